Background: an optimization exercise with open tools, aiming at small area. Do not read the settings as production practice.
Function was checked by simulation only, so behaviour that the tests miss may differ from the original.
The runs stand in the order in which they began. Some may have run side by side, so a run need not build on the results above it, and the first need not be the original design.
The series may have gaps, and a smaller design here may also do less where the tests do not look.
The clock cells of runs 6 to 12 come from the design's own scripts or RTL, not from TritonCTS.
No driver is modelled on the clock port, so clock power and skew are understated where the tree is cut down; a real chip needs a root buffer or a tree.
Power and IR drop assume default switching activity.

<file path="config.mk">
export PLATFORM = sky130hd
export DESIGN_NAME = randt
export DESIGN_NICKNAME = randt
export VERILOG_FILES = /design/flow/design.v
export SDC_FILE = /design/flow/constraint.sdc
export NUM_CORES = 4
export LEC_CHECK = 0
export CAP_MARGIN = 20
export CORE_MARGIN = 2
export CORE_UTILIZATION = 40
export SLEW_MARGIN = 20
</file>
<file path="constraint.sdc">
create_clock -name core_clock -period 20.0 [get_ports {clk}]
set_input_delay 4.0000 -clock core_clock [delete_from_list [all_inputs] [get_ports {clk}]]
set_output_delay 4.0000 -clock core_clock [all_outputs]
set_load 0.01 [all_outputs]
</file>
<file path="design.v">
module randt (
    input clk,
    input rst,
    input i_Rx_Serial,
    output o_Rx_DV,
    output [7:0] o_Rx_Byte,
    output active,
    output reg tx
);
    parameter IDLE = 3'b000;
    parameter START = 3'b001;
    parameter DATA_STATE = 3'b010;
    parameter STOP = 3'b011;
    parameter CLEAN = 3'b100;
    parameter clks_bit = 434;
    reg [2:0] current_state;
    reg [8:0] clk_count;
    reg [2:0] index_bit;
    reg [7:0] data;
    reg active_reg;
    parameter S_IDLE = 3'b000;
    parameter S_RX_START_BIT = 3'b001;
    parameter S_RX_DATA_BITS = 3'b010;
    parameter S_RX_STOP_BIT = 3'b011;
    parameter S_CLEANUP = 3'b100;
    reg r_Rx_Data_R;
    reg r_Rx_Data;
    reg [12:0] r_Clock_Count;
    reg [2:0] r_Bit_Index;
    reg [7:0] r_Rx_Byte;
    reg r_Rx_DV;
    reg [2:0] r_SM_Main;
    reg start_received;
    reg stop_received;
    always @(posedge clk or posedge rst) begin
        if (rst) begin
            r_Rx_Data_R <= 1'b1;
            r_Rx_Data <= 1'b1;
        end else begin
            r_Rx_Data_R <= i_Rx_Serial;
            r_Rx_Data <= r_Rx_Data_R;
        end
    end
    always @(posedge clk or posedge rst) begin
        if (rst) begin
            r_SM_Main <= S_IDLE;
            r_Rx_DV <= 1'b0;
            r_Clock_Count <= 0;
            r_Bit_Index <= 0;
            r_Rx_Byte <= 8'b0;
            start_received <= 0;
            stop_received <= 0;
        end else begin
            case (r_SM_Main)
                S_IDLE: begin
                    r_Rx_DV <= 1'b0;
                    r_Clock_Count <= 0;
                    r_Bit_Index <= 0;
                    if (r_Rx_Data == 1'b0) 
                        r_SM_Main <= S_RX_START_BIT;
                end
                S_RX_START_BIT: begin
                    if (r_Clock_Count == (clks_bit - 1) / 2) begin
                        if (r_Rx_Data == 1'b0) begin
                            r_Clock_Count <= 0;
                            r_SM_Main <= S_RX_DATA_BITS;
                        end else begin
                            r_SM_Main <= S_IDLE;
                        end
                    end else begin
                        r_Clock_Count <= r_Clock_Count + 1;
                    end
                end
                S_RX_DATA_BITS: begin
                    if (r_Clock_Count < clks_bit - 1) begin
                        r_Clock_Count <= r_Clock_Count + 1;
                    end else begin
                        r_Clock_Count <= 0;
                        r_Rx_Byte[r_Bit_Index] <= r_Rx_Data;
                        if (r_Bit_Index < 7) begin
                            r_Bit_Index <= r_Bit_Index + 1;
                        end else begin
                            r_SM_Main <= S_RX_STOP_BIT;
                        end
                    end
                end
                S_RX_STOP_BIT: begin
                    if (r_Clock_Count < clks_bit - 1) begin
                        r_Clock_Count <= r_Clock_Count + 1;
                    end else begin
                        r_Rx_DV <= 1'b1;
                        r_Clock_Count <= 0;
                        r_SM_Main <= S_CLEANUP;
                    end
                end
                S_CLEANUP: begin
                    r_SM_Main <= S_IDLE;
                    r_Rx_DV <= 1'b0;
                end
            endcase
        end
    end
    assign o_Rx_DV = r_Rx_DV;
    assign o_Rx_Byte = r_Rx_Byte;
  always @(posedge clk or posedge rst) begin
    if (rst) begin
        current_state <= IDLE;
        tx <= 1'b1;
        active_reg <= 0;
        clk_count <= 0;
        index_bit <= 0;
    end else begin
        case (current_state)
            IDLE: begin
                if (o_Rx_DV) begin
                    data <= o_Rx_Byte;
                    active_reg <= 1'b1;
                    index_bit <= 0;   
                    current_state <= START;
                end
            end
            START: begin
                tx <= 1'b0;
                if (clk_count < clks_bit - 1) clk_count <= clk_count + 1;
                else begin
                    clk_count <= 0;
                    current_state <= DATA_STATE;
                end
            end
            DATA_STATE: begin
                tx <= data[index_bit];
                if (clk_count < clks_bit - 1) begin
                    clk_count <= clk_count + 1;
                end else begin
                    clk_count <= 0;
                    if (index_bit < 7) begin
                        index_bit <= index_bit + 1;
                    end else begin
                        current_state <= STOP;
                    end
                end
            end
            STOP: begin
                tx <= 1'b1;
                if (clk_count < clks_bit - 1) clk_count <= clk_count + 1;
                else begin
                    clk_count <= 0;
                    active_reg <= 1'b0;
                    current_state <= IDLE;   
                end
            end
        endcase
    end
end
    assign active = active_reg;
endmodule
</file>
<file path="run.sh">
#!/bin/bash
# synth_recipe.tcl (not shown) runs the flow's synth.tcl, then flattens the netlist and writes it again
# the make line also repeats each setting of config.mk as NAME=value (left out here)
make -C /OpenROAD-flow-scripts/flow DESIGN_CONFIG=/design/flow/config.mk WORK_HOME=/design/flow/orfs CLKGATE_MAP_FILE= SYNTH_SCRIPT=/design/flow/synth_recipe.tcl finish
</file>
==> results.txt, run 1 <==
drt first pass iters=4; number of global-route vias before repair=approximately 2000; Crit-path slowest cell=dfstp_2; RSZ-0062 raised after global routing=no; crit end category=output pin; CP required=between 15000 and 20000 ps; share of the synthesized area in the top cell type=0.376; number of flops mapped to enable cells by yosys=8; number of H-tree levels=2; row count=30; Remaining Overflow, GRT=0; Worst R2R Setup Slack=around 18000 ps; Total GRT Usage=0.161; Num CTS Buffers=5; Crit path buffers/inverters=1; vias=between 2000 and 2500; worst r2r src=r_Bit_Index[0]$_DFFE_PP0P_; post-synthesis register bit count=54; max FFs per register=13; synth-to-layout area growth=10.6%; CP Launch Type=flop; layer with the highest usage=met2; Post-Synth Adder-Cell Area=0.0481; grt met3 use=0.0364; Crit Path Class=reg2out; Post-synth top flop=dfrtp_1; commonest non-fill, non-tap cells in the layout=dfrtp_1, nand2_1, nand3_1, nor2_1, inv_1; Final setup viols=0; status=finished clean; final WL=5.69 mm; min Tclk post-route=5350 ps; die area=7850 um2; fraction of layout cells with a size suffix above 1=0.0782; worst hold start=r_Rx_Data_R$_DFF_PP1_; CP endpoint=tx; clk sinks=54; xor and xnor area share after synthesis=0.0367; final number of max-transition violations=0; IO buf count=13; core area=6870 um2; Worst Hold Class=reg2reg; FMAX=187 MHz; DRC violations left=0; syn nets=297; Top reg by flops=r_Clock_Count; maxcap violations=0; filler cell count=658; GPL Wtd Cong=between 0.8 and 0.9; Compound-Gate Fraction of Synth Area=0.135; routed len/inst=between 10 and 15 um; cell accounting for the most synthesized area=dfrtp_1; CP Depth=1; RR Endpoint=r_Rx_Byte[0]$_DFFE_PP0P_; sum of negative setup slack=0 ps; Worst EP arrival=1350 ps; CTS Root Cell=clkbuf_8; simple-gate share of the synthesized area=0.202; Final Skew=8.97 ps; Syn Inst Count=283; area of the mapped netlist=2860 um2; largest delay contributor family on the critical path=flip-flops; Worst-Skew Late Latency=300 ps; Ant. Diodes=0; 1st-iter DRT viols=118; crit path cell chain=clkdlybuf4s50_1; post-route ant nets=0; Die Y=around 89 um; IO Count=14; Final period util=0.268; sequential share of the synthesized area=0.487; Post-CTS Setup Bufs=0; Layout Nets=307; max_slew headroom=0.462; initial core utilization=0.417; M2 GR Usage=0.243; CTS Hold Bufs=0; placed wire-length estimate=4.00 mm; Syn. warnings=1; Max Root-Sink Buffers=2; ranking of synthesized cells by area=dfrtp_1, edfxtp_1, ha_1; die width=88.6 um; mux share of post-synthesis cell area=0.0533; first-pass GRT wire length=9.89 mm; largest family of logic cells by synthesized area=simple AND/OR/NAND/NOR gates; r2r worst-path depth=6; worst-margin pin slew=~810 ps; worst stage delay on the critical path=530 ps; post-cts sizing count=0; CP max FO=2; Via density=around 5.6; clock transition at the registers of the reported paths=100 ps; syn avg cell area=10.1 um2; Post-synth ARST share=0.852; TritonCTS clock tree=built; initial antenna violation count=0; M1 GR Usage=0.235; pin count of the biggest net entering global routing=47; commonest non-fill, non-tap cell in the layout=dfrtp_1; post-synthesis cell type count=55; Critical Path Source=tx$_DFFE_PP1N_; final hold vios=0
==> worst min-delay path by stage <==
stage | endpoint | slack (ps) | depth (start not counted)
global route | r_Rx_Data$_DFF_PP1_ | 370 | 0
finish | r_Rx_Data$_DFF_PP1_ | 360 | 0
floorplan | r_Rx_Data$_DFF_PP1_ | 350 | 0
global placement | r_Rx_Data$_DFF_PP1_ | 350 | 0
CTS | r_Rx_Data$_DFF_PP1_ | 360 | 0
detailed placement | r_Rx_Data$_DFF_PP1_ | 350 | 0
==> logic make-up (layout without fill, tap and decap cells) <==
| group | Yosys count | in the layout |
|---|---|---|
| AOI/OAI and AO/OA | 56 | 56 |
| DFF | 54 | 54 |
| buffers and inverters | 28 | 39 |
| xor gates and xnor gates | 12 | 12 |
| muxes | 12 | 12 |
| and+or+nand+nor | 110 | 110 |
| adders and majority gates | 11 | 11 |
==> area by class of cell <==
type | count | area, um2 | area share
clock buffer | 6 | 72.6 | 0.0229
timing repair buffer | 16 | 153 | 0.0482
sequential | 54 | 1400 | 0.441
tap | 96 | 120 | 0.0379
inverter | 15 | 57.6 | 0.0182
clock inverter | 2 | 8.76 | 0.00277
multi-input combinational | 201 | 1360 | 0.429
==> synthesized netlist by cell type (all sizes together) (4+ instances only) <==
cell and n:
o2bb2ai 4, mux2 6, edfxtp 8, o21ai 12, xnor2 10, clkbuf 8
nor4 6, inv 15, nor2 20, buf 5, and3 6, a21oi 11
nand2 21, nand4 7, nor3 10, dfrtp 43, nand3 20, a21o 4
ha 11, mux2i 4
==> metal layers <==
layer	vias up	routed length, um	share of wire
met4	0	33	0.0058
met3	2	186	0.033
met1	1071	2890	0.51
li1	1060	-	-
met2	39	2590	0.45
met5	-	0	0
==> stage by stage <==
step / worst slack, ps / instance area [um2] / cells / util / hold slack [ps]
6_report: 14650 / 3170 / 390 / 0.461 / 362
3_5_place_dp: 14690 / 3080 / 382 / 0.449 / 349
2_1_floorplan: 14920 / 2860 / 283 / - / 345
3_3_place_gp: 14670 / 3080 / 382 / 0.449 / 349
4_1_cts: 14630 / 3160 / 390 / 0.461 / 364
5_1_grt: 14580 / 3170 / 390 / 0.461 / 370
Power of run 1 is not shown: the default activity estimate is doubtful for this run.
==> run 2, diff against run 1 <==
==> design.v (replaced) <==
module randt (
    input clk,
    input rst,
    input i_Rx_Serial,
    output o_Rx_DV,
    output [7:0] o_Rx_Byte,
    output active,
    output reg tx
);
    localparam [8:0] C216 = 9'b000011101;
    localparam [8:0] C433 = 9'b110010010;
    localparam [8:0] C0   = 9'b000000000;
    localparam [3:0] R_IDLE  = 4'd0;
    localparam [3:0] R_START = 4'd1;
    localparam [3:0] R_STOP  = 4'd2;
    localparam [3:0] R_CLEAN = 4'd3;
    localparam [3:0] T_IDLE  = 4'd0;
    localparam [3:0] T_START = 4'd1;
    localparam [3:0] T_STOP  = 4'd2;
    reg r_Rx_Data_R;
    reg r_Rx_Data;
    reg [3:0] rs;
    reg [8:0] rc;
    reg [7:0] data;
    reg [3:0] ts;
    reg [8:0] tc;
    always @(posedge clk or posedge rst) begin
        if (rst) begin
            r_Rx_Data_R <= 1'b1;
            r_Rx_Data <= 1'b1;
        end else begin
            r_Rx_Data_R <= i_Rx_Serial;
            r_Rx_Data <= r_Rx_Data_R;
        end
    end
    wire r_hit = (rs == R_START) ? (rc == C216) : (rc == C433);
    wire r_clr = (rs == R_IDLE) || (rs == R_CLEAN) || r_hit;
    always @(posedge clk) begin
        rc[0] <= ~((rc[8] ^ rc[4]) | r_clr);
        rc[8:1] <= ~(rc[7:0] | {8{r_clr}});
    end
    always @(posedge clk or posedge rst) begin
        if (rst) begin
            rs <= R_IDLE;
        end else begin
            case (rs)
                R_IDLE:  if (!r_Rx_Data) rs <= R_START;
                R_START: if (r_hit) rs <= r_Rx_Data ? R_IDLE : 4'b1000;
                R_STOP:  if (r_hit) rs <= R_CLEAN;
                R_CLEAN: rs <= R_IDLE;
                default: if (rs[3] && r_hit) rs <= (rs == 4'b1111) ? R_STOP : rs + 4'd1;
            endcase
        end
    end
    always @(posedge clk) begin
        if (rs[3] && r_hit) data[rs[2:0]] <= r_Rx_Data;
    end
    assign o_Rx_DV = (rs == R_CLEAN);
    assign o_Rx_Byte = data;
    wire t_hit = (tc == C433);
    wire t_clr = (ts == T_IDLE) || t_hit;
    always @(posedge clk) begin
        tc[0] <= ~((tc[8] ^ tc[4]) | t_clr);
        tc[8:1] <= ~(tc[7:0] | {8{t_clr}});
    end
    always @(posedge clk or posedge rst) begin
        if (rst) begin
            ts <= T_IDLE;
        end else begin
            case (ts)
                T_IDLE:  if (o_Rx_DV) ts <= T_START;
                T_START: if (t_hit) ts <= 4'b1000;
                T_STOP:  if (t_hit) ts <= T_IDLE;
                default: if (ts[3] && t_hit) ts <= (ts == 4'b1111) ? T_STOP : ts + 4'd1;
            endcase
        end
    end
    always @(posedge clk or posedge rst) begin
        if (rst) begin
            tx <= 1'b1;
        end else if (tc == C0) begin
            tx <= (ts == T_START) ? 1'b0 : ts[3] ? data[ts[2:0]] : 1'b1;
        end
    end
    assign active = (ts != T_IDLE);
endmodule
==> run 2 against run 1 <==
Clock skew rose by 2.7 ps; sequential share of layout area decreased by 2.0 points; via count is 35% lower; setup slack got worse by 990 ps; critical path type unchanged; largest cell class unchanged.
==> results.txt, run 2 <==
Syn Inst Count=184 (was 283); Worst Hold Class=reg2reg (unchanged); ranking of synthesized cells by area=dfxtp_1, edfxtp_1, dfrtp_1 (was dfrtp_1, edfxtp_1, ha_1); final WL=3.70 mm (was 5.69 mm); fraction of layout cells with a size suffix above 1=0.106 (was 0.0782); commonest non-fill, non-tap cell in the layout=nor2_1 (was dfrtp_1); Layout Nets=211 (was 307); Syn. warnings=1 (unchanged); Worst-Skew Late Latency=280 ps (was 300 ps); 1st-iter DRT viols=72 (was 118); routed len/inst=14.8 um (was 14.6 um); syn avg cell area=9.93 um2 (was 10.1 um2); Max Root-Sink Buffers=2 (unchanged); clk sinks=37 (was 54); die width=71.6 um (was 88.6 um); worst-margin pin slew=744 ps (was 805 ps); GPL Wtd Cong=0.926 (was 0.811); maxcap violations=0 (unchanged); placed wire-length estimate=2.77 mm (was 4.00 mm); max_slew headroom=0.503 (was 0.462); Post-CTS Setup Bufs=0 (unchanged); commonest non-fill, non-tap cells in the layout=nor2_1, dfxtp_1, o21ai_0, clkdlybuf4s50_1 (was dfrtp_1, nand2_1, nand3_1, nor2_1, inv_1); number of global-route vias before repair=1338 (was 2018); post-synthesis cell type count=48 (was 55); post-synthesis register bit count=37 (was 54); RSZ-0062 raised after global routing=no (unchanged); sum of negative setup slack=0 ps (unchanged); pin count of the biggest net entering global routing=13 (was 47); worst hold slack=361 ps (was 362 ps); CTS Root Cell=clkbuf_8 (unchanged); crit path cell chain=ha_1, nor3b_1, clkdlybuf4s50_1 (was clkdlybuf4s50_1); Post-synth ARST share=0.297 (was 0.852); CTS Hold Bufs=0 (unchanged); syn nets=197 (was 297); largest delay contributor family on the critical path=buffers and inverters (was flip-flops); CP required=16000 ps (about the same); post-route ant nets=0 (unchanged); area of the mapped netlist=1830 um2 (was 2860 um2); initial antenna violation count=0 (unchanged); crit end category=output pin (unchanged); Crit Path Class=reg2out (unchanged); drt first pass iters=4 (unchanged); Final setup viols=0 (unchanged); Ant. Diodes=0 (unchanged); TritonCTS clock tree=built (unchanged); Total GRT Usage=0.162 (was 0.161); Worst EP arrival=2340 ps (was 1350 ps); FMAX=158 MHz (was 187 MHz); CP max FO=12 (was 2); Synth top cells by count=nor2_1, dfxtp_1, o21ai_0 (was dfrtp_1, nand2_1, nand3_1, nor2_1, inv_1); number of flops mapped to enable cells by yosys=8 (unchanged); Crit path buffers/inverters=1 (unchanged); IO buf count=13 (unchanged); final hold vios=0 (unchanged); Final Skew=11.7 ps (was 8.97 ps); core area=4380 um2 (was 6870 um2); synth-to-layout area growth=14.3% (was 10.6%); Via density=5.65 (was 5.57); Final WS setup=13660 ps (was 14650 ps); Crit-path slowest cell=clkdlybuf4s50_1 (was dfstp_2); status=finished clean (unchanged); initial core utilization=0.417 (about the same); Remaining Overflow, GRT=0 (unchanged); Die Y=71.6 um (was 88.6 um); number of H-tree levels=2 (unchanged); Num CTS Buffers=5 (unchanged); sequential share of the synthesized area=0.481 (was 0.487); worst stage delay on the critical path=640 ps (was 530 ps); share of the synthesized area in the top cell type=0.197 (was 0.376); CP Launch Type=flop (unchanged); final number of max-transition violations=0 (unchanged); first-pass GRT wire length=6.62 mm (was 9.89 mm); min Tclk post-route=6340 ps (was 5350 ps); vias=1417 (was 2172); DRC violations left=0 (unchanged); Final period util=0.317 (was 0.268); die area=5130 um2 (was 7850 um2); Post-synth top flop=dfxtp_1 (was dfrtp_1); count leader, synth=nor2_1 (was dfrtp_1); post-cts sizing count=0 (unchanged); IO Count=14 (unchanged); row count=24 (was 30); clock transition at the registers of the reported paths=80 ps (was 100 ps); dpl ws=13940 ps (was 14690 ps); cell accounting for the most synthesized area=dfxtp_1 (was dfrtp_1)
==> run 2: cell count changes after synthesis, sizes merged, moves of 4 or more <==
| cell | change |
|---|---|
| dfrtp | -35 |
| nand3 | -14 |
| xnor2 | -8 |
| mux2i | -4 |
| clkbuf | -4 |
| nor3 | -5 |
| and3 | -5 |
| a21oi | -6 |
| nand4 | -6 |
| nor2 | +6 |
| nor4 | -4 |
| nand2 | -9 |
| dfxtp | +18 |
==> run 2: area by class of cell <==
cell class,count,area [um2]
clock buffers,7,86.3
repair buffers,13,130
well taps,52,65.1
fillers,412,2290
flip-flops and latches,37,880
inverters,12,45.0
clock inverters,1,6.26
multi-input cells,129,877
==> run 2: metrics by stage <==
| step | utilization | cell area (um2) | cells |
|---|---|---|---|
| 2_1_floorplan | - | 1830 | 184 |
| 3_3_place_gp | 0.455 | 2000 | 243 |
| 3_5_place_dp | 0.455 | 2000 | 243 |
| 4_1_cts | 0.477 | 2090 | 251 |
| 5_1_grt | 0.477 | 2090 | 251 |
| 6_report | 0.477 | 2090 | 251 |
==> run 2: routing by layer <==
layer,part of all wire,GRT usage,vias to the layer above
met5,0,0,-
met4,0.0081,0.0398,0
met3,0.038,0.0380,4
met2,0.47,0.247,32
met1,0.49,0.235,692
li1,-,-,689
==> run 2: kinds of logic (layout without fill, tap and decap cells) <==
kind of cell,after synthesis,count (layout),share of synthesized area
AO/OA/AOI/OAI,40,40,0.146
XOR/XNOR,5,5,0.0240
adder cells (fa/ha/maj),10,10,0.0684
buffers and inverters,18,33,0.0390
flip-flops,37,37,0.481
multiplexers,7,7,0.0554
AND/OR/NAND/NOR,67,67,0.186
==> run 2: final timing paths <==
check | from | to | slack [ps] | cells after the start
setup / recovery | rs[0]$_DFFE_PP0P_ | o_Rx_DV | 13660 | 3
hold / removal | r_Rx_Data_R$_DFF_PP1_ | r_Rx_Data$_DFF_PP1_ | 360 | 0
setup reg to reg | ts[0]$_DFFE_PP0P_ | ts[1]$_DFFE_PP0P_ | 17640 | 6
hold reg to reg | r_Rx_Data_R$_DFF_PP1_ | r_Rx_Data$_DFF_PP1_ | 360 | 0
max in group asynchronous | rst | tx$_DFFE_PP1N_ | 15610 | 2
min in group asynchronous | rst | rs[1]$_DFFE_PP0P_ | 4030 | 2
Power of run 2 is not shown: the default activity estimate is doubtful for this run.
==> run 3, diff against run 2 <==
==> flow/run.sh (new file) <==
#!/bin/bash
# Standard ORFS layout, with two changes:
#  - synthesis maps logic with an area-oriented ABC script and without the
#    half/full-adder extraction step (same Yosys script, same registers);
#  - ports are buffered with the smallest buffer instead of clkdlybuf4s50_1.
set -euo pipefail
rm -rf myscripts
cp -r "$FLOW_HOME/scripts" myscripts
cp flow/abc_area.script myscripts/abc_area.script
bash standard.sh SCRIPTS_DIR="$PWD/myscripts" ABC_AREA=1 ADDER_MAP_FILE= synth > synth.log 2>&1
bash standard.sh "BUFFER_PORTS_ARGS=-buffer_cell sky130_fd_sc_hd__buf_1" finish > layout.log 2>&1
==> flow/abc_area.script (new file) <==
strash
&get -n
&fraig -x
&put
scorr
dc2
strash
dch -f
map -a
strash
dch -f
map -a
==> standard.sh (new file) <==
#!/bin/bash
# synth_recipe.tcl (not shown) runs the flow's synth.tcl, then flattens the netlist and writes it again
# the make line also repeats each setting of config.mk as NAME=value (left out here)
make -C /OpenROAD-flow-scripts/flow DESIGN_CONFIG=/design/flow/config.mk WORK_HOME=/design/flow/orfs CLKGATE_MAP_FILE= SYNTH_SCRIPT=/design/flow/synth_recipe.tcl "${@:-finish}"
removed: run.sh
==> run 3 against run 2 <==
Critical endpoint unchanged; first-iteration DRC count grew 71%; clock-buffer cell count is the same; critical path type unchanged; non-clock buffer count is the same.
==> results.txt, run 3 <==
Die Y=64.8 um (was 71.6 um); Layout Nets=192 (was 211); Crit path top cell by count=clkinv_1; 1st-iter DRT viols=123 (was 72); Crit-path slowest cell=dfrtp_1 (was clkdlybuf4s50_1); final hold vios=0 (unchanged); status=finished clean (unchanged); CTS Root Cell=clkbuf_8 (unchanged); routed len/inst=11.6 um (was 14.8 um); number of flops mapped to enable cells by yosys=8 (unchanged); Worst R2R Setup Slack=17460 ps (was 17640 ps); sum of negative setup slack=0 ps (unchanged); worst hold start=r_Rx_Data_R$_DFF_PP1_ (unchanged); syn nets=172 (was 197); CP Launch Type=flop (unchanged); row count=22 (was 24); WHS Endpoint=r_Rx_Data$_DFF_PP1_ (unchanged); IO buf count=13 (unchanged); placed wire-length estimate=2.12 mm (was 2.77 mm); worst stage delay on the critical path=420 ps (was 640 ps); GPL Wtd Cong=0.873 (was 0.926); Remaining Overflow, GRT=0 (unchanged); Critical Path Source=rs[0]$_DFFE_PP0P_ (unchanged); area of the mapped netlist=1480 um2 (was 1830 um2); post-synthesis register bit count=37 (unchanged); Final period util=0.281 (was 0.317); CTS Hold Bufs=0 (unchanged); syn avg cell area=8.75 um2 (was 9.93 um2); RR Endpoint=rs[1]$_DFFE_PP0P_ (was ts[1]$_DFFE_PP0P_); Worst EP arrival=1620 ps (was 2340 ps); multi-input combinational cell area=529 um2 (was 877 um2); Post-synth ARST share=0.297 (unchanged); min Tclk post-route=5620 ps (was 6340 ps); Syn Inst Count=169 (was 184); crit end category=output pin (unchanged); die area=4200 um2 (was 5130 um2); max_slew headroom=0.475 (was 0.503); vias=1188 (was 1417); Max Root-Sink Buffers=2 (unchanged); initial core utilization=0.410 (was 0.417); fin area=1690 um2 (was 2090 um2); crit path cell chain=clkinv_1, nor2_1, clkinv_1, nor3_1, buf_1 (was ha_1, nor3b_1, clkdlybuf4s50_1); CP required=16000 ps (about the same); DRC violations left=0 (unchanged); Final Skew=4.82 ps (was 11.7 ps); commonest non-fill, non-tap cell in the layout=nor2_1 (unchanged); Num CTS Buffers=5 (unchanged); filler cell count=354 (was 412); commonest non-fill, non-tap cells in the layout=nor2_1, clkinv_1, dfxtp_1 (was nor2_1, dfxtp_1, o21ai_0, clkdlybuf4s50_1); first-pass GRT wire length=4.64 mm (was 6.62 mm); initial antenna violation count=0 (unchanged); Syn. warnings=1 (unchanged); Post-CTS Setup Bufs=0 (unchanged); RSZ-0062 raised after global routing=no (unchanged); clock transition at the registers of the reported paths=60 ps (was 80 ps); Post-synth top flop=dfxtp_1 (unchanged); IO Count=14 (unchanged); final WL=2.77 mm (was 3.70 mm); core area=3610 um2 (was 4380 um2); TritonCTS clock tree=built (unchanged); Total GRT Usage=0.147 (was 0.162); Worst Hold Class=reg2reg (unchanged); Crit Path Class=reg2out (unchanged); worst-margin pin slew=785 ps (was 744 ps); synth-to-layout area growth=14.6% (was 14.3%); cell accounting for the most synthesized area=dfxtp_1 (unchanged); Final setup viols=0 (unchanged); Synth top cells by count=nor2_1, clkinv_1, dfxtp_1 (was nor2_1, dfxtp_1, o21ai_0); maxcap violations=0 (unchanged); worst hold slack=356 ps (was 361 ps); number of global-route vias before repair=1065 (was 1338); clk sinks=37 (unchanged); Worst-Skew Late Latency=280 ps (about the same); number of H-tree levels=2 (unchanged); CP max FO=6 (was 12); count leader, synth=nor2_1 (unchanged); pin count of the biggest net entering global routing=13 (unchanged); Via density=4.99 (was 5.65); Reg area=880 um2 (unchanged); FMAX=178 MHz (was 158 MHz); placed inst area=1590 um2 (was 2000 um2); sequential share of the synthesized area=0.595 (was 0.481); worst r2r src=rs[0]$_DFFE_PP0P_ (was ts[0]$_DFFE_PP0P_); post-cts sizing count=0 (unchanged); die width=64.8 um (was 71.6 um); Hold Crit Depth=0 (unchanged); share of the synthesized area in the top cell type=0.244 (was 0.197); final number of max-transition violations=0 (unchanged); r2r worst-path depth=10 (was 6); fraction of layout cells with a size suffix above 1=0.0684 (was 0.106); drt first pass iters=4 (unchanged); Ant. Diodes=0 (unchanged); post-synthesis cell type count=22 (was 48); ranking of synthesized cells by area=dfxtp_1, edfxtp_1, dfrtp_1 (unchanged); post-route ant nets=0 (unchanged)
run 3: cell count changes after synthesis, sizes merged, moves of 3 or more:
cell | previous run | this run
nor3 | 5 | 9
clkbuf | 4 | 0
inv | 12 | 0
o21ai | 13 | 8
ha | 10 | 0
a21oi | 5 | 13
mux2 | 5 | 0
nand3 | 6 | 9
nor2 | 26 | 44
clkinv | 0 | 20
nor4bb | 3 | 0
run 3: per-layer routing:
| metal | vias to the layer above | GRT usage | routed length (um) |
|---|---|---|---|
| met5 | - | 0 | 0 |
| met4 | 0 | 0.0638 | 0 |
| met3 | 0 | 0.0590 | 189 |
| met2 | 41 | 0.229 | 1330 |
| met1 | 537 | 0.180 | 1250 |
| li1 | 610 | - | - |
run 3: per-stage QoR:
stage / setup WS (ps) / instances / util
2_1_floorplan: 14940 / 169 / -
3_3_place_gp: 14770 / 230 / 0.440
3_5_place_dp: 14710 / 230 / 0.440
4_1_cts: 14390 / 238 / 0.468
5_1_grt: 14200 / 238 / 0.470
6_report: 14380 / 238 / 0.470
run 3: area by class of cell:
cell class / instances / share of cell area
clock buffer: 7 / 0.0569
clock inverter: 1 / 0.00295
inverter: 20 / 0.0443
multi-input combinational: 112 / 0.312
sequential: 37 / 0.519
tap: 48 / 0.0355
timing repair buffer: 13 / 0.0288
run 3: how the worst max path moves through the flow:
stage | to | cells after the start | slack (ps)
CTS | o_Rx_DV | 5 | 14390
finish | o_Rx_DV | 5 | 14380
detailed placement | o_Rx_DV | 5 | 14710
global route | o_Rx_DV | 5 | 14200
global placement | o_Rx_DV | 5 | 14770
floorplan | o_Rx_DV | 4 | 14940
run 3: cell families (layout without fill, tap and decap cells):
| group | after synthesis | in the layout | synth area share |
|---|---|---|---|
| compound gates | 32 | 32 | 0.125 |
| xor+xnor | 1 | 1 | 0.00592 |
| buf+inv | 20 | 41 | 0.0508 |
| flops | 37 | 37 | 0.595 |
| simple gates | 79 | 79 | 0.223 |
run 3: worst max-delay path: cells and delay by family, from the launching register on:
family	cells	cell delay, ps
AND/OR/NAND/NOR	2	430
flip-flops	1	420
buffers and inverters	3	490
Power of run 3 is not shown: the default activity estimate is doubtful for this run.
==> run 4, diff against run 3 <==
--- a/flow/run.sh
+++ b/flow/run.sh
@@ -10,2 +10,2 @@
 bash standard.sh SCRIPTS_DIR="$PWD/myscripts" ABC_AREA=1 ADDER_MAP_FILE= synth > synth.log 2>&1
-bash standard.sh "BUFFER_PORTS_ARGS=-buffer_cell sky130_fd_sc_hd__buf_1" finish > layout.log 2>&1
+bash standard.sh "BUFFER_PORTS_ARGS=-buffer_cell sky130_fd_sc_hd__buf_1" "CTS_ARGS=-sink_clustering_enable -sink_clustering_size 50 -sink_clustering_max_diameter 500 -buf_list sky130_fd_sc_hd__clkbuf_8 -root_buf sky130_fd_sc_hd__clkbuf_8 -dont_use_dummy_load -repair_clock_nets" finish > layout.log 2>&1
==> run 4 against run 3 <==
Still clean on timing, DRC and antenna; critical path depth is the same; clock-buffer cell count shrank 2; global-route usage is essentially flat; sequential share of layout area grew 1.0 points; setup slack gained 3.9 ps; hold slack lost 1.3 ps; critical path type unchanged; critical endpoint unchanged; largest cell class unchanged; highest routed layer unchanged.
==> results.txt, run 4 <==
Post-Synth Adder-Cell Area=0 (unchanged); vias=1182 (was 1188); initial core utilization=0.410 (unchanged); share of the synthesized area in the top cell type=0.244 (unchanged); cell accounting for the most synthesized area=dfxtp_1 (unchanged); area of the mapped netlist=1480 um2 (unchanged); Syn. warnings=1 (unchanged); number of H-tree levels=2 (unchanged); Crit path top cell by count=clkinv_1 (unchanged); ranking of synthesized cells by area=dfxtp_1, edfxtp_1, dfrtp_1 (unchanged); Synth top cells by count=nor2_1, clkinv_1, dfxtp_1 (unchanged); sequential share of the synthesized area=0.595 (unchanged); TritonCTS clock tree=built (unchanged); Hold Crit Depth=0 (unchanged); CP required=16000 ps (about the same); Worst R2R Setup Slack=17460 ps (about the same); Via density=5.03 (was 4.99); worst-margin pin slew=786 ps (was 785 ps); Final period util=0.281 (about the same); worst hold start=r_Rx_Data_R$_DFF_PP1_ (unchanged); IO buf count=13 (unchanged); Crit path buffers/inverters=3 (unchanged); multi-input combinational cell area=529 um2 (unchanged); clk sinks=37 (unchanged); die width=64.8 um (unchanged); Worst Hold Class=reg2reg (unchanged); post-synthesis cell type count=22 (unchanged); CTS Root Cell=clkbuf_8 (unchanged); worst hold slack=354 ps (was 356 ps); r2r worst-path depth=10 (unchanged); row count=22 (unchanged); Final setup viols=0 (unchanged); xor and xnor area share after synthesis=0.00592 (unchanged); post-route ant nets=0 (unchanged); Compound-Gate Fraction of Synth Area=0.125 (unchanged); Reg area=880 um2 (unchanged); largest delay contributor family on the critical path=buffers and inverters (unchanged); Max Root-Sink Buffers=2 (unchanged); status=finished clean (unchanged); number of global-route vias before repair=1063 (was 1065); Worst-Skew Late Latency=280 ps (about the same); post-synthesis register bit count=37 (unchanged); die area=4200 um2 (unchanged); FMAX=178 MHz (about the same); Syn Inst Count=169 (unchanged); Num CTS Buffers=5 (unchanged); synth-to-layout area growth=12.4% (was 14.6%); placed inst area=1590 um2 (unchanged); routed len/inst=11.7 um (was 11.6 um); post-cts sizing count=0 (unchanged); grt met3 use=0.0590 (unchanged); final number of max-transition violations=0 (unchanged); final hold vios=0 (unchanged); first-pass GRT wire length=4.62 mm (was 4.64 mm); DRC violations left=0 (unchanged); Post-synth top flop=dfxtp_1 (unchanged); layer with the highest usage=met2 (unchanged); syn avg cell area=8.75 um2 (unchanged); Post-synth ARST share=0.297 (unchanged); crit end category=output pin (unchanged); sum of negative setup slack=0 ps (unchanged); CTS Hold Bufs=0 (unchanged); filler cell count=357 (was 354); core area=3610 um2 (unchanged); 1st-iter DRT viols=142 (was 123); M1 GR Usage=0.180 (unchanged); max_slew headroom=0.474 (was 0.475); Final WS setup=14380 ps (about the same); Final Skew=8.96 ps (was 4.82 ps); clock transition at the registers of the reported paths=50 ps (was 60 ps); CP Launch Type=flop (unchanged); IO Count=14 (unchanged); commonest non-fill, non-tap cells in the layout=nor2_1, clkinv_1, dfxtp_1 (unchanged); largest family of logic cells by synthesized area=simple AND/OR/NAND/NOR gates (unchanged); Crit-path slowest cell=dfrtp_1 (unchanged); worst stage delay on the critical path=420 ps (about the same); worst r2r src=rs[0]$_DFFE_PP0P_ (unchanged); pin count of the biggest net entering global routing=13 (unchanged); Total GRT Usage=0.147 (about the same); dpl ws=14710 ps (unchanged); simple-gate share of the synthesized area=0.223 (unchanged); RSZ-0062 raised after global routing=no (unchanged); mux share of post-synthesis cell area=0 (unchanged); Crit Path Class=reg2out (unchanged); maxcap violations=0 (unchanged); syn nets=172 (unchanged); crit path cell chain=clkinv_1, nor2_1, clkinv_1, nor3_1, buf_1 (unchanged); final WL=2.75 mm (was 2.77 mm); Die Y=64.8 um (unchanged); number of flops mapped to enable cells by yosys=8 (unchanged); min Tclk post-route=5620 ps (about the same); Remaining Overflow, GRT=0 (unchanged); Layout Nets=192 (unchanged); count leader, synth=nor2_1 (unchanged); drt first pass iters=4 (unchanged); commonest non-fill, non-tap cell in the layout=nor2_1 (unchanged); Worst EP arrival=1620 ps (about the same); CP max FO=6 (unchanged); placed wire-length estimate=2.12 mm (unchanged); RR Endpoint=rs[1]$_DFFE_PP0P_ (unchanged); Post-CTS Setup Bufs=0 (unchanged); GPL Wtd Cong=0.873 (unchanged); fin area=1660 um2 (was 1690 um2); fraction of layout cells with a size suffix above 1=0.0535 (was 0.0684); WHS Endpoint=r_Rx_Data$_DFF_PP1_ (unchanged); Ant. Diodes=0 (unchanged); M2 GR Usage=0.228 (was 0.229); initial antenna violation count=0 (unchanged)
run 4: cells by family after synthesis:
family / count (synthesis)
flip-flops: 37
AO/OA/AOI/OAI: 32
XOR/XNOR: 1
buffers and inverters: 20
AND/OR/NAND/NOR: 79
run 4: per-stage QoR:
step	utilization	std cells
final	0.461	235
after global routing	0.461	235
after CTS	0.459	235
after detailed placement	0.440	230
after global placement	0.440	230
after floorplan	-	169
run 4: worst max-delay path by stage:
stage                                 start  endpoint  cells past startpoint
after global placement    rs[0]$_DFFE_PP0P_   o_Rx_DV                      5
after CTS                 rs[0]$_DFFE_PP0P_   o_Rx_DV                      5
after floorplan           rs[0]$_DFFE_PP0P_   o_Rx_DV                      4
after global routing      rs[0]$_DFFE_PP0P_   o_Rx_DV                      5
after detailed placement  rs[0]$_DFFE_PP0P_   o_Rx_DV                      5
final                     rs[0]$_DFFE_PP0P_   o_Rx_DV                      5
run 4: cell type report:
type | count | area share
Clock buffer | 5 | 0.0414
Inverter | 20 | 0.0452
Multi-Input combinational cell | 112 | 0.319
Sequential cell | 37 | 0.529
Tap cell | 48 | 0.0361
Timing Repair Buffer | 13 | 0.0294
run 4: layer usage:
layer  up-vias  part of all wire
li1        609                 -
met1       540              0.47
met2        33              0.47
met3         0             0.059
met4         0                 0
met5         -                 0
run 4: worst reg2reg max path: cells and delay by family (launching register included):
family / cells / cell delay, ps
AND/OR/NAND/NOR: 4 / 1220
flip-flops: 1 / 420
buffers and inverters: 3 / 370
AO/OA/AOI/OAI: 3 / 430
Power of run 4 is not shown: the default activity estimate is doubtful for this run.
==> run 5, diff against run 4 <==
--- a/flow/run.sh
+++ b/flow/run.sh
@@ -10,2 +10,2 @@
 bash standard.sh SCRIPTS_DIR="$PWD/myscripts" ABC_AREA=1 ADDER_MAP_FILE= synth > synth.log 2>&1
-bash standard.sh "BUFFER_PORTS_ARGS=-buffer_cell sky130_fd_sc_hd__buf_1" "CTS_ARGS=-sink_clustering_enable -sink_clustering_size 50 -sink_clustering_max_diameter 500 -buf_list sky130_fd_sc_hd__clkbuf_8 -root_buf sky130_fd_sc_hd__clkbuf_8 -dont_use_dummy_load -repair_clock_nets" finish > layout.log 2>&1
+bash standard.sh "BUFFER_PORTS_ARGS=-buffer_cell sky130_fd_sc_hd__buf_1" "CTS_ARGS=-sink_clustering_enable -sink_clustering_size 50 -sink_clustering_max_diameter 500 -buf_list sky130_fd_sc_hd__clkbuf_4 -root_buf sky130_fd_sc_hd__clkbuf_4 -dont_use_dummy_load -repair_clock_nets" finish > layout.log 2>&1
==> run 5 against run 4 <==
Sequential cell count unchanged; still clean; register-to-register slack improved by 30 ps; via count about the same; setup slack worse by 35 ps; design area fell by 1.9%; sequential share of layout area rose by 1.0 points; global-route usage is 0.19 points lower; routed wire length is 0.51% lower; synthesized area unchanged; first-iteration DRC count rose by 9.9%; hold slack improved by 3.7 ps; clock skew is 7.8 ps higher.
==> results.txt, run 5 <==
placed wire-length estimate=2.12 mm (unchanged); IO Count=14 (unchanged); post-route ant nets=0 (unchanged); vias=1183 (was 1182); area of the mapped netlist=1480 um2 (unchanged); WHS Endpoint=r_Rx_Data$_DFF_PP1_ (unchanged); Layout Nets=192 (unchanged); clock transition at the registers of the reported paths=80 ps (was 50 ps); Hold Crit Depth=0 (unchanged); r2r worst-path depth=10 (unchanged); min Tclk post-route=5650 ps (was 5620 ps); DRC violations left=0 (unchanged); placed inst area=1590 um2 (unchanged); cell accounting for the most synthesized area=dfxtp_1 (unchanged); Final Non-Filler Cells=235 (unchanged); worst r2r src=rs[0]$_DFFE_PP0P_ (unchanged); CP max FO=6 (unchanged); syn avg cell area=8.75 um2 (unchanged); ranking of synthesized cells by area=dfxtp_1, edfxtp_1, dfrtp_1 (unchanged); routed len/inst=11.6 um (was 11.7 um); post-layout util=0.452 (was 0.461); Crit Path Class=reg2out (unchanged); commonest non-fill, non-tap cells in the layout=nor2_1, clkinv_1, dfxtp_1 (unchanged); placed instance count=230 (unchanged); Syn. warnings=1 (unchanged); Num CTS Buffers=5 (unchanged); worst-margin pin slew=779 ps (was 786 ps); Final Skew=16.8 ps (was 8.96 ps); Post-Synth Adder-Cell Area=0 (unchanged); initial core utilization=0.410 (unchanged); Total GRT Usage=0.145 (was 0.147); sequential share of the synthesized area=0.595 (unchanged); Final setup viols=0 (unchanged); Post-synth ARST share=0.297 (unchanged); syn nets=172 (unchanged); maxcap violations=0 (unchanged); Via density=5.03 (about the same); status=finished clean (unchanged); synth-to-layout area growth=10.2% (was 12.4%); number of flops mapped to enable cells by yosys=8 (unchanged); worst hold start=r_Rx_Data_R$_DFF_PP1_ (unchanged); core area=3610 um2 (unchanged); die width=64.8 um (unchanged); CTS Root Cell=clkbuf_4 (was clkbuf_8); drt first pass iters=4 (unchanged); FMAX=177 MHz (was 178 MHz); Die Y=64.8 um (unchanged); Post-synth top flop=dfxtp_1 (unchanged); Max Root-Sink Buffers=2 (unchanged); post-synthesis cell type count=22 (unchanged); commonest non-fill, non-tap cell in the layout=nor2_1 (unchanged); RSZ-0062 raised after global routing=no (unchanged); final hold vios=0 (unchanged); max_slew headroom=0.478 (was 0.474); sum of negative setup slack=0 ps (unchanged); Worst Hold Class=reg2reg (unchanged); fraction of layout cells with a size suffix above 1=0.0535 (unchanged); Ant. Diodes=0 (unchanged); number of global-route vias before repair=1061 (was 1063); Remaining Overflow, GRT=0 (unchanged); die area=4200 um2 (unchanged); initial antenna violation count=0 (unchanged); Compound-Gate Fraction of Synth Area=0.125 (unchanged); largest family of logic cells by synthesized area=simple AND/OR/NAND/NOR gates (unchanged); number of H-tree levels=2 (unchanged); CP Launch Type=flop (unchanged); GPL Wtd Cong=0.873 (unchanged); CTS Hold Bufs=0 (unchanged); row count=22 (unchanged); first-pass GRT wire length=4.62 mm (unchanged); final number of max-transition violations=0 (unchanged); post-cts sizing count=0 (unchanged); RR Endpoint=rs[1]$_DFFE_PP0P_ (unchanged); fin area=1630 um2 (was 1660 um2); clk sinks=37 (unchanged); Synth top cells by count=nor2_1, clkinv_1, dfxtp_1 (unchanged); Post-CTS Setup Bufs=0 (unchanged); crit end category=output pin (unchanged); mux share of post-synthesis cell area=0 (unchanged); TritonCTS clock tree=built (unchanged); simple-gate share of the synthesized area=0.223 (unchanged); pin count of the biggest net entering global routing=13 (unchanged); Worst R2R Setup Slack=17490 ps (was 17460 ps); 1st-iter DRT viols=156 (was 142); Syn Inst Count=169 (unchanged); filler cell count=359 (was 357); post-synthesis register bit count=37 (unchanged); count leader, synth=nor2_1 (unchanged); CP required=16000 ps (about the same); final WL=2.73 mm (was 2.75 mm); share of the synthesized area in the top cell type=0.244 (unchanged); Worst EP arrival=1650 ps (was 1620 ps); Worst-Skew Late Latency=330 ps (was 280 ps); xor and xnor area share after synthesis=0.00592 (unchanged); IO buf count=13 (unchanged); Final period util=0.283 (was 0.281)
## run 5: cell counts after synthesis
No cell type changed its count.
## run 5: per-layer routing
metal | GRT usage | wire [um]
met5 | 0 | 0
met4 | 0.0559 | 21
met3 | 0.0538 | 207
met2 | 0.228 | 1280
met1 | 0.181 | 1220
## run 5: through the flow
step	setup WS, ps	hold slack, ps
5_1_grt	14150	369
3_3_place_gp	14770	347
4_1_cts	14350	360
3_5_place_dp	14710	348
2_1_floorplan	14940	345
6_report	14350	358
## run 5: cell type report
cell class / count / area, um2 / area share
Clock buffer: 5 / 37.5 / 0.0230
Timing Repair Buffer: 13 / 48.8 / 0.0299
Inverter: 20 / 75.1 / 0.0460
Tap cell: 48 / 60.1 / 0.0368
Sequential cell: 37 / 880 / 0.540
Multi-Input combinational cell: 112 / 529 / 0.325
## run 5: worst max-delay path by stage
stage / cells after the start / endpoint / from
finish: 5 / o_Rx_DV / rs[0]$_DFFE_PP0P_
detailed placement: 5 / o_Rx_DV / rs[0]$_DFFE_PP0P_
global placement: 5 / o_Rx_DV / rs[0]$_DFFE_PP0P_
CTS: 5 / o_Rx_DV / rs[0]$_DFFE_PP0P_
global route: 5 / o_Rx_DV / rs[0]$_DFFE_PP0P_
floorplan: 4 / o_Rx_DV / rs[0]$_DFFE_PP0P_
## run 5: worst max-delay path: stages (launching register included)
cell and delay [ps]:
dfrtp_1 430, clkinv_1 140, nor2_1 180, clkinv_1 150, nor3_1 240, buf_1 200
## run 5: kinds of logic after synthesis
group,count (synthesis)
buffers and inverters,20
AO/OA/AOI/OAI,32
XOR/XNOR,1
flip-flops,37
AND/OR/NAND/NOR,79
Power of run 5 is not shown: the default activity estimate is doubtful for this run.
==> run 6, diff against run 5 <==
==> design.v (replaced) <==
module randt (
    input clk,
    input rst,
    input i_Rx_Serial,
    output o_Rx_DV,
    output [7:0] o_Rx_Byte,
    output active,
    output reg tx
);
    localparam [8:0] C216 = 9'b000011101;
    localparam [8:0] C433 = 9'b110010010;
    localparam [8:0] C0   = 9'b000000000;
    reg r_Rx_Data_R, r_Rx_Data;
    reg [3:0] rs;
    reg [8:0] rc;
    reg [7:0] data;
    reg [3:0] ts;
    reg [8:0] tc;
    always @(posedge clk or posedge rst) begin
        if (rst) begin
            r_Rx_Data_R <= 1'b1;
            r_Rx_Data <= 1'b1;
        end else begin
            r_Rx_Data_R <= i_Rx_Serial;
            r_Rx_Data <= r_Rx_Data_R;
        end
    end
    wire r_idle = (rs[3:2] == 2'b00);
    wire r_start = (rs == 4'b0100);
    wire r_clean = (rs == 4'b0110);
    wire r_hit = r_start ? (rc == C216) : (rc == C433);
    wire r_clr = r_idle || r_clean || r_hit;
    always @(posedge clk) begin
        rc[0] <= ~((rc[8] ^ rc[4]) | r_clr);
        rc[8:1] <= ~(rc[7:0] | {8{r_clr}});
    end
    reg [3:0] rs_n;
    always @(*) begin
        rs_n = rs;
        if (r_idle) begin
            if (!r_Rx_Data) rs_n = 4'b0100;
        end else case (rs)
            4'b0100: if (r_hit) rs_n = r_Rx_Data ? 4'b00xx : 4'b1000;
            4'b1000: if (r_hit) rs_n = 4'b1001;
            4'b1001: if (r_hit) rs_n = 4'b1010;
            4'b1010: if (r_hit) rs_n = 4'b1011;
            4'b1011: if (r_hit) rs_n = 4'b1100;
            4'b1100: if (r_hit) rs_n = 4'b1101;
            4'b1101: if (r_hit) rs_n = 4'b1110;
            4'b1110: if (r_hit) rs_n = 4'b1111;
            4'b1111: if (r_hit) rs_n = 4'b0101;
            4'b0101: if (r_hit) rs_n = 4'b0110;
            4'b0110: rs_n = 4'b00xx;
            default: rs_n = 4'bxxxx;
        endcase
    end
    always @(posedge clk or posedge rst) begin
        if (rst) rs[3:2] <= 2'b00;
        else rs[3:2] <= rs_n[3:2];
    end
    always @(posedge clk) rs[1:0] <= rs_n[1:0];
    reg [7:0] we;
    always @(*) begin
        we = 8'b0;
        case (rs)
            4'b1000: we[0] = r_hit;
            4'b1001: we[1] = r_hit;
            4'b1010: we[2] = r_hit;
            4'b1011: we[3] = r_hit;
            4'b1100: we[4] = r_hit;
            4'b1101: we[5] = r_hit;
            4'b1110: we[6] = r_hit;
            4'b1111: we[7] = r_hit;
            default: we = 8'b0;
        endcase
    end
    integer i;
    always @(posedge clk) begin
        for (i = 0; i < 8; i = i + 1)
            if (we[i]) data[i] <= r_Rx_Data;
    end
    assign o_Rx_DV = r_clean;
    assign o_Rx_Byte = data;
    wire t_idle = (ts[3:2] == 2'b00);
    wire t_hit = (tc == C433);
    wire t_clr = t_idle || t_hit;
    always @(posedge clk) begin
        tc[0] <= ~((tc[8] ^ tc[4]) | t_clr);
        tc[8:1] <= ~(tc[7:0] | {8{t_clr}});
    end
    reg [3:0] ts_n;
    reg tbit;
    always @(*) begin
        ts_n = ts;
        tbit = 1'b1;
        if (t_idle) begin
            if (o_Rx_DV) ts_n = 4'b0100;
        end else case (ts)
            4'b0100: begin tbit = 1'b0; if (t_hit) ts_n = 4'b1000; end
            4'b1000: begin tbit = data[0]; if (t_hit) ts_n = 4'b1001; end
            4'b1001: begin tbit = data[1]; if (t_hit) ts_n = 4'b1010; end
            4'b1010: begin tbit = data[2]; if (t_hit) ts_n = 4'b1011; end
            4'b1011: begin tbit = data[3]; if (t_hit) ts_n = 4'b1100; end
            4'b1100: begin tbit = data[4]; if (t_hit) ts_n = 4'b1101; end
            4'b1101: begin tbit = data[5]; if (t_hit) ts_n = 4'b1110; end
            4'b1110: begin tbit = data[6]; if (t_hit) ts_n = 4'b1111; end
            4'b1111: begin tbit = data[7]; if (t_hit) ts_n = 4'b0101; end
            4'b0101: if (t_hit) ts_n = 4'b00xx;
            default: begin ts_n = 4'bxxxx; tbit = 1'bx; end
        endcase
    end
    always @(posedge clk or posedge rst) begin
        if (rst) ts[3:2] <= 2'b00;
        else ts[3:2] <= ts_n[3:2];
    end
    always @(posedge clk) ts[1:0] <= ts_n[1:0];
    always @(posedge clk or posedge rst) begin
        if (rst) tx <= 1'b1;
        else if (tc == C0) tx <= tbit;
    end
    assign active = ~t_idle;
endmodule
==> flow/run.sh (replaced) <==
#!/bin/bash
# Standard ORFS layout (standard.sh), with these changes:
#  - synthesis runs the standard flow's Yosys script unchanged but maps logic with an
#    area-oriented ABC script and skips the half/full-adder extraction step;
#  - ports are buffered with sky130_fd_sc_hd__buf_1;
#  - clock tree: the clock port drives a few leaf clock buffers, one per
#    cluster of registers (flow/cts.tcl), instead of TritonCTS's H-tree.
set -euo pipefail
rm -rf myscripts
cp -r "$FLOW_HOME/scripts" myscripts
cp flow/abc_area.script myscripts/abc_area.script
cp flow/cts.tcl myscripts/cts.tcl
export MY_CTS_LEAVES=${MY_CTS_LEAVES:-4}
export MY_CTS_BUF=${MY_CTS_BUF:-sky130_fd_sc_hd__clkbuf_4}
bash standard.sh SCRIPTS_DIR="$PWD/myscripts" ABC_AREA=1 ADDER_MAP_FILE= synth > synth.log 2>&1
bash standard.sh SCRIPTS_DIR="$PWD/myscripts" "BUFFER_PORTS_ARGS=-buffer_cell sky130_fd_sc_hd__buf_1" finish > layout.log 2>&1
==> flow/abc_area.script (replaced) <==
strash
dc2
dch -f
map -a
strash
dc2
dch -f
map -a
strash
dc2
dch -f
map -a
==> flow/cts.tcl (new file) <==
utl::set_metrics_stage "cts__{}"
source $::env(SCRIPTS_DIR)/load.tcl
erase_non_stage_variables cts
load_design 3_place.odb 3_place.sdc

# Clock distribution: the clock port drives a few leaf clock buffers
# directly, each serving one cluster of registers (split by x position).
set nleaf $::env(MY_CTS_LEAVES)
set bufcell $::env(MY_CTS_BUF)
set block [ord::get_db_block]
set dbu [$block getDefUnits]
set sinks {}
foreach pin [get_pins -of_objects [get_nets clk]] {
  set it [sta::sta_to_db_pin $pin]
  set inst [$it getInst]
  lassign [$inst getLocation] x y
  lappend sinks [list $x $y $pin]
}
set sinks [lsort -integer -index 0 $sinks]
set n [llength $sinks]
puts "clock sinks: $n, leaves: $nleaf"
for {set g 0} {$g < $nleaf} {incr g} {
  set lo [expr {($g * $n) / $nleaf}]
  set hi [expr {(($g + 1) * $n) / $nleaf - 1}]
  set pins {}
  set sx 0; set sy 0
  foreach s [lrange $sinks $lo $hi] {
    lassign $s x y pin
    set sx [expr {$sx + $x}]; set sy [expr {$sy + $y}]
    lappend pins $pin
  }
  set cnt [expr {$hi - $lo + 1}]
  set cx [expr {double($sx) / $cnt / $dbu}]
  set cy [expr {double($sy) / $cnt / $dbu}]
  insert_buffer -buffer_cell $bufcell -net clk -load_pins $pins -location [list $cx $cy] -buffer_name clkleaf_$g -net_name clknet_leaf_$g
}
set_propagated_clock [all_clocks]

log_cmd estimate_parasitics -placement

set_placement_padding -global \
  -left $::env(CELL_PAD_IN_SITES_DETAIL_PLACEMENT) \
  -right $::env(CELL_PAD_IN_SITES_DETAIL_PLACEMENT)
detailed_placement
log_cmd estimate_parasitics -placement

repair_timing_helper
detailed_placement
check_placement -verbose

report_metrics 4 "cts final"
orfs_write_db $::env(RESULTS_DIR)/4_1_cts.odb
orfs_write_sdc $::env(RESULTS_DIR)/4_cts.sdc
==> run 6 against run 5 <==
Setup slack improved by 200 ps; largest cell class unchanged; still clean; highest routed layer unchanged; critical path depth unchanged; design area decreased by 4.5%; register-to-register slack improved by 590 ps; critical endpoint unchanged.
==> results.txt, run 6 <==
status=finished clean (unchanged); min Tclk post-route=5460 ps (was 5650 ps); number of flops mapped to enable cells by yosys=12 (was 8); commonest non-fill, non-tap cells in the layout=nor2_1, dfxtp_1, clkinv_1 (was nor2_1, clkinv_1, dfxtp_1); Remaining Overflow, GRT=0 (unchanged); commonest non-fill, non-tap cell in the layout=nor2_1 (unchanged); row count=21 (was 22); layer with the highest usage=met2 (unchanged); r2r worst-path depth=7 (was 10); placed instance count=210 (was 230); filler cell count=334 (was 359); Worst R2R Setup Slack=18080 ps (was 17490 ps); IO Count=14 (unchanged); initial core utilization=0.422 (was 0.410); PD cells=~150 nW/um2; Post-synth top flop=dfxtp_1 (unchanged); largest family of logic cells by synthesized area=simple AND/OR/NAND/NOR gates (unchanged); first-pass GRT wire length=4.19 mm (was 4.62 mm); Crit Path Class=reg2out (unchanged); Hold Crit Depth=0 (unchanged); WHS Endpoint=r_Rx_Data$_DFF_PP1_ (unchanged); final hold vios=0 (unchanged); Critical Path Source=rs[2]$_DFFE_PP0P_ (was rs[0]$_DFFE_PP0P_); Die Y=63.6 um (was 64.8 um); routed len/inst=11.6 um (about the same); DRC violations left=0 (unchanged); fraction of layout cells with a size suffix above 1=0.0595 (was 0.0535); final number of max-transition violations=0 (unchanged); crit end category=output pin (unchanged); 1st-iter DRT viols=51 (was 156); worst hold start=r_Rx_Data_R$_DFF_PP1_ (unchanged); pin count of the biggest net entering global routing=12 (was 13); Total GRT Usage=0.124 (was 0.145); final WL=2.47 mm (was 2.73 mm); mux share of post-synthesis cell area=0 (unchanged); worst-margin pin slew=387 ps (was 779 ps); drt first pass iters=4 (unchanged); Post-Synth Adder-Cell Area=0 (unchanged); Worst-Skew Late Latency=160 ps (was 330 ps); placed wire-length estimate=1.93 mm (was 2.12 mm); sequential share of the synthesized area=0.633 (was 0.595); GPL Wtd Cong=0.906 (was 0.873); Final setup viols=0 (unchanged); xor and xnor area share after synthesis=0.00617 (was 0.00592); overall power after layout=0.240 mW; Synth top cells by count=nor2_1, dfxtp_1, clkinv_1 (was nor2_1, clkinv_1, dfxtp_1); worst vdd ir=80.0 uV; M2 GR Usage=0.245 (was 0.228); syn avg cell area=9.40 um2 (was 8.75 um2); simple-gate share of the synthesized area=0.237 (was 0.223); share of the synthesized area in the top cell type=0.254 (was 0.244); CTS Hold Bufs=0 (unchanged); syn nets=154 (was 172); Final Non-Filler Cells=214 (was 235); RR Endpoint=rs[0]$_SDFFCE_PP0P_ (was rs[1]$_DFFE_PP0P_); worst r2r src=rs[2]$_DFFE_PP0P_ (was rs[0]$_DFFE_PP0P_); CP max FO=5 (was 6); cell accounting for the most synthesized area=dfxtp_1 (unchanged); core area=3360 um2 (was 3610 um2); Via density=4.97 (was 5.03); post-route ant nets=0 (unchanged); CP required=16000 ps (about the same); max_slew headroom=0.739 (was 0.478); post-synthesis cell type count=25 (was 22); Ant. Diodes=0 (unchanged); die area=4040 um2 (was 4200 um2); die width=63.6 um (was 64.8 um); Final Skew=15.5 ps (was 16.8 ps); CP Launch Type=flop (unchanged); Layout Nets=173 (was 192); initial antenna violation count=0 (unchanged); M1 GR Usage=0.148 (was 0.181); grt met3 use=0.0107 (was 0.0538); clock transition at the registers of the reported paths=100 ps (was 80 ps); area of the mapped netlist=1420 um2 (was 1480 um2); number of global-route vias before repair=986 (was 1061); Post-CTS Setup Bufs=0 (unchanged); FMAX=183 MHz (was 177 MHz); Syn. warnings=1 (unchanged); Worst Hold Class=reg2reg (unchanged); ranking of synthesized cells by area=dfxtp_1, edfxtp_1, nor2_1 (was dfxtp_1, edfxtp_1, dfrtp_1); Final period util=0.273 (was 0.283); RSZ-0062 raised after global routing=no (unchanged); Worst EP arrival=1460 ps (was 1650 ps); vias=1063 (was 1183); Leakage=0.566 nW; Post-synth ARST share=0.189 (was 0.297); sum of negative setup slack=0 ps (unchanged); post-cts sizing count=0 (unchanged); IO buf count=13 (unchanged); synth-to-layout area growth=9.60% (was 10.2%); Compound-Gate Fraction of Synth Area=0.0837 (was 0.125); count leader, synth=nor2_1 (unchanged); maxcap violations=0 (unchanged); Syn Inst Count=151 (was 169); post-synthesis register bit count=37 (unchanged)
## run 6: power breakdown
part	switching (mW)	total (mW)	internal [mW]
registers	0.0252	0.136	0.111
logic	0.0488	0.0775	0.0287
clock network	0.0170	0.0265	0.00957
## run 6: worst max path at each step
stage / cells after the start / to / slack (ps)
after CTS: 5 / o_Rx_DV / 14560
after global placement: 5 / o_Rx_DV / 14810
after global routing: 5 / o_Rx_DV / 14340
final: 5 / o_Rx_DV / 14540
after floorplan: 4 / o_Rx_DV / 15020
after detailed placement: 5 / o_Rx_DV / 14740
## run 6: routing by layer
metal	up-vias	wire, um
met4	0	30
met2	17	1250
met1	500	1130
met3	2	61
li1	544	-
met5	-	0
## run 6: kinds of logic (layout without fill, tap and decap cells)
kind of cell | after synthesis | count (layout)
AOI/OAI and AO/OA | 18 | 18
xor gates and xnor gates | 1 | 1
buffers and inverters | 15 | 32
DFF | 37 | 37
and+or+nand+nor | 80 | 80
## run 6: critical path, stage by stage, from the launching register on
cell and delay (ps):
dfrtp_1 430, clkinv_1 180, nor2_1 160, clkinv_1 120
nor2_1 240, buf_1 180
## run 6: final cells by class
cell class              instances  area (um2)  share of cell area
multi-input cells              99         464               0.298
well taps                      46        57.6              0.0370
clock buffers                   4        30.0              0.0193
inverters                      15        56.3              0.0362
repair buffers                 13        48.8              0.0314
flip-flops and latches         37         900               0.578
## run 6: metrics by stage
| stage | utilization | hold slack (ps) | area [um2] | worst slack [ps] |
|---|---|---|---|---|
| 2_1_floorplan | - | 345 | 1420 | 15020 |
| 3_3_place_gp | 0.454 | 347 | 1530 | 14810 |
| 3_5_place_dp | 0.454 | 351 | 1530 | 14740 |
| 4_1_cts | 0.463 | 365 | 1560 | 14560 |
| 5_1_grt | 0.463 | 371 | 1560 | 14340 |
| 6_report | 0.463 | 364 | 1560 | 14540 |
==> run 7, diff against run 6 <==
--- a/flow/run.sh
+++ b/flow/run.sh
@@ -12,4 +12,4 @@
 cp flow/cts.tcl myscripts/cts.tcl
-export MY_CTS_LEAVES=${MY_CTS_LEAVES:-4}
-export MY_CTS_BUF=${MY_CTS_BUF:-sky130_fd_sc_hd__clkbuf_4}
+export MY_CTS_LEAVES=${MY_CTS_LEAVES:-2}
+export MY_CTS_BUF=${MY_CTS_BUF:-sky130_fd_sc_hd__clkbuf_8}
 bash standard.sh SCRIPTS_DIR="$PWD/myscripts" ABC_AREA=1 ADDER_MAP_FILE= synth > synth.log 2>&1
==> run 7 against run 6 <==
Design area fell by 0.16%; clock power barely moved; setup slack got worse by 24 ps; synthesized cell count did not move; sequential power barely moved; routed wire length fell by 0.97%.
==> results.txt, run 7 <==
status=finished clean (unchanged); Leakage=0.562 nW (was 0.566 nW); Crit Path Class=reg2out (unchanged); syn nets=154 (unchanged); Die Y=63.6 um (unchanged); pin count of the biggest net entering global routing=20 (was 12); CP required=16000 ps (about the same); post-cts sizing count=0 (unchanged); filler cell count=333 (was 334); 1st-iter DRT viols=88 (was 51); IO buf count=13 (unchanged); Final setup viols=0 (unchanged); multi-input combinational cell area=464 um2 (unchanged); row count=21 (unchanged); first-pass GRT wire length=4.14 mm (was 4.19 mm); initial core utilization=0.422 (unchanged); post-synthesis cell type count=25 (unchanged); count leader, synth=nor2_1 (unchanged); Syn Inst Count=151 (unchanged); PD cells=154 nW/um2 (about the same); CTS Hold Bufs=0 (unchanged); Final period util=0.274 (was 0.273); share of the synthesized area in the top cell type=0.254 (unchanged); commonest non-fill, non-tap cell in the layout=nor2_1 (unchanged); sequential share of the synthesized area=0.633 (unchanged); min Tclk post-route=5480 ps (was 5460 ps); initial antenna violation count=0 (unchanged); crit path cell chain=clkinv_1, nor2_1, clkinv_1, nor2_1, buf_1 (unchanged); Via density=5.08 (was 4.97); fraction of layout cells with a size suffix above 1=0.0482 (was 0.0595); Syn. warnings=1 (unchanged); clock transition at the registers of the reported paths=100 ps (about the same); die area=4040 um2 (unchanged); Post-synth top flop=dfxtp_1 (unchanged); Layout Nets=171 (was 173); crit end category=output pin (unchanged); Post-CTS Setup Bufs=0 (unchanged); CP Launch Type=flop (unchanged); syn avg cell area=9.40 um2 (unchanged); Reg area=900 um2 (unchanged); core area=3360 um2 (unchanged); worst-margin pin slew=382 ps (was 387 ps); dpl ws=14740 ps (unchanged); FMAX=182 MHz (was 183 MHz); Worst EP arrival=1480 ps (was 1460 ps); ranking of synthesized cells by area=dfxtp_1, edfxtp_1, nor2_1 (unchanged); number of global-route vias before repair=960 (was 986); post-layout util=0.462 (was 0.463); worst stage delay on the critical path=440 ps (was 430 ps); Worst-Skew Late Latency=160 ps (about the same); placed wire-length estimate=1.93 mm (unchanged); Ant. Diodes=0 (unchanged); Total GRT Usage=0.121 (was 0.124); final WL=2.45 mm (was 2.47 mm); cell accounting for the most synthesized area=dfxtp_1 (unchanged); routed len/inst=11.6 um (about the same); max_slew headroom=0.742 (was 0.739); sum of negative setup slack=0 ps (unchanged); commonest non-fill, non-tap cells in the layout=nor2_1, dfxtp_1, clkinv_1 (unchanged); final number of max-transition violations=0 (unchanged); GPL Wtd Cong=0.906 (unchanged); final hold vios=0 (unchanged); Final Skew=10.7 ps (was 15.5 ps); Worst Hold Class=reg2reg (unchanged); post-synthesis register bit count=37 (unchanged); RSZ-0062 raised after global routing=no (unchanged); vias=1077 (was 1063); DRC violations left=0 (unchanged); number of flops mapped to enable cells by yosys=12 (unchanged); area of the mapped netlist=1420 um2 (unchanged); Remaining Overflow, GRT=0 (unchanged); die width=63.6 um (unchanged); Post-synth ARST share=0.189 (unchanged); Crit-path slowest cell=dfrtp_1 (unchanged); post-route ant nets=0 (unchanged); IO Count=14 (unchanged); Final WS setup=14520 ps (was 14540 ps); Synth top cells by count=nor2_1, dfxtp_1, clkinv_1 (unchanged); synth-to-layout area growth=9.43% (was 9.60%); worst vdd ir=81.9 uV (was 80.0 uV); maxcap violations=0 (unchanged); CP max FO=5 (unchanged); drt first pass iters=4 (unchanged)
[run 7: cell types whose count changed in the layout (fill, tap and decap cells not counted)]
cell,previous run,this run
clkbuf_4,4,0
clkbuf_8,0,2
[run 7: report_power, final]
group / internal [mW] / switching [mW] / total (mW) / leakage, nW
Clock: 0.00931 / 0.0171 / 0.0264 / 0.0144
Combinational: 0.0287 / 0.0488 / 0.0775 / 0.207
Sequential: 0.111 / 0.0250 / 0.136 / 0.340
[run 7: worst paths after layout]
path	endpoint	cells after the start	from	slack (ps)
max	o_Rx_DV	5	rs[2]$_DFFE_PP0P_	14520
min	r_Rx_Data$_DFF_PP1_	0	r_Rx_Data_R$_DFF_PP1_	360
max reg2reg	rs[0]$_SDFFCE_PP0P_	7	rs[2]$_DFFE_PP0P_	18070
min reg2reg	r_Rx_Data$_DFF_PP1_	0	r_Rx_Data_R$_DFF_PP1_	360
max in group asynchronous	r_Rx_Data_R$_DFF_PP1_	2	rst	16050
min in group asynchronous	ts[2]$_DFFE_PP0P_	2	rst	3690
[run 7: through the flow]
step	power [mW]	cell area, um2	std cells	hold slack, ps
3_3_place_gp	0.212	1530	210	347
3_5_place_dp	0.215	1530	210	351
6_report	0.240	1550	212	363
2_1_floorplan	0.193	1420	151	345
4_1_cts	0.241	1550	212	366
5_1_grt	0.260	1550	212	371
[run 7: area by class of cell]
cell class	instances	share of cell area
flip-flops and latches	37	0.579
multi-input cells	99	0.299
well taps	46	0.0370
inverters	15	0.0362
repair buffers	13	0.0314
clock buffers	2	0.0177
[run 7: worst max-delay path: cells and delay by family, from the launching register on]
| family | cells | cell delay [ps] |
|---|---|---|
| DFF | 1 | 440 |
| and+or+nand+nor | 2 | 400 |
| buffers and inverters | 3 | 480 |
[run 7: cells by family (layout without fill, tap and decap cells)]
group	Yosys count	count (layout)	synth area share
AND/OR/NAND/NOR	80	80	0.237
flip-flops	37	37	0.633
AO/OA/AOI/OAI	18	18	0.0837
buffers and inverters	15	30	0.0396
XOR/XNOR	1	1	0.00617
[run 7: routing by layer]
| metal | share of wire | vias up | GRT usage | wire length [um] |
|---|---|---|---|---|
| li1 | - | 542 | - | - |
| met1 | 0.46 | 511 | 0.155 | 1140 |
| met2 | 0.49 | 20 | 0.232 | 1200 |
| met3 | 0.032 | 4 | 0.00893 | 79 |
| met4 | 0.013 | 0 | 0.00815 | 31 |
| met5 | 0 | - | 0 | 0 |
==> run 8, diff against run 7 <==
--- a/flow/run.sh
+++ b/flow/run.sh
@@ -12,4 +12,4 @@
 cp flow/cts.tcl myscripts/cts.tcl
-export MY_CTS_LEAVES=${MY_CTS_LEAVES:-2}
-export MY_CTS_BUF=${MY_CTS_BUF:-sky130_fd_sc_hd__clkbuf_8}
+export MY_CTS_LEAVES=${MY_CTS_LEAVES:-1}
+export MY_CTS_BUF=${MY_CTS_BUF:-sky130_fd_sc_hd__clkbuf_16}
 bash standard.sh SCRIPTS_DIR="$PWD/myscripts" ABC_AREA=1 ADDER_MAP_FILE= synth > synth.log 2>&1
==> run 8 against run 7 <==
Setup slack worse by 43 ps; clock-buffer cell count decreased by 1; first-iteration DRC count fell by 38%; sequential share of layout area up 0.093 points; power is essentially flat; maximum frequency down 0.77%; cell count down 0.47%; largest cell class unchanged; largest power group unchanged; highest routed layer unchanged.
==> results.txt, run 8 <==
status=finished clean (unchanged); CP required=16000 ps (about the same); clock transition at the registers of the reported paths=120 ps (was 100 ps); initial core utilization=0.422 (unchanged); Worst EP arrival=1520 ps (was 1480 ps); RSZ-0062 raised after global routing=no (unchanged); Worst-Skew Late Latency=180 ps (was 160 ps); CTS Hold Bufs=0 (unchanged); Leakage=0.559 nW (was 0.562 nW); final number of max-transition violations=0 (unchanged); count leader, synth=nor2_1 (unchanged); post-synthesis cell type count=25 (unchanged); die width=63.6 um (unchanged); Layout Nets=170 (was 171); overall power after layout=0.240 mW (about the same); Remaining Overflow, GRT=0 (unchanged); Post-CTS Setup Bufs=0 (unchanged); Die Y=63.6 um (unchanged); pin count of the biggest net entering global routing=38 (was 20); sum of negative setup slack=0 ps (unchanged); Ant. Diodes=0 (unchanged); Synth top cells by count=nor2_1, dfxtp_1, clkinv_1 (unchanged); worst stage delay on the critical path=450 ps (was 440 ps); cell accounting for the most synthesized area=dfxtp_1 (unchanged); PD cells=154 nW/um2 (about the same); CP max FO=5 (unchanged); Syn. warnings=1 (unchanged); Crit-path slowest cell=dfrtp_1 (unchanged); CP Launch Type=flop (unchanged); Post-synth ARST share=0.189 (unchanged); placed wire-length estimate=1.93 mm (unchanged); row count=21 (unchanged); Crit Path Class=reg2out (unchanged); Crit path buffers/inverters=3 (unchanged); Final Skew=2.60 ps (was 10.7 ps); core area=3360 um2 (unchanged); crit end category=output pin (unchanged); crit path cell chain=clkinv_1, nor2_1, clkinv_1, nor2_1, buf_1 (unchanged); IO Count=14 (unchanged); post-cts sizing count=0 (unchanged); DRC violations left=0 (unchanged); Total GRT Usage=0.123 (was 0.121); post-route ant nets=0 (unchanged); fraction of layout cells with a size suffix above 1=0.0424 (was 0.0482); sequential share of the synthesized area=0.633 (unchanged); worst-margin pin slew=388 ps (was 382 ps); syn nets=154 (unchanged); Final period util=0.276 (was 0.274); syn avg cell area=9.40 um2 (unchanged); ranking of synthesized cells by area=dfxtp_1, edfxtp_1, nor2_1 (unchanged); IO buf count=13 (unchanged); FMAX=181 MHz (was 182 MHz); Syn Inst Count=151 (unchanged); initial antenna violation count=0 (unchanged); die area=4040 um2 (unchanged); Post-synth top flop=dfxtp_1 (unchanged); drt first pass iters=4 (unchanged); first-pass GRT wire length=4.17 mm (was 4.14 mm); number of global-route vias before repair=948 (was 960); share of the synthesized area in the top cell type=0.254 (unchanged); final WL=2.47 mm (was 2.45 mm); area of the mapped netlist=1420 um2 (unchanged); Worst Hold Class=reg2reg (unchanged); max_slew headroom=0.738 (was 0.742); 1st-iter DRT viols=55 (was 88); GPL Wtd Cong=0.906 (unchanged); vias=1069 (was 1077); post-synthesis register bit count=37 (unchanged); commonest non-fill, non-tap cell in the layout=nor2_1 (unchanged); commonest non-fill, non-tap cells in the layout=nor2_1, dfxtp_1, clkinv_1 (unchanged); maxcap violations=0 (unchanged); worst vdd ir=66.7 uV (was 81.9 uV); synth-to-layout area growth=9.25% (was 9.43%); final hold vios=0 (unchanged); Via density=5.07 (was 5.08); Final setup viols=0 (unchanged); number of flops mapped to enable cells by yosys=12 (unchanged); largest delay contributor family on the critical path=buffers and inverters (unchanged); min Tclk post-route=5520 ps (was 5480 ps); routed len/inst=11.7 um (was 11.6 um)
-- run 8: changes by cell type in the layout (fill, tap and decap cells not counted), sizes merged --
| cell | delta |
|---|---|
| clkbuf | -1 |
-- run 8: kinds of logic after synthesis --
kind of cell,synth area share
flip-flops,0.633
XOR/XNOR,0.00617
AND/OR/NAND/NOR,0.237
buffers and inverters,0.0396
AO/OA/AOI/OAI,0.0837
-- run 8: final timing paths --
path	startpoint	to	slack [ps]	cells past startpoint
max	rs[2]$_DFFE_PP0P_	o_Rx_DV	14480	5
min	r_Rx_Data_R$_DFF_PP1_	r_Rx_Data$_DFF_PP1_	370	0
max reg2reg	rs[2]$_DFFE_PP0P_	rs[0]$_SDFFCE_PP0P_	18080	7
min reg2reg	r_Rx_Data_R$_DFF_PP1_	r_Rx_Data$_DFF_PP1_	370	0
max in group asynchronous	rst	tx$_DFFE_PP1N_	16080	2
min in group asynchronous	rst	ts[2]$_DFFE_PP0P_	3670	2
-- run 8: final cells by class --
class                      instances  area [um2]
inverter                          15        56.3
clock buffer                       1        25.0
timing repair buffer              13        48.8
sequential                        37         900
multi-input combinational         99         464
tap                               46        57.6
fill                             335        1810
-- run 8: where the power goes --
group / switching, mW / internal, mW / total (mW)
Combinational: 0.0489 / 0.0287 / 0.0776
Clock: 0.0169 / 0.00940 / 0.0263
Sequential: 0.0250 / 0.111 / 0.136
-- run 8: worst reg2reg max path, cell delays in order, from the launching register on --
cell and delay (ps):
dfrtp_1 450, clkinv_1 180, nor2_1 160, clkinv_1 120, o22ai_1 150, and3_2 220, nor2_1 70, a21oi_1 280
-- run 8: per-stage QoR --
stage | utilization | area (um2) | cells | hold WS (ps) | setup WS, ps
2_1_floorplan | - | 1420 | 151 | 345 | 15020
3_3_place_gp | 0.454 | 1530 | 210 | 347 | 14810
3_5_place_dp | 0.454 | 1530 | 210 | 351 | 14740
4_1_cts | 0.461 | 1550 | 211 | 369 | 14510
5_1_grt | 0.461 | 1550 | 211 | 373 | 14290
6_report | 0.461 | 1550 | 211 | 368 | 14480
-- run 8: per-layer routing --
metal	wire, um	global-route usage	vias to the layer above
li1	-	-	538
met1	1160	0.166	505
met2	1200	0.228	22
met3	70	0.00536	4
met4	30	0.0109	0
met5	0	0	-
==> run 9, diff against run 8 <==
==> design.v (replaced) <==
module randt (
    input clk,
    input rst,
    input i_Rx_Serial,
    output o_Rx_DV,
    output [7:0] o_Rx_Byte,
    output active,
    output reg tx
);
    localparam [8:0] C_HALF = 9'b111000100;   
    localparam [8:0] C_END  = 9'b110010010;   
    reg r_Rx_Data_R;
    reg r_Rx_Data;
    reg [3:0] rs;
    reg [8:0] rc;
    reg [7:0] data;
    reg [3:0] ts;
    reg [8:0] tc;
    always @(posedge clk or posedge rst) begin
        if (rst) begin
            r_Rx_Data_R <= 1'b1;
            r_Rx_Data <= 1'b1;
        end else begin
            r_Rx_Data_R <= i_Rx_Serial;
            r_Rx_Data <= r_Rx_Data_R;
        end
    end
    wire s = r_Rx_Data;
    wire r_idle = ~(rs[3] | rs[2]);
    wire r_clean = ~rs[3] & rs[2] & ~rs[1] & rs[0];
    wire r_hit = (rc == C_END);
    wire r_ld = r_idle | r_clean;
    always @(posedge clk) begin
        if (r_ld) rc <= C_HALF;
        else if (r_hit) rc <= 9'd0;
        else rc <= ~{rc[7:0], rc[8] ^ rc[4]};
    end
    always @(posedge clk or posedge rst) begin
        if (rst) begin
            rs[3:2] <= 2'b00;
        end else begin
            rs[3] <= rs[3] ? ~(r_hit & rs[2] & rs[1] & rs[0])
                           : (r_hit & rs[2] & rs[1] & ~s);
            rs[2] <= rs[3] ? (rs[2] | (r_hit & rs[1] & rs[0]))
                           : rs[2] ? (rs[1] ? ~r_hit : ~rs[0])
                                   : ~s;
        end
    end
    always @(posedge clk) begin
        rs[1] <= r_idle | (rs[1] ^ (r_hit & rs[0]));
        rs[0] <= r_idle | (rs[0] ^ r_hit);
    end
    wire r_wr = r_hit & rs[3];
    wire [3:0] r_lo = {rs[1] & rs[0], rs[1] & ~rs[0], ~rs[1] & rs[0], ~rs[1] & ~rs[0]};
    wire [1:0] r_hi = {r_wr & rs[2], r_wr & ~rs[2]};
    wire [7:0] r_we = {{4{r_hi[1]}} & r_lo, {4{r_hi[0]}} & r_lo};
    integer i;
    always @(posedge clk) begin
        for (i = 0; i < 8; i = i + 1)
            if (r_we[i]) data[i] <= s;
    end
    assign o_Rx_DV = r_clean;
    assign o_Rx_Byte = data;
    wire t_idle = ~(ts[3] | ts[2]);
    wire t_hit = (tc == C_END);
    wire t_clr = t_idle | t_hit;
    always @(posedge clk) begin
        tc[0] <= ~((tc[8] ^ tc[4]) | t_clr);
        tc[8:1] <= ~(tc[7:0] | {8{t_clr}});
    end
    always @(posedge clk or posedge rst) begin
        if (rst) begin
            ts[3:2] <= 2'b00;
        end else begin
            ts[3] <= ts[3] ^ (t_hit & ts[2] & ts[1] & ts[0]);
            ts[2] <= ts[3] ? (ts[2] | (t_hit & ts[1] & ts[0]))
                           : ts[2] ? ~t_hit : o_Rx_DV;
        end
    end
    always @(posedge clk) begin
        ts[1] <= t_idle | (ts[1] ^ (t_hit & ts[0]));
        ts[0] <= t_idle | (ts[0] ^ t_hit);
    end
    wire [3:0] t_m1 = ts[0] ? {data[7], data[5], data[3], data[1]} : {data[6], data[4], data[2], data[0]};
    wire [1:0] t_m2 = ts[1] ? {t_m1[3], t_m1[1]} : {t_m1[2], t_m1[0]};
    wire t_m3 = ts[2] ? t_m2[1] : t_m2[0];
    wire tbit = ts[3] ? t_m3 : ~(ts[2] & ts[1]);
    always @(posedge clk or posedge rst) begin
        if (rst) tx <= 1'b1;
        else if (tc == 9'd0) tx <= tbit;
    end
    assign active = ~t_idle;
endmodule
--- a/flow/run.sh
+++ b/flow/run.sh
@@ -12,4 +12,4 @@
 cp flow/cts.tcl myscripts/cts.tcl
-export MY_CTS_LEAVES=${MY_CTS_LEAVES:-1}
-export MY_CTS_BUF=${MY_CTS_BUF:-sky130_fd_sc_hd__clkbuf_16}
+export MY_CTS_LEAVES=${MY_CTS_LEAVES:-2}
+export MY_CTS_BUF=${MY_CTS_BUF:-sky130_fd_sc_hd__clkbuf_8}
 bash standard.sh SCRIPTS_DIR="$PWD/myscripts" ABC_AREA=1 ADDER_MAP_FILE= synth > synth.log 2>&1
==> run 9 against run 8 <==
Clock-buffer cell count rose by 1; synthesized area decreased by 4.1%; setup slack better by 130 ps; cell count decreased by 0.95%; critical endpoint unchanged; register-to-register slack worse by 120 ps; highest routed layer unchanged.
==> results.txt, run 9 <==
sum of negative setup slack=0 ps (unchanged); Final period util=0.270 (was 0.276); RR Endpoint=data[7]$_DFFE_PP_ (was rs[0]$_SDFFCE_PP0P_); area of the mapped netlist=1360 um2 (was 1420 um2); top sig layer=met4 (unchanged); CP max FO=6 (was 5); syn nets=151 (was 154); Layout Nets=168 (was 170); placed instance count=207 (was 210); crit path cell chain=clkinv_1, nor2_1, clkinv_1, nor2_1, buf_1 (unchanged); Final Skew=6.77 ps (was 2.60 ps); initial antenna violation count=0 (unchanged); Worst-Skew Late Latency=160 ps (was 180 ps); CP required=16000 ps (about the same); final hold vios=0 (unchanged); worst-margin pin slew=550 ps (was 388 ps); Final Non-Filler Cells=209 (was 211); core area=3310 um2 (was 3360 um2); post-cts sizing count=0 (unchanged); post-synthesis register bit count=37 (unchanged); crit end category=output pin (unchanged); commonest non-fill, non-tap cell in the layout=nor2_1 (unchanged); commonest non-fill, non-tap cells in the layout=nor2_1, dfxtp_1, clkinv_1 (unchanged); Crit Path Class=reg2out (unchanged); routed len/inst=11.0 um (was 11.7 um); r2r worst-path depth=9 (was 7); Die Y=62.4 um (was 63.6 um); Ant. Diodes=0 (unchanged); Worst EP arrival=1390 ps (was 1520 ps); filler cell count=344 (was 335); worst r2r src=rc[4]$_SDFF_PP0_ (was rs[2]$_DFFE_PP0P_); Post-synth ARST share=0.189 (unchanged); fraction of layout cells with a size suffix above 1=0.0613 (was 0.0424); syn avg cell area=9.21 um2 (was 9.40 um2); share of the synthesized area in the top cell type=0.323 (was 0.254); IO Count=14 (unchanged); row count=21 (unchanged); RSZ-0062 raised after global routing=no (unchanged); Synth top cells by count=nor2_1, dfxtp_1, clkinv_1 (unchanged); max_slew headroom=0.630 (was 0.738); first-pass GRT wire length=4.25 mm (was 4.17 mm); die width=62.4 um (was 63.6 um); IO buf count=13 (unchanged); vias=1011 (was 1069); sequential share of the synthesized area=0.631 (was 0.633); post-synthesis cell type count=21 (was 25); WHS Endpoint=r_Rx_Data$_DFF_PP1_ (unchanged); ranking of synthesized cells by area=dfxtp_1, edfxtp_1, nor2_1 (unchanged); Crit-path slowest cell=dfxtp_1 (was dfrtp_1); Via density=4.84 (was 5.07); cell accounting for the most synthesized area=dfxtp_1 (unchanged); Hold Crit Depth=0 (unchanged); min Tclk post-route=5390 ps (was 5520 ps); number of flops mapped to enable cells by yosys=8 (was 12); worst stage delay on the critical path=420 ps (was 450 ps); Total GRT Usage=0.128 (was 0.123); Syn. warnings=1 (unchanged); worst hold start=r_Rx_Data_R$_DFF_PP1_ (unchanged); Post-synth top flop=dfxtp_1 (unchanged); synth-to-layout area growth=9.83% (was 9.25%); Worst Hold Class=reg2reg (unchanged); final number of max-transition violations=0 (unchanged); clock transition at the registers of the reported paths=100 ps (was 120 ps); FMAX=185 MHz (was 181 MHz); Reg area=860 um2 (was 900 um2); status=finished clean (unchanged); number of global-route vias before repair=1033 (was 948); drt first pass iters=4 (unchanged); Post-CTS Setup Bufs=0 (unchanged); post-route ant nets=0 (unchanged); 1st-iter DRT viols=37 (was 55); die area=3890 um2 (was 4040 um2); GPL Wtd Cong=0.851 (was 0.906); Worst R2R Setup Slack=17960 ps (was 18080 ps); CTS Hold Bufs=0 (unchanged); Syn Inst Count=148 (was 151); final WL=2.29 mm (was 2.47 mm); CP Launch Type=flop (unchanged); placed wire-length estimate=1.82 mm (was 1.93 mm); count leader, synth=nor2_1 (unchanged); metal2 WL=1.14 mm (was 1.20 mm); DRC violations left=0 (unchanged); Remaining Overflow, GRT=0 (unchanged); Final setup viols=0 (unchanged); metal1 wirelength=1.00 mm (was 1.16 mm); maxcap violations=0 (unchanged); multi-input combinational cell area=439 um2 (was 464 um2); initial core utilization=0.412 (was 0.422); pin count of the biggest net entering global routing=20 (was 38); met3 wire length=99 um (was 70 um)
[run 9: area by class of cell]
class	count	share of cell area
Sequential cell	37	0.574
Clock buffer	2	0.0184
Timing Repair Buffer	13	0.0326
Tap cell	46	0.0385
Inverter	17	0.0426
Multi-Input combinational cell	94	0.293
[run 9: how the worst max path moves through the flow]
stage	start	end	slack [ps]	depth (start not counted)
global placement	rs[0]$_DFF_P_	o_Rx_DV	14860	5
finish	rs[0]$_DFF_P_	o_Rx_DV	14610	5
global route	rs[0]$_DFF_P_	o_Rx_DV	14440	5
floorplan	rs[0]$_DFF_P_	o_Rx_DV	15040	4
detailed placement	rs[0]$_DFF_P_	o_Rx_DV	14800	5
CTS	rs[0]$_DFF_P_	o_Rx_DV	14600	5
[run 9: through the flow]
step / area [um2] / setup slack (ps) / util / hold WS (ps)
floorplan: 1360 / 15040 / - / 345
global placement: 1470 / 14860 / 0.444 / 347
detailed placement: 1470 / 14800 / 0.444 / 348
CTS: 1500 / 14600 / 0.452 / 364
global route: 1500 / 14440 / 0.452 / 375
finish: 1500 / 14610 / 0.452 / 362
[run 9: metal layers]
metal	vias up	GRT usage
li1	525	-
met1	464	0.151
met2	16	0.240
met3	6	0.0199
met4	0	0.0333
met5	-	0
[run 9: critical path: cells and delay by family, from the launching register on]
family,cells,cell delay (ps)
buffers and inverters,3,450
DFF,1,420
and+or+nand+nor,2,360
[run 9: kinds of logic after synthesis]
family | synth area share
flops | 0.631
simple gates | 0.231
compound gates | 0.0909
buf+inv | 0.0468
Power of run 9 is not shown: the default activity estimate is doubtful for this run.
==> run 10, diff against run 9 <==
==> flow/abc_area.script (replaced) <==
strash
&get -n
&deepsyn -T 30
&put
dch -f
map -a
strash
dch -f
map -a
==> run 10 against run 9 <==
Hold slack got worse by 2.3 ps; via count is essentially flat; sequential cell count unchanged; clock-buffer cell count did not move; utilization is 1.7 points higher; global-route usage grew 0.87 points; clock skew up 4.7 ps; routed wire length increased by 6.2%; design area is 2.8% lower; highest routed layer unchanged.
==> results.txt, run 10 <==
die width=61.5 um (was 62.4 um); worst stage delay on the critical path=620 ps (was 420 ps); Layout Nets=161 (was 168); final hold vios=0 (unchanged); status=finished clean (unchanged); post-layout util=0.469 (was 0.452); CTS Hold Bufs=0 (unchanged); clock transition at the registers of the reported paths=90 ps (was 100 ps); Ant. Diodes=0 (unchanged); worst-margin pin slew=677 ps (was 550 ps); DRC violations left=0 (unchanged); syn avg cell area=9.38 um2 (was 9.21 um2); fin area=1450 um2 (was 1500 um2); count leader, synth=nor2_1 (unchanged); CP max FO=8 (was 6); CP Launch Type=flop (unchanged); pin count of the biggest net entering global routing=20 (unchanged); ranking of synthesized cells by area=dfxtp_1, edfxtp_1, nor2_1 (unchanged); crit path cell chain=clkinv_1, nor4_1, buf_1 (was clkinv_1, nor2_1, clkinv_1, nor2_1, buf_1); post-synthesis cell type count=18 (was 21); syn nets=144 (was 151); Total GRT Usage=0.137 (was 0.128); commonest non-fill, non-tap cells in the layout=nor2_1, dfxtp_1, clkinv_1 (unchanged); row count=20 (was 21); GPL Wtd Cong=0.707 (was 0.851); number of flops mapped to enable cells by yosys=8 (unchanged); synth-to-layout area growth=9.93% (was 9.83%); Crit path buffers/inverters=2 (was 3); maxcap violations=0 (unchanged); Crit-path slowest cell=nor4_1 (was dfxtp_1); final number of max-transition violations=0 (unchanged); routed len/inst=12.2 um (was 11.0 um); initial core utilization=0.426 (was 0.412); vias=1010 (was 1011); sum of negative setup slack=0 ps (unchanged); placed wire-length estimate=1.88 mm (was 1.82 mm); initial antenna violation count=0 (unchanged); Via density=5.05 (was 4.84); Synth top cells by count=nor2_1, dfxtp_1, clkinv_1 (unchanged); post-route ant nets=0 (unchanged); core area=3100 um2 (was 3310 um2); Worst EP arrival=1720 ps (was 1390 ps); Final Skew=11.5 ps (was 6.77 ps); final WL=2.44 mm (was 2.29 mm); min Tclk post-route=5720 ps (was 5390 ps); Worst-Skew Late Latency=160 ps (about the same); post-synthesis register bit count=37 (unchanged); Worst Hold Class=reg2reg (unchanged); sequential share of the synthesized area=0.650 (was 0.631); Post-synth top flop=dfxtp_1 (unchanged); number of global-route vias before repair=911 (was 1033); largest delay contributor family on the critical path=simple AND/OR/NAND/NOR gates (was buffers and inverters); Final period util=0.286 (was 0.270); commonest non-fill, non-tap cell in the layout=nor2_1 (unchanged); fraction of layout cells with a size suffix above 1=0.0385 (was 0.0613); IO Count=14 (unchanged); cell accounting for the most synthesized area=dfxtp_1 (unchanged); die area=3780 um2 (was 3890 um2); first-pass GRT wire length=4.00 mm (was 4.25 mm); post-cts sizing count=0 (unchanged); Die Y=61.5 um (was 62.4 um); Crit Path Class=reg2out (unchanged); Syn Inst Count=141 (was 148); max_slew headroom=0.545 (was 0.630); drt first pass iters=4 (unchanged); RSZ-0062 raised after global routing=no (unchanged); Post-synth ARST share=0.189 (unchanged); Syn. warnings=1 (unchanged); area of the mapped netlist=1320 um2 (was 1360 um2); crit end category=output pin (unchanged); CP required=16000 ps (about the same); FMAX=175 MHz (was 185 MHz); Final setup viols=0 (unchanged); share of the synthesized area in the top cell type=0.333 (was 0.323); Post-CTS Setup Bufs=0 (unchanged); 1st-iter DRT viols=28 (was 37); placed inst area=1430 um2 (was 1470 um2); Remaining Overflow, GRT=0 (unchanged); IO buf count=13 (unchanged)
run 10: cell types whose count changed after synthesis, sizes merged, moves of 3 or more:
cell / delta
o21ai: -3
nor2: -5
a21oi: +5
nand3: -4
nor4: +5
nor3: -4
o22ai: +4
run 10: kinds of logic (layout without fill, tap and decap cells):
family	Yosys count	count (layout)	synth area share
xor gates and xnor gates	1	1	0.00662
DFF	37	37	0.650
buffers and inverters	18	33	0.0511
and+or+nand+nor	62	62	0.197
AOI/OAI and AO/OA	23	23	0.0956
run 10: worst paths after layout:
path	from	endpoint	slack, ps	cells past startpoint
min	r_Rx_Data_R$_DFF_PP1_	r_Rx_Data$_DFF_PP1_	360	0
max in group asynchronous	rst	r_Rx_Data$_DFF_PP1_	16050	2
max	rs[2]$_DFF_PP0_	o_Rx_DV	14280	3
min in group asynchronous	rst	ts[2]$_DFF_PP0_	3700	2
min reg2reg	r_Rx_Data_R$_DFF_PP1_	r_Rx_Data$_DFF_PP1_	360	0
max reg2reg	rc[4]$_SDFF_PP0_	data[7]$_DFFE_PP_	17760	10
run 10: routing by layer:
layer / up-vias / track usage / share of wire / wire length (um)
li1: 505 / - / - / -
met1: 475 / 0.164 / 0.44 / 1060
met2: 27 / 0.271 / 0.51 / 1250
met3: 3 / 0.0126 / 0.043 / 105
met4: 0 / 0.0122 / 0.0086 / 21
met5: - / 0 / 0 / 0
run 10: per-stage QoR:
stage	worst slack [ps]	std cells	hold slack (ps)
floorplan	14760	141	345
detailed placement	14490	198	347
global route	14140	200	366
global placement	14590	198	348
finish	14280	200	360
CTS	14300	200	362
run 10: area by class of cell:
type	count	area, um2
clock buffer	2	27.5
fill	337	1650
inverter	18	67.6
sequential	37	860
tap	44	55.1
timing repair buffer	13	48.8
multi-input combinational	86	395
Power of run 10 is not shown: the default activity estimate is doubtful for this run.
==> run 11, diff against run 10 <==
--- a/design.v
+++ b/design.v
@@ -10,3 +10,2 @@
     localparam [8:0] C_HALF = 9'b111000100;   
-    localparam [8:0] C_END  = 9'b110010010;   
     reg r_Rx_Data_R;
@@ -30,3 +29,3 @@
     wire r_clean = ~rs[3] & rs[2] & ~rs[1] & rs[0];
-    wire r_hit = (rc == C_END);
+    wire r_hit = rc[7] & ~rc[6] & ~rc[5] & rc[4] & ~rc[3] & ~rc[2] & rc[1] & ~rc[0];
     wire r_ld = r_idle | r_clean;
@@ -64,6 +63,6 @@
     wire t_idle = ~(ts[3] | ts[2]);
-    wire t_hit = (tc == C_END);
+    wire t_hit = tc[8] & ~tc[7] & tc[6] & tc[5] & tc[3] & tc[2] & tc[1] & ~tc[0];
     wire t_clr = t_idle | t_hit;
     always @(posedge clk) begin
-        tc[0] <= ~((tc[8] ^ tc[4]) | t_clr);
+        tc[0] <= ~((tc[8] ^ tc[6]) | t_clr);
         tc[8:1] <= ~(tc[7:0] | {8{t_clr}});
@@ -89,3 +88,3 @@
         if (rst) tx <= 1'b1;
-        else if (tc == 9'd0) tx <= tbit;
+        else if (~tc[7] & ~tc[5] & ~tc[4] & ~tc[3] & ~tc[1]) tx <= tbit;
     end
==> flow/abc_area.script (replaced) <==
strash
&get -n
&deepsyn -J 200 -T 60 -S 0
&put
dch -f
map -a
strash
&get -n
&deepsyn -J 200 -T 60 -S 1
&put
dch -f
map -a
==> run 11 against run 10 <==
Die area unchanged; non-clock buffer count unchanged; design area unchanged; clock skew about the same; critical path type unchanged; largest cell class unchanged.
==> results.txt, run 11 <==
status=finished clean (unchanged); clock transition at the registers of the reported paths=100 ps (was 90 ps); sum of negative setup slack=0 ps (unchanged); initial antenna violation count=0 (unchanged); layer with the highest usage=met2 (unchanged); area of the mapped netlist=1320 um2 (unchanged); Worst-Skew Late Latency=170 ps (was 160 ps); row count=20 (unchanged); Synth top cells by count=nor2_1, dfxtp_1, nand2_1 (was nor2_1, dfxtp_1, clkinv_1); crit end category=output pin (unchanged); filler cell count=295 (was 337); Crit Path Class=reg2out (unchanged); CTS Hold Bufs=0 (unchanged); count leader, synth=nor2_1 (unchanged); post-synthesis register bit count=37 (unchanged); core area=3100 um2 (unchanged); cell accounting for the most synthesized area=dfxtp_1 (unchanged); Post-synth ARST share=0.189 (unchanged); min Tclk post-route=5550 ps (was 5720 ps); die width=61.5 um (unchanged); max_slew headroom=0.465 (was 0.545); pin count of the biggest net entering global routing=20 (unchanged); share of the synthesized area in the top cell type=0.333 (unchanged); grt met3 use=0.0105 (was 0.0126); CP Launch Type=flop (unchanged); Syn. warnings=1 (unchanged); GPL Wtd Cong=0.864 (was 0.707); post-synthesis cell type count=24 (was 18); post-layout util=0.469 (unchanged); syn nets=140 (was 144); M1 GR Usage=0.178 (was 0.164); die area=3780 um2 (unchanged); first-pass GRT wire length=3.69 mm (was 4.00 mm); fraction of layout cells with a size suffix above 1=0.0592 (was 0.0385); IO buf count=13 (unchanged); number of global-route vias before repair=875 (was 911); placed instance count=194 (was 198); placed wire-length estimate=1.72 mm (was 1.88 mm); Die Y=61.5 um (unchanged); worst-margin pin slew=796 ps (was 677 ps); Total GRT Usage=0.124 (was 0.137); worst hold slack=362 ps (was 360 ps); final hold vios=0 (unchanged); drt first pass iters=4 (unchanged); number of flops mapped to enable cells by yosys=8 (unchanged); IO Count=14 (unchanged); Final setup viols=0 (unchanged); synth-to-layout area growth=9.93% (unchanged); Remaining Overflow, GRT=0 (unchanged); commonest non-fill, non-tap cell in the layout=nor2_1 (unchanged); vias=957 (was 1010); Worst Hold Class=reg2reg (unchanged); syn avg cell area=9.65 um2 (was 9.38 um2); CP max FO=5 (was 8); routed len/inst=11.4 um (was 12.2 um); ranking of synthesized cells by area=dfxtp_1, edfxtp_1, dfrtp_1 (was dfxtp_1, edfxtp_1, nor2_1); multi-input combinational cell area=395 um2 (unchanged); 1st-iter DRT viols=64 (was 28); commonest non-fill, non-tap cells in the layout=nor2_1, dfxtp_1, nand2_1 (was nor2_1, dfxtp_1, clkinv_1); Final Non-Filler Cells=196 (was 200); post-route ant nets=0 (unchanged); sequential share of the synthesized area=0.650 (unchanged); RSZ-0062 raised after global routing=no (unchanged); Post-synth top flop=dfxtp_1 (unchanged); maxcap violations=0 (unchanged); Ant. Diodes=0 (unchanged); Reg area=860 um2 (unchanged); final WL=2.24 mm (was 2.44 mm); DRC violations left=0 (unchanged); initial core utilization=0.426 (unchanged); Worst EP arrival=1550 ps (was 1720 ps); Post-CTS Setup Bufs=0 (unchanged); CP required=16000 ps (about the same); final number of max-transition violations=0 (unchanged); Layout Nets=157 (was 161); post-cts sizing count=0 (unchanged); Final Skew=11.1 ps (was 11.5 ps); Syn Inst Count=137 (was 141); Via density=4.88 (was 5.05); M2 GR Usage=0.209 (was 0.271); FMAX=180 MHz (was 175 MHz); Final period util=0.277 (was 0.286)
-- run 11: layout make-up --
cell class,count,area share
Clock buffer,2,0.0189
Inverter,18,0.0465
Sequential cell,37,0.591
Multi-Input combinational cell,82,0.272
Tap cell,44,0.0379
Timing Repair Buffer,13,0.0336
-- run 11: metal layers --
metal / routed length (um) / part of all wire / vias to the layer above
li1: - / - / 494
met1: 1070 / 0.48 / 438
met2: 1030 / 0.46 / 22
met3: 105 / 0.047 / 3
met4: 31 / 0.014 / 0
met5: 0 / 0 / -
-- run 11: through the flow --
| step | setup WS, ps | instance area [um2] |
|---|---|---|
| 3_5_place_dp | 14670 | 1430 |
| 5_1_grt | 14270 | 1450 |
| 6_report | 14460 | 1450 |
| 3_3_place_gp | 14730 | 1430 |
| 2_1_floorplan | 14870 | 1320 |
| 4_1_cts | 14480 | 1450 |
-- run 11: worst paths after layout --
check / from / end / slack (ps) / cells after the start
max reg2reg: rc[3]$_SDFF_PP0_ / data[7]$_DFFE_PP_ / 17480 / 8
min in group asynchronous: rst / ts[2]$_DFF_PP0_ / 3690 / 2
max: rs[2]$_DFF_PP0_ / o_Rx_DV / 14460 / 3
min reg2reg: r_Rx_Data_R$_DFF_PP1_ / r_Rx_Data$_DFF_PP1_ / 360 / 0
max in group asynchronous: rst / r_Rx_Data_R$_DFF_PP1_ / 16060 / 2
min: r_Rx_Data_R$_DFF_PP1_ / r_Rx_Data$_DFF_PP1_ / 360 / 0
-- run 11: cells by family after synthesis --
| kind of cell | synth area share |
|---|---|
| and+or+nand+nor | 0.205 |
| DFF | 0.650 |
| AOI/OAI and AO/OA | 0.0870 |
| buffers and inverters | 0.0511 |
| xor gates and xnor gates | 0.00662 |
-- run 11: critical path, stage by stage, from the launching register on --
cell      delay, ps
dfrtp_1         400
clkinv_1         90
nor4_1          670
buf_1           220
Power of run 11 is not shown: the default activity estimate is doubtful for this run.
==> run 12, diff against run 11 <==
==> flow/abc_area.script (replaced) <==
strash
&get -n
&deepsyn -J 200 -T 60 -S 0
&dch -f
&nf -R 1000 -p
&put
strash
&get -n
&dch -f
&nf -R 1000 -p
&put
==> run 12 against run 11 <==
Hold slack improved by 2.6 ps; synthesized cell count fell by 14%; setup slack improved by 160 ps; non-clock buffer count did not move; utilization fell by 0.31 points.
==> results.txt, run 12 <==
status=finished clean (unchanged); initial core utilization=0.423 (was 0.426); GPL Wtd Cong=0.778 (was 0.864); worst-margin pin slew=691 ps (was 796 ps); core area=3080 um2 (was 3100 um2); final hold vios=0 (unchanged); initial antenna violation count=0 (unchanged); min Tclk post-route=5390 ps (was 5550 ps); synth-to-layout area growth=10.1% (was 9.93%); cell accounting for the most synthesized area=dfxtp_1 (unchanged); RR Endpoint=data[7]$_DFFE_PP_ (unchanged); worst stage delay on the critical path=440 ps (was 670 ps); number of flops mapped to enable cells by yosys=8 (unchanged); placed wire-length estimate=1.62 mm (was 1.72 mm); CP required=16000 ps (about the same); Post-CTS Setup Bufs=0 (unchanged); commonest non-fill, non-tap cells in the layout=nor2_1, dfxtp_1, nand2_1 (unchanged); Crit Path Class=reg2out (unchanged); DRC violations left=0 (unchanged); Via density=5.02 (was 4.88); drt first pass iters=4 (unchanged); RSZ-0062 raised after global routing=no (unchanged); Post-synth ARST share=0.189 (unchanged); first-pass GRT wire length=3.62 mm (was 3.69 mm); final number of max-transition violations=0 (unchanged); Post-synth top flop=dfxtp_1 (unchanged); Final setup viols=0 (unchanged); Worst Hold Class=reg2reg (unchanged); crit end category=output pin (unchanged); syn nets=121 (was 140); worst hold start=r_Rx_Data_R$_DFF_PP1_ (unchanged); worst hold slack=365 ps (was 362 ps); Worst-Skew Late Latency=160 ps (was 170 ps); max_slew headroom=0.535 (was 0.465); worst r2r src=rc[3]$_SDFF_PP0_ (unchanged); die area=3730 um2 (was 3780 um2); post-cts sizing count=0 (unchanged); CTS Hold Bufs=0 (unchanged); top sig layer=met4 (unchanged); fraction of layout cells with a size suffix above 1=0.0451 (was 0.0592); Die Y=61.0 um (was 61.5 um); Syn Inst Count=118 (was 137); filler cell count=302 (was 295); crit path cell chain=nor2_1, clkinv_1, buf_1 (was clkinv_1, nor4_1, buf_1); Remaining Overflow, GRT=0 (unchanged); sum of negative setup slack=0 ps (unchanged); IO Count=14 (unchanged); Final period util=0.269 (was 0.277); met3 wire length=97 um (was 105 um); metal1 wirelength=1.04 mm (was 1.07 mm); maxcap violations=0 (unchanged); final WL=2.11 mm (was 2.24 mm); sequential share of the synthesized area=0.661 (was 0.650); Crit-path slowest cell=dfrtp_1 (was nor4_1); post-synthesis cell type count=29 (was 24); number of global-route vias before repair=805 (was 875); share of the synthesized area in the top cell type=0.338 (was 0.333); clock transition at the registers of the reported paths=100 ps (about the same); 1st-iter DRT viols=33 (was 64); die width=61.0 um (was 61.5 um); post-synthesis register bit count=37 (unchanged); Hold Crit Depth=0 (unchanged); CP max FO=8 (was 5); metal2 WL=951 um (was 1.03 mm); Worst EP arrival=1390 ps (was 1550 ps); ranking of synthesized cells by area=dfxtp_1, edfxtp_1, dfrtp_1 (unchanged); r2r worst-path depth=5 (was 8); post-route ant nets=0 (unchanged); Worst R2R Setup Slack=17980 ps (was 17480 ps); pin count of the biggest net entering global routing=20 (unchanged); Synth top cells by count=dfxtp_1, nor2_1, nand2_1 (was nor2_1, dfxtp_1, nand2_1); CP Launch Type=flop (unchanged); Total GRT Usage=0.124 (about the same); IO buf count=13 (unchanged); WHS Endpoint=r_Rx_Data$_DFF_PP1_ (unchanged); vias=888 (was 957); routed len/inst=11.9 um (was 11.4 um); Final Skew=2.57 ps (was 11.1 ps); Layout Nets=138 (was 157); Syn. warnings=1 (unchanged); syn avg cell area=11.0 um2 (was 9.65 um2); area of the mapped netlist=1300 um2 (was 1320 um2); FMAX=186 MHz (was 180 MHz); row count=20 (unchanged); Ant. Diodes=0 (unchanged)
[run 12: cell types whose count changed after synthesis, moves of 2 or more]
| cell | before | now |
|---|---|---|
| a21oi_1 | 4 | 1 |
| nor2b_1 | 0 | 2 |
| xor2_1 | 0 | 2 |
| xnor2_1 | 1 | 3 |
| nand2b_1 | 0 | 4 |
| nor2_1 | 25 | 22 |
| clkinv_1 | 18 | 3 |
| or2_2 | 2 | 0 |
| nand3_1 | 4 | 1 |
| nand2_1 | 19 | 14 |
[run 12: worst max-delay path by stage]
stage                          startpoint  endpoint  slack (ps)
after floorplan           ts[3]$_DFF_PP0_    active       15040
after global placement    ts[3]$_DFF_PP0_    active       14810
after detailed placement  ts[3]$_DFF_PP0_    active       14800
after CTS                 ts[3]$_DFF_PP0_    active       14590
after global routing      ts[3]$_DFF_PP0_    active       14460
final                     ts[3]$_DFF_PP0_    active       14610
[run 12: layout make-up]
| class | instances | area, um2 | area share |
|---|---|---|---|
| Sequential cell | 37 | 860 | 0.600 |
| Multi-Input combinational cell | 78 | 430 | 0.300 |
| Tap cell | 44 | 55.1 | 0.0384 |
| Timing Repair Buffer | 13 | 48.8 | 0.0341 |
| Clock buffer | 2 | 27.5 | 0.0192 |
| Inverter | 3 | 11.3 | 0.00786 |
[run 12: metal layers]
metal,track usage,vias to the layer above
met5,0,-
met4,0.0124,0
met3,0.0105,2
met2,0.208,17
met1,0.183,425
li1,-,444
[run 12: logic make-up (layout without fill, tap and decap cells)]
family,after synthesis,after routing,synth area share
AND/OR/NAND/NOR,56,56,0.201
flip-flops,37,37,0.661
AO/OA/AOI/OAI,15,15,0.0712
XOR/XNOR,5,5,0.0337
buffers and inverters,3,18,0.00865
multiplexers,2,2,0.0250
[run 12: critical path: cells and delay by family (launching register included)]
kind	cells	cell delay, ps
flip-flops	1	440
buffers and inverters	2	380
AND/OR/NAND/NOR	1	400
[run 12: through the flow]
| step | area [um2] | setup WS (ps) | instances | utilization |
|---|---|---|---|---|
| after detailed placement | 1410 | 14800 | 175 | 0.457 |
| after global placement | 1410 | 14810 | 175 | 0.457 |
| after floorplan | 1300 | 15040 | 118 | - |
| after global routing | 1430 | 14460 | 177 | 0.465 |
| final | 1430 | 14610 | 177 | 0.465 |
| after CTS | 1430 | 14590 | 177 | 0.465 |
Power of run 12 is not shown: the default activity estimate is doubtful for this run.

## port drivers added, routing unchanged
Ports are ideal in the flow. The routed layouts listed here were re-timed in OpenROAD.
Step 1 (the two cells are an assumption about what drives the block):
set clk [get_ports {clk}]
set_driving_cell -lib_cell sky130_fd_sc_hd__clkbuf_16 $clk
set_driving_cell -lib_cell sky130_fd_sc_hd__buf_2 [delete_from_list [all_inputs] $clk]
Step 2 times the ports against the registers' clock, not the clock port: input delays grow and output delays shrink by t, the midpoint of the rising clock arrivals with the driver on.
a / b / c = ideal / step 1 / step 2; a / b = the first two.
| run | shift t [ns] | slack for setup (ns) | hold WS [ns] | worst setup path after step 2 | latest minus earliest clock arrival (ns) |
|---|---|---|---|---|---|
| run 1 | 0.328 | 14.649 / 14.620 / 14.696 | 0.362 / 0.362 / 0.362 | input to register | 0.009 / 0.009 |
| run 2 | 0.301 | 13.656 / 13.630 / 13.931 | 0.361 / 0.361 / 0.361 | register to output | 0.012 / 0.012 |
| run 3 | 0.299 | 14.378 / 14.357 / 14.656 | 0.356 / 0.356 / 0.356 | register to output | 0.004 / 0.005 |
| run 4 | 0.295 | 14.382 / 14.361 / 14.656 | 0.354 / 0.354 / 0.354 | register to output | 0.009 / 0.010 |
| run 5 | 0.338 | 14.347 / 14.328 / 14.666 | 0.358 / 0.358 / 0.358 | register to output | 0.018 / 0.018 |
| run 6 | 0.187 | 14.543 / 14.507 / 14.694 | 0.364 / 0.364 / 0.364 | register to output | 0.016 / 0.016 |
| run 7 | 0.191 | 14.519 / 14.486 / 14.676 | 0.363 / 0.363 / 0.363 | register to output | 0.012 / 0.011 |
| run 8 | 0.205 | 14.477 / 14.447 / 14.652 | 0.368 / 0.368 / 0.368 | register to output | 0.003 / 0.003 |
| run 9 | 0.189 | 14.608 / 14.576 / 14.764 | 0.362 / 0.362 / 0.362 | register to output | 0.007 / 0.007 |
| run 10 | 0.189 | 14.281 / 14.248 / 14.437 | 0.360 / 0.360 / 0.360 | register to output | 0.012 / 0.011 |
| run 11 | 0.194 | 14.455 / 14.421 / 14.615 | 0.362 / 0.362 / 0.362 | register to output | 0.012 / 0.012 |
| run 12 | 0.190 | 14.614 / 14.584 / 14.773 | 0.365 / 0.365 / 0.365 | register to output | 0.003 / 0.003 |
After both steps every run listed still meets setup and hold.
